This design comes from an exercise in tuning for small area and a short achievable clock period on the open sky130 flow, not from production work. In this exercise RTL edits were held to simulation tests only and were not proved equivalent to the original. Runs are listed by start time; runs that overlapped did not see each other's results, and the first one shown may already differ from the original design. Some runs may be left out. An edit can pass the tests and still lose a function that they never use.

File: flow/run.sh
#!/bin/bash
# synth_recipe.tcl (not shown) runs the flow's synth.tcl, then flattens the netlist and writes it again
# the make line also repeats each setting of config.mk as NAME=value (left out here)
make -C /OpenROAD-flow-scripts/flow DESIGN_CONFIG=/design/flow/config.mk WORK_HOME=/design/flow/orfs CLKGATE_MAP_FILE= SYNTH_SCRIPT=/design/flow/synth_recipe.tcl finish
File: flow/config.mk
export PLATFORM = sky130hd
export DESIGN_NAME = det_4x4
export DESIGN_NICKNAME = det_4x4
export VERILOG_FILES = /design/flow/design.v
export SDC_FILE = /design/flow/constraint.sdc
export NUM_CORES = 4
export LEC_CHECK = 0
export CAP_MARGIN = 20
export CORE_MARGIN = 2
export CORE_UTILIZATION = 45
export PLACE_DENSITY = 0.6
export SLEW_MARGIN = 20
File: flow/constraint.sdc
create_clock -name core_clock -period 45.0 [get_ports {clk}]
set_input_delay 9.0000 -clock core_clock [delete_from_list [all_inputs] [get_ports {clk}]]
set_output_delay 9.0000 -clock core_clock [all_outputs]
set_load 0.01 [all_outputs]
File: flow/design.v
module det_4x4(
    input clk,
    input [127:0] A,
    output reg signed [7:0] det,
    output reg overflow_flag
);
    wire signed [7:0] a, b, c, d, e, f, g, h, i, j, k, l, m, n, o, p;
    reg signed [31:0] M1, M2, M3, M4;
    reg signed [39:0] det_temp;
    assign a = A[127:120];
    assign b = A[119:112];
    assign c = A[111:104];
    assign d = A[103:96];
    assign e = A[95:88];
    assign f = A[87:80];
    assign g = A[79:72];
    assign h = A[71:64];
    assign i = A[63:56];
    assign j = A[55:48];
    assign k = A[47:40];
    assign l = A[39:32];
    assign m = A[31:24];
    assign n = A[23:16];
    assign o = A[15:8];
    assign p = A[7:0];
    function signed [15:0] bit_mult;
        input signed [7:0] a, b;
        begin
            bit_mult = 0;
            if (b[0]) bit_mult = bit_mult + a;
            if (b[1]) bit_mult = bit_mult + (a <<< 1);
            if (b[2]) bit_mult = bit_mult + (a <<< 2);
            if (b[3]) bit_mult = bit_mult + (a <<< 3);
            if (b[4]) bit_mult = bit_mult + (a <<< 4);
            if (b[5]) bit_mult = bit_mult + (a <<< 5);
            if (b[6]) bit_mult = bit_mult + (a <<< 6);
            if (b[7]) bit_mult = bit_mult - (a <<< 7);   
        end
    endfunction
    function signed [39:0] bit_mult_w;
        input signed [7:0] a;
        input signed [31:0] b;
        begin
            bit_mult_w = 0;
            if (a[0]) bit_mult_w = bit_mult_w + b;
            if (a[1]) bit_mult_w = bit_mult_w + (b <<< 1);
            if (a[2]) bit_mult_w = bit_mult_w + (b <<< 2);
            if (a[3]) bit_mult_w = bit_mult_w + (b <<< 3);
            if (a[4]) bit_mult_w = bit_mult_w + (b <<< 4);
            if (a[5]) bit_mult_w = bit_mult_w + (b <<< 5);
            if (a[6]) bit_mult_w = bit_mult_w + (b <<< 6);
            if (a[7]) bit_mult_w = bit_mult_w - (b <<< 7);   
        end
    endfunction
    always @(posedge clk) begin
        M1 = bit_mult_w(f, (bit_mult(k, p) - bit_mult(l, o)))
           - bit_mult_w(g, (bit_mult(j, p) - bit_mult(l, n)))
           + bit_mult_w(h, (bit_mult(j, o) - bit_mult(k, n)));
        M2 = bit_mult_w(e, (bit_mult(k, p) - bit_mult(l, o)))
           - bit_mult_w(g, (bit_mult(i, p) - bit_mult(l, m)))
           + bit_mult_w(h, (bit_mult(i, o) - bit_mult(k, m)));
        M3 = bit_mult_w(e, (bit_mult(j, p) - bit_mult(l, n)))
           - bit_mult_w(f, (bit_mult(i, p) - bit_mult(l, m)))
           + bit_mult_w(h, (bit_mult(i, n) - bit_mult(j, m)));
        M4 = bit_mult_w(e, (bit_mult(j, o) - bit_mult(k, n)))
           - bit_mult_w(f, (bit_mult(i, o) - bit_mult(k, m)))
           + bit_mult_w(g, (bit_mult(i, n) - bit_mult(j, m)));
        det_temp = bit_mult_w(a, M1) - bit_mult_w(b, M2) + bit_mult_w(c, M3) - bit_mult_w(d, M4);
        det = det_temp[7:0];
        if (det_temp > 127 || det_temp < -128)
            overflow_flag = 1;
        else
            overflow_flag = 0;
    end
endmodule
==> report_table.html, run 1 <==
<table>
<tr><th>Metric</th><th>Value</th></tr>
<tr><th colspan="2">Status</th></tr>
<tr><td>Run status</td><td>finished clean</td></tr>
<tr><th colspan="2">Clock network</th></tr>
<tr><td>Register clock-pin slew on the reported worst setup and hold paths</td><td>0.04 ns</td></tr>
<tr><td>Clock tree root buffer cell</td><td>sky130_fd_sc_hd__clkbuf_16</td></tr>
<tr><td>H-Tree Level Count</td><td>1</td></tr>
<tr><td>Post-cts hold buffer count</td><td>0</td></tr>
<tr><td>Max clock buf depth</td><td>2</td></tr>
<tr><td>Number of buffers created by CTS</td><td>3</td></tr>
<tr><td>Clock tree sinks</td><td>9</td></tr>
<tr><td>TritonCTS clock tree</td><td>built</td></tr>
<tr><th colspan="2">Final layout</th></tr>
<tr><td>Final-stage net count</td><td>36.90k</td></tr>
<tr><td>Synthesis-to-layout area growth</td><td>7.917%</td></tr>
<tr><td>Layout filler cell count</td><td>49.45k</td></tr>
<tr><td>Area taken by multi-input logic gates</td><td>208,200 um2</td></tr>
<tr><td>Share of final-layout standard cells stronger than drive strength 1</td><td>0.08755</td></tr>
<tr><td>Area taken by flip-flops and latches</td><td>180.2 um2</td></tr>
<tr><th colspan="2">STA</th></tr>
<tr><td>Final cycle utilization of the critical path</td><td>0.9596</td></tr>
<tr><td>Number of hold-slack violations in the final timing report</td><td>0</td></tr>
<tr><td>Final setup violation count</td><td>0</td></tr>
<tr><td>Final Critical Period</td><td>43.18 ns</td></tr>
<tr><td>Worst slew margin</td><td>0.1980</td></tr>
<tr><td>Worst-margin pin slew</td><td>1.203 ns</td></tr>
<tr><td>Final Max Slew Viols</td><td>0</td></tr>
<tr><td>Total Negative Setup Slacks</td><td>0 ns</td></tr>
<tr><td>Fmax</td><td>23.16 MHz</td></tr>
<tr><th colspan="2">Critical path</th></tr>
<tr><td>Highest net fanout along the worst path</td><td>6</td></tr>
<tr><td>Cell family contributing the most delay on the critical path</td><td>adder cells</td></tr>
<tr><td>Critical Path RT</td><td>45.11 ns</td></tr>
<tr><td>Max stage delay on crit path</td><td>0.60 ns</td></tr>
<tr><td>Kind of end point of the critical path</td><td>flip-flop</td></tr>
<tr><td>Crit path DAT</td><td>43.29 ns</td></tr>
<tr><td>CP dominant cell by count</td><td>sky130_fd_sc_hd__ha_1</td></tr>
<tr><td>CP Class</td><td>in -&gt; reg</td></tr>
<tr><td>Critical Path Start Type</td><td>input pin</td></tr>
<tr><td>Crit-path slowest cell</td><td>sky130_fd_sc_hd__fa_1</td></tr>
<tr><td>Worst path bufs/invs</td><td>28</td></tr>
<tr><th colspan="2">Global route</th></tr>
<tr><td>Via count of the first global-routing pass</td><td>207.8k</td></tr>
<tr><td>Number of antenna violations at the first check in global routing</td><td>30</td></tr>
<tr><td>Wire length of the first global-routing pass</td><td>1,195,000 um</td></tr>
<tr><td>Total global routing track utilization</td><td>0.3055</td></tr>
<tr><td>Final global-route overflow total</td><td>0</td></tr>
<tr><td>Pin count of the biggest net entering global routing</td><td>125</td></tr>
<tr><th colspan="2">Min path</th></tr>
<tr><td>Path category of the worst min-delay check</td><td>reg -&gt; out</td></tr>
<tr><th colspan="2">Yosys</th></tr>
<tr><td>Netlist Area Pre-Place</td><td>220,000 um2</td></tr>
<tr><td>Synth Area in Compound Gates</td><td>0.2977</td></tr>
<tr><td>Proportion of synthesized flip-flops having asynchronous set or reset</td><td>0</td></tr>
<tr><td>Post-synthesis simple-gate area fraction</td><td>0.1657</td></tr>
<tr><td>Nets in the synthesized netlist</td><td>36.53k</td></tr>
<tr><td>Main combinational cell family by area after synthesis</td><td>compound AO/OA/AOI/OAI gates</td></tr>
<tr><td>Xor and xnor fraction of the mapped netlist area</td><td>0.1380</td></tr>
<tr><td>Top flip-flop cell by instance count after synthesis</td><td>sky130_fd_sc_hd__dfxtp_1</td></tr>
<tr><td>Mean cell area of the mapped netlist</td><td>6.908 um2</td></tr>
<tr><td>Post-Syn Instances</td><td>31.84k</td></tr>
<tr><td>Adder-cell share of the synthesized area</td><td>0.2734</td></tr>
<tr><td>Seq cells post-synth</td><td>9</td></tr>
<tr><td>Multiplexer area fraction after synthesis</td><td>0.05935</td></tr>
<tr><td>Netlist cell types</td><td>107</td></tr>
<tr><td>Post-synthesis sequential area ratio</td><td>0.0008191</td></tr>
<tr><td>Number of synthesized flops with an enable pin</td><td>0</td></tr>
<tr><td>Warnings from Yosys</td><td>1</td></tr>
<tr><th colspan="2">Placed design</th></tr>
<tr><td>Global placer's final weighted congestion</td><td>1.010</td></tr>
<tr><td>Port bufs</td><td>137</td></tr>
<tr><td>Placed wire-length estimate after detailed placement</td><td>675,500 um</td></tr>
<tr><th colspan="2">Floorplanning</th></tr>
<tr><td>Chip width</td><td>703.1 um</td></tr>
<tr><td>Initial core utilization</td><td>0.4521</td></tr>
<tr><td>Row Count</td><td>256</td></tr>
<tr><td>CORE AREA</td><td>486,500 um2</td></tr>
<tr><td>Full die area</td><td>494,400 um2</td></tr>
<tr><td>Vertical die dimension</td><td>703.1 um</td></tr>
<tr><td>Ports placed on the boundary</td><td>138</td></tr>
<tr><th colspan="2">Drt</th></tr>
<tr><td>Remaining antenna violation count</td><td>0</td></tr>
<tr><td>Wire length after detailed routing</td><td>794,100 um</td></tr>
<tr><td>Number of optimization iterations in the first detailed-route pass</td><td>6</td></tr>
<tr><td>Avg Vias per Cell</td><td>5.788</td></tr>
<tr><td>Remaining design rule violation count</td><td>0</td></tr>
<tr><td>1st-iter DRT viols</td><td>14.39k</td></tr>
<tr><td>Routed vias</td><td>223.9k</td></tr>
<tr><td>WL/cell</td><td>20.53 um</td></tr>
<tr><th colspan="2">Flow run</th></tr>
<tr><td>Max-cap violation count</td><td>0</td></tr>
</table>
==> flip-flops by register name, summed over array words and instances, names as in the netlist <==
name / flops
det: 8
overflow_flag: 1
==> final timing paths <==
path                  cells past startpoint   start             to
worst max-delay path                    184   A[57]  overflow_flag
worst min-delay path                      1  det[2]         det[2]
==> logic make-up (layout without fill, tap and decap cells) <==
| group | Yosys count | in the layout |
|---|---|---|
| other | 0 | 17 |
| adder cells (fa/ha/maj) | 4565 | 4565 |
| XOR/XNOR | 3442 | 3442 |
| AND/OR/NAND/NOR | 7981 | 7981 |
| multiplexers | 1192 | 1192 |
| buffers and inverters | 3808 | 4179 |
| AO/OA/AOI/OAI | 10840 | 10840 |
| flip-flops | 9 | 9 |
==> stage by stage <==
stage               cell area (um2)  hold WS, ns  std cells    util  setup WS (ns)
floorplan                    220000        9.304      31840       -         0.1140
global placement             234400        9.754      38590  0.4817         0.2733
detailed placement           234400        9.759      38590  0.4817         0.1058
CTS                          234500        10.01      38590  0.4819         0.1919
global route                 237300        10.03      38660  0.4878        -0.2824
finish                       237400        10.00      38680  0.4879          1.818
==> final cells by class <==
class / count / share of cell area
Multi-Input combinational cell: 28020 / 0.8773
Inverter: 2917 / 0.04622
Timing Repair Buffer: 1258 / 0.04125
Tap cell: 6450 / 0.03400
Sequential cell: 9 / 0.0007591
Clock buffer: 4 / 0.0003321
Antenna cell: 17 / 0.0001792
==> cell usage after synthesis (372+ instances only) <==
master | instances | area share
sky130_fd_sc_hd__fa_1 | 404 | 0.037
sky130_fd_sc_hd__nand3_1 | 372 | 0.0085
sky130_fd_sc_hd__clkbuf_1 | 710 | 0.012
sky130_fd_sc_hd__mux2_2 | 898 | 0.046
sky130_fd_sc_hd__o21ai_0 | 2719 | 0.062
sky130_fd_sc_hd__a21o_1 | 1099 | 0.038
sky130_fd_sc_hd__xnor2_1 | 2494 | 0.099
sky130_fd_sc_hd__o21a_1 | 564 | 0.019
sky130_fd_sc_hd__nor2_1 | 2978 | 0.051
sky130_fd_sc_hd__nand2b_1 | 516 | 0.015
sky130_fd_sc_hd__o21bai_1 | 1085 | 0.037
sky130_fd_sc_hd__inv_1 | 2885 | 0.049
sky130_fd_sc_hd__ha_1 | 4155 | 0.24
sky130_fd_sc_hd__nand2_1 | 2102 | 0.036
sky130_fd_sc_hd__nor3_1 | 490 | 0.011
sky130_fd_sc_hd__xor2_1 | 933 | 0.037
sky130_fd_sc_hd__nor2b_1 | 481 | 0.014
sky130_fd_sc_hd__a21oi_1 | 4011 | 0.091
==> metal layers <==
| layer | track usage | part of all wire | vias up |
|---|---|---|---|
| met5 | 0 | 0.00016 | - |
| met4 | 0.1691 | 0.067 | 18 |
| met3 | 0.02295 | 0.046 | 1118 |
| met2 | 0.5196 | 0.45 | 4879 |
| met1 | 0.3818 | 0.43 | 104200 |
| li1 | - | - | 113600 |
==> layout by cell type, fill, tap and decap left out, types with 60 or more instances in the layout <==
| cell | n |
|---|---|
| sky130_fd_sc_hd__ha_1 | 4128 |
| sky130_fd_sc_hd__a21oi_1 | 3848 |
| sky130_fd_sc_hd__nor2_1 | 2976 |
| sky130_fd_sc_hd__inv_1 | 2861 |
| sky130_fd_sc_hd__o21ai_0 | 2554 |
| sky130_fd_sc_hd__xnor2_1 | 2435 |
| sky130_fd_sc_hd__nand2_1 | 2100 |
| sky130_fd_sc_hd__buf_4 | 1108 |
| sky130_fd_sc_hd__a21o_1 | 1099 |
| sky130_fd_sc_hd__o21bai_1 | 1080 |
| sky130_fd_sc_hd__mux2_2 | 897 |
| sky130_fd_sc_hd__xor2_1 | 887 |
| sky130_fd_sc_hd__o21a_1 | 559 |
| sky130_fd_sc_hd__nand2b_1 | 516 |
| sky130_fd_sc_hd__nor3_1 | 481 |
| sky130_fd_sc_hd__nor2b_1 | 480 |
| sky130_fd_sc_hd__fa_1 | 404 |
| sky130_fd_sc_hd__nand3_1 | 371 |
| sky130_fd_sc_hd__and2_1 | 304 |
| sky130_fd_sc_hd__mux2i_1 | 288 |
| sky130_fd_sc_hd__or3_1 | 189 |
| sky130_fd_sc_hd__o31ai_1 | 174 |
| sky130_fd_sc_hd__a21oi_2 | 159 |
| sky130_fd_sc_hd__a211oi_1 | 150 |
| sky130_fd_sc_hd__and3_1 | 141 |
| sky130_fd_sc_hd__o21ai_1 | 129 |
| sky130_fd_sc_hd__a31oi_1 | 114 |
| sky130_fd_sc_hd__o211ai_1 | 106 |
| sky130_fd_sc_hd__nand4_1 | 92 |
| sky130_fd_sc_hd__or2_2 | 81 |
| sky130_fd_sc_hd__a21boi_0 | 66 |
| sky130_fd_sc_hd__nor4_1 | 60 |
==> what timing repair did <==
action / 4_1_cts / 5_1_grt
setup buffers: 0 / 67
endpoints found under the setup margin: 0 / 1
resized for setup: 0 / 671
Power of run 1 is left out: the tool's default activity adds up to more than one toggle a clock period on the data nets, which glitch-free logic cannot reach.
==> run 2: too many edits to list; what changed since run 1 <==
flow/design.v: 75 -> 6219 lines; modules unchanged: 0
  det_4x4: edited, 75 -> 6215 lines, shown in part
  det_fa: new, 4 lines
==> module det_4x4 as of run 2, first 44 of 6215 lines <==
module det_4x4(
    input clk,
    input [127:0] A,
    output reg signed [7:0] det,
    output reg overflow_flag
);
  wire n1 = A[89] & ~A[88];
  wire n2 = A[90] ^ A[89];
  wire n3 = (A[91] & ~A[90] & ~A[89]) | (~A[91] & A[90] & A[89]);
  wire n4 = A[92] ^ A[91];
  wire n5 = (A[93] & ~A[92] & ~A[91]) | (~A[93] & A[92] & A[91]);
  wire n6 = A[94] ^ A[93];
  wire n7 = (A[95] & ~A[94] & ~A[93]) | (~A[95] & A[94] & A[93]);
  wire n8 = A[25] & ~A[24];
  wire n9 = A[26] ^ A[25];
  wire n10 = (A[27] & ~A[26] & ~A[25]) | (~A[27] & A[26] & A[25]);
  wire n11 = A[28] ^ A[27];
  wire n12 = (A[29] & ~A[28] & ~A[27]) | (~A[29] & A[28] & A[27]);
  wire n13 = A[30] ^ A[29];
  wire n14 = (A[31] & ~A[30] & ~A[29]) | (~A[31] & A[30] & A[29]);
  wire n15 = A[81] & ~A[80];
  wire n16 = A[82] ^ A[81];
  wire n17 = (A[83] & ~A[82] & ~A[81]) | (~A[83] & A[82] & A[81]);
  wire n18 = A[84] ^ A[83];
  wire n19 = (A[85] & ~A[84] & ~A[83]) | (~A[85] & A[84] & A[83]);
  wire n20 = A[86] ^ A[85];
  wire n21 = (A[87] & ~A[86] & ~A[85]) | (~A[87] & A[86] & A[85]);
  wire n22 = A[17] & ~A[16];
  wire n23 = A[18] ^ A[17];
  wire n24 = (A[19] & ~A[18] & ~A[17]) | (~A[19] & A[18] & A[17]);
  wire n25 = A[20] ^ A[19];
  wire n26 = (A[21] & ~A[20] & ~A[19]) | (~A[21] & A[20] & A[19]);
  wire n27 = A[22] ^ A[21];
  wire n28 = (A[23] & ~A[22] & ~A[21]) | (~A[23] & A[22] & A[21]);
  wire n29 = A[73] & ~A[72];
  wire n30 = A[74] ^ A[73];
  wire n31 = (A[75] & ~A[74] & ~A[73]) | (~A[75] & A[74] & A[73]);
  wire n32 = A[76] ^ A[75];
  wire n33 = (A[77] & ~A[76] & ~A[75]) | (~A[77] & A[76] & A[75]);
  wire n34 = A[78] ^ A[77];
  wire n35 = (A[79] & ~A[78] & ~A[77]) | (~A[79] & A[78] & A[77]);
  wire n36 = A[9] & ~A[8];
  wire n37 = A[10] ^ A[9];
  wire n38 = (A[11] & ~A[10] & ~A[9]) | (~A[11] & A[10] & A[9]);
==> module det_fa as of run 2 <==
module det_fa(input a, input b, input c, output s, output co);
  assign s = a ^ b ^ c;
  assign co = (a & b) | (a & c) | (b & c);
endmodule
--- a/flow/config.mk
+++ b/flow/config.mk
@@ -5,8 +5,11 @@
 export SDC_FILE = /design/flow/constraint.sdc
 export NUM_CORES = 4
 export LEC_CHECK = 0
+export ABC_AREA = 1
 export CAP_MARGIN = 20
 export CORE_MARGIN = 2
 export CORE_UTILIZATION = 45
 export PLACE_DENSITY = 0.6
 export SLEW_MARGIN = 20
+export SYNTH_HIERARCHICAL = 1
+export SYNTH_MINIMUM_KEEP_SIZE = 0
==> run 2 against run 1 <==
Still clean. Maximum frequency is 68% higher. Area after synthesis is 68% lower. Worst hold slack better by 0.043 ns. Critical path type unchanged. Critical endpoint unchanged.
==> report_table.html, run 2 <==
<table>
<tr><th>Metric</th><th>Value</th></tr>
<tr><th colspan="2">Clock network</th></tr>
<tr><td>Clock tree sinks</td><td>9 (unchanged)</td></tr>
<tr><td>Register clock-pin slew on the reported worst setup and hold paths</td><td>0.07 ns (was 0.04 ns)</td></tr>
<tr><td>Clock tree root buffer cell</td><td>sky130_fd_sc_hd__clkbuf_16 (unchanged)</td></tr>
<tr><td>Number of buffers created by CTS</td><td>3 (unchanged)</td></tr>
<tr><td>TritonCTS clock tree</td><td>built (unchanged)</td></tr>
<tr><td>Post-cts hold buffer count</td><td>0 (unchanged)</td></tr>
<tr><td>Number of gates resized after cts</td><td>0 (unchanged)</td></tr>
<tr><td>H-Tree Level Count</td><td>1 (unchanged)</td></tr>
<tr><td>Setup bufs post-CTS</td><td>0 (unchanged)</td></tr>
<tr><td>Max clock buf depth</td><td>2 (unchanged)</td></tr>
<tr><th colspan="2">Floorplanning</th></tr>
<tr><td>CORE AREA</td><td>156,600 um2 (was 486,500 um2)</td></tr>
<tr><td>Row Count</td><td>145 (was 256)</td></tr>
<tr><td>Ports placed on the boundary</td><td>138 (unchanged)</td></tr>
<tr><td>Initial core utilization</td><td>0.4544 (was 0.4521)</td></tr>
<tr><td>Chip width</td><td>401.6 um (was 703.1 um)</td></tr>
<tr><td>Full die area</td><td>161,300 um2 (was 494,400 um2)</td></tr>
<tr><td>Vertical die dimension</td><td>401.6 um (was 703.1 um)</td></tr>
<tr><th colspan="2">Yosys</th></tr>
<tr><td>Cell accounting for the most synthesized area</td><td>sky130_fd_sc_hd__fa_1 (was sky130_fd_sc_hd__ha_1)</td></tr>
<tr><td>Nets in the synthesized netlist</td><td>10.82k (was 36.53k)</td></tr>
<tr><td>Netlist Area Pre-Place</td><td>71,140 um2 (was 220,000 um2)</td></tr>
<tr><td>Post-Syn Instances</td><td>9,003 (was 31.84k)</td></tr>
<tr><td>Post-synthesis simple-gate area fraction</td><td>0.1878 (was 0.1657)</td></tr>
<tr><td>Xor and xnor fraction of the mapped netlist area</td><td>0.1560 (was 0.1380)</td></tr>
<tr><td>Seq cells post-synth</td><td>9 (unchanged)</td></tr>
<tr><td>Main combinational cell family by area after synthesis</td><td>adder cells (was compound AO/OA/AOI/OAI gates)</td></tr>
<tr><td>Post-synthesis sequential area ratio</td><td>0.002532 (was 0.0008191)</td></tr>
<tr><td>Number of synthesized flops with an enable pin</td><td>0 (unchanged)</td></tr>
<tr><td>Most common cell in the synthesized netlist</td><td>sky130_fd_sc_hd__nand2_1 (was sky130_fd_sc_hd__ha_1)</td></tr>
<tr><td>Ranking of synthesized cells by instance count</td><td>sky130_fd_sc_hd__nand2_1, sky130_fd_sc_hd__fa_1, sky130_fd_sc_hd__xor2_1, sky130_fd_sc_hd__o22ai_1, sky130_fd_sc_hd__inv_1 (was sky130_fd_sc_hd__ha_1, sky130_fd_sc_hd__a21oi_1, sky130_fd_sc_hd__nor2_1, sky130_fd_sc_hd__inv_1, sky130_fd_sc_hd__o21ai_0)</td></tr>
<tr><td>Top flip-flop cell by instance count after synthesis</td><td>sky130_fd_sc_hd__dfxtp_1 (unchanged)</td></tr>
<tr><td>Mean cell area of the mapped netlist</td><td>7.902 um2 (was 6.908 um2)</td></tr>
<tr><td>Multiplexer area fraction after synthesis</td><td>0 (was 0.05935)</td></tr>
<tr><td>Top-area cell type share of the netlist area</td><td>0.4283 (was 0.2364)</td></tr>
<tr><td>Adder-cell share of the synthesized area</td><td>0.4575 (was 0.2734)</td></tr>
<tr><td>Netlist cell types</td><td>48 (was 107)</td></tr>
<tr><td>Synth Area in Compound Gates</td><td>0.1225 (was 0.2977)</td></tr>
<tr><td>Proportion of synthesized flip-flops having asynchronous set or reset</td><td>0 (unchanged)</td></tr>
<tr><td>Dominant cells by area after synthesis</td><td>sky130_fd_sc_hd__fa_1, sky130_fd_sc_hd__xor2_1, sky130_fd_sc_hd__nand2_1 (was sky130_fd_sc_hd__ha_1, sky130_fd_sc_hd__xnor2_1, sky130_fd_sc_hd__a21oi_1)</td></tr>
<tr><td>Warnings from Yosys</td><td>7 (was 1)</td></tr>
<tr><th colspan="2">Global route</th></tr>
<tr><td>Total global routing track utilization</td><td>0.4980 (was 0.3055)</td></tr>
<tr><td>Busiest metal layer after global routing</td><td>met2 (unchanged)</td></tr>
<tr><td>Wire length of the first global-routing pass</td><td>559,800 um (was 1,195,000 um)</td></tr>
<tr><td>Final global-route overflow total</td><td>0 (unchanged)</td></tr>
<tr><td>Met2 demand-to-capacity share in global routing</td><td>0.7072 (was 0.5196)</td></tr>
<tr><td>Via count of the first global-routing pass</td><td>70.92k (was 207.8k)</td></tr>
<tr><td>GR met1 Demand/Resource</td><td>0.6081 (was 0.3818)</td></tr>
<tr><td>Pin count of the biggest net entering global routing</td><td>46 (was 125)</td></tr>
<tr><td>Met3 track demand over resource in global routing</td><td>0.1978 (was 0.02295)</td></tr>
<tr><td>Number of antenna violations at the first check in global routing</td><td>26 (was 30)</td></tr>
<tr><th colspan="2">Final layout</th></tr>
<tr><td>Synthesis-to-layout area growth</td><td>5.863% (was 7.917%)</td></tr>
<tr><td>Layout filler cell count</td><td>15.38k (was 49.45k)</td></tr>
<tr><td>Share of final-layout standard cells stronger than drive strength 1</td><td>0.05723 (was 0.08755)</td></tr>
<tr><td>Number of standard cells in the final layout excluding fillers</td><td>10.94k (was 38.68k)</td></tr>
<tr><td>Final-stage net count</td><td>10.70k (was 36.90k)</td></tr>
<tr><td>Most common cell after layout, fill and taps aside</td><td>sky130_fd_sc_hd__nand2_1 (was sky130_fd_sc_hd__ha_1)</td></tr>
<tr><td>Number of flip-flops in the largest register</td><td>8 (unchanged)</td></tr>
<tr><td>Area taken by flip-flops and latches</td><td>180.2 um2 (unchanged)</td></tr>
<tr><td>Most frequent cells in the layout</td><td>sky130_fd_sc_hd__nand2_1, sky130_fd_sc_hd__fa_1, sky130_fd_sc_hd__xor2_1, sky130_fd_sc_hd__o22ai_1, sky130_fd_sc_hd__inv_1 (was sky130_fd_sc_hd__ha_1, sky130_fd_sc_hd__a21oi_1, sky130_fd_sc_hd__nor2_1, sky130_fd_sc_hd__inv_1, sky130_fd_sc_hd__o21ai_0)</td></tr>
<tr><td>Area taken by multi-input logic gates</td><td>65,880 um2 (was 208,200 um2)</td></tr>
<tr><th colspan="2">Critical path</th></tr>
<tr><td>Kind of end point of the critical path</td><td>flip-flop (unchanged)</td></tr>
<tr><td>Crit-path slowest cell</td><td>sky130_fd_sc_hd__nand2_1 (was sky130_fd_sc_hd__fa_1)</td></tr>
<tr><td>Max stage delay on crit path</td><td>0.91 ns (was 0.60 ns)</td></tr>
<tr><td>Critical Path RT</td><td>45.19 ns (was 45.11 ns)</td></tr>
<tr><td>Highest net fanout along the worst path</td><td>20 (was 6)</td></tr>
<tr><td>CP dominant cell by count</td><td>sky130_fd_sc_hd__fa_1 (was sky130_fd_sc_hd__ha_1)</td></tr>
<tr><td>CP Class</td><td>in -&gt; reg (unchanged)</td></tr>
<tr><td>Crit path DAT</td><td>25.89 ns (was 43.29 ns)</td></tr>
<tr><td>Worst setup path endpoint</td><td>overflow_flag (unchanged)</td></tr>
<tr><td>Critical Path Start Type</td><td>input pin (unchanged)</td></tr>
<tr><td>Launching instance or port of the critical path</td><td>A[72] (was A[57])</td></tr>
<tr><th colspan="2">Drt</th></tr>
<tr><td>Routed vias</td><td>72.82k (was 223.9k)</td></tr>
<tr><td>Remaining antenna violation count</td><td>0 (unchanged)</td></tr>
<tr><td>Avg Vias per Cell</td><td>6.654 (was 5.788)</td></tr>
<tr><td>Number of optimization iterations in the first detailed-route pass</td><td>9 (was 6)</td></tr>
<tr><td>1st-iter DRT viols</td><td>11.80k (was 14.39k)</td></tr>
<tr><td>WL/cell</td><td>37.23 um (was 20.53 um)</td></tr>
<tr><td>Wire length after detailed routing</td><td>407,400 um (was 794,100 um)</td></tr>
<tr><td>Remaining design rule violation count</td><td>0 (unchanged)</td></tr>
<tr><th colspan="2">STA</th></tr>
<tr><td>RSZ-0062 raised after global routing</td><td>false</td></tr>
<tr><td>Total Negative Setup Slacks</td><td>0 ns (unchanged)</td></tr>
<tr><td>Final Max Slew Viols</td><td>0 (unchanged)</td></tr>
<tr><td>Worst hold margin</td><td>10.04 ns (was 10.00 ns)</td></tr>
<tr><td>Worst slew margin</td><td>0.1234 (was 0.1980)</td></tr>
<tr><td>Final Critical Period</td><td>25.69 ns (was 43.18 ns)</td></tr>
<tr><td>Number of hold-slack violations in the final timing report</td><td>0 (unchanged)</td></tr>
<tr><td>Final cycle utilization of the critical path</td><td>0.5709 (was 0.9596)</td></tr>
<tr><td>Final setup violation count</td><td>0 (unchanged)</td></tr>
<tr><td>Fmax</td><td>38.92 MHz (was 23.16 MHz)</td></tr>
<tr><td>Worst-margin pin slew</td><td>1.306 ns (was 1.203 ns)</td></tr>
<tr><th colspan="2">Placed design</th></tr>
<tr><td>Placed cells</td><td>10.93k (was 38.59k)</td></tr>
<tr><td>Global placer's final weighted congestion</td><td>1.140 (was 1.010)</td></tr>
<tr><td>Placed wire-length estimate after detailed placement</td><td>315,800 um (was 675,500 um)</td></tr>
<tr><td>Port bufs</td><td>137 (unchanged)</td></tr>
<tr><th colspan="2">Min path</th></tr>
<tr><td>Path category of the worst min-delay check</td><td>reg -&gt; out (unchanged)</td></tr>
<tr><td>Worst Hold Launch</td><td>det[2] (unchanged)</td></tr>
<tr><th colspan="2">Flow run</th></tr>
<tr><td>Max-cap violation count</td><td>0 (unchanged)</td></tr>
<tr><th colspan="2">Status</th></tr>
<tr><td>Run status</td><td>finished clean (unchanged)</td></tr>
</table>
run 2: critical path: cells and delay by family:
kind	cells	cell delay, ns
XOR/XNOR	3	1.35
adder cells (fa/ha/maj)	20	9.28
AND/OR/NAND/NOR	16	3.53
AO/OA/AOI/OAI	2	0.71
buffers and inverters	3	1.99
run 2: worst min path at each step:
stage          endpoint  depth (start not counted)
2_1_floorplan    det[0]                          0
3_5_place_dp     det[7]                          1
5_1_grt          det[2]                          1
4_1_cts          det[2]                          1
3_3_place_gp     det[2]                          1
6_report         det[2]                          1
run 2: routing by layer:
layer | share of wire | vias to the layer above
met4 | 0.098 | 14
met3 | 0.15 | 1697
met1 | 0.35 | 35720
met2 | 0.40 | 6557
li1 | - | 28830
met5 | 0.00032 | -
run 2: layout make-up:
cell class              count  share of cell area
multi-input cells        7667              0.8748
repair buffers            464             0.05080
inverters                 733             0.03653
well taps                2058             0.03419
flip-flops and latches      9            0.002392
clock buffers               3           0.0009968
diodes                      8           0.0002658
clock inverters             1          0.00006645
run 2: stage by stage:
step	util	setup WS (ns)	instance area, um2
after CTS	0.4809	19.64	75300
after global routing	0.4809	19.02	75300
after floorplan	-	22.36	71140
final	0.4810	19.31	75320
after detailed placement	0.4804	19.32	75220
after global placement	0.4804	19.26	75220
run 2: cell families after synthesis:
logic type / Yosys count
AOI/OAI and AO/OA: 1452
xor gates and xnor gates: 1247
adders and majority gates: 1688
buffers and inverters: 1327
DFF: 9
and+or+nand+nor: 3280
run 2: per-module statistics from Yosys (local to each module, per instance):
module | flops+latches | area (um2) | cells | copies in the design
det_4x4 | 9 | 40680 | 7481 | 1
det_fa | 0 | 20.02 | 1 | 1522
Power of run 2 is left out for the same reason.
--- run 3: outline of the changes from run 2 ---
flow/design.v: 6219 -> 6317 lines; modules unchanged: 1
  det_4x4: edited, 6215 -> 6309 lines, shown in part
  det_ha: new, 4 lines
==> module det_4x4 as of run 3, first 38 of 6309 lines <==
module det_4x4(
    input clk,
    input [127:0] A,
    output reg signed [7:0] det,
    output reg overflow_flag
);
  wire n1 = A[81] & ~A[80];
  wire n2 = A[82] ^ A[81];
  wire n3 = (A[83] & ~A[82] & ~A[81]) | (~A[83] & A[82] & A[81]);
  wire n4 = A[84] ^ A[83];
  wire n5 = (A[85] & ~A[84] & ~A[83]) | (~A[85] & A[84] & A[83]);
  wire n6 = A[86] ^ A[85];
  wire n7 = (A[87] & ~A[86] & ~A[85]) | (~A[87] & A[86] & A[85]);
  wire n8 = (A[80] & A[120]) ^ A[81];
  wire n9 = ((A[80] & A[121]) | (n1 & A[120])) ^ A[81];
  wire n10 = ((A[80] & A[122]) | (n1 & A[121])) ^ A[81];
  wire n11 = ((A[80] & A[123]) | (n1 & A[122])) ^ A[81];
  wire n12 = ((A[80] & A[124]) | (n1 & A[123])) ^ A[81];
  wire n13 = ((A[80] & A[125]) | (n1 & A[124])) ^ A[81];
  wire n14 = ((A[80] & A[126]) | (n1 & A[125])) ^ A[81];
  wire n15 = ((A[80] & A[127]) | (n1 & A[126])) ^ A[81];
  wire n16 = ~(((A[80] & A[127]) | (n1 & A[127])) ^ A[81]);
  wire n17 = (n2 & A[120]) ^ A[83];
  wire n18 = ((n2 & A[121]) | (n3 & A[120])) ^ A[83];
  wire n19 = ((n2 & A[122]) | (n3 & A[121])) ^ A[83];
  wire n20 = ((n2 & A[123]) | (n3 & A[122])) ^ A[83];
  wire n21 = ((n2 & A[124]) | (n3 & A[123])) ^ A[83];
  wire n22 = ((n2 & A[125]) | (n3 & A[124])) ^ A[83];
  wire n23 = ((n2 & A[126]) | (n3 & A[125])) ^ A[83];
  wire n24 = ((n2 & A[127]) | (n3 & A[126])) ^ A[83];
  wire n25 = ~(((n2 & A[127]) | (n3 & A[127])) ^ A[83]);
  wire n26 = (n4 & A[120]) ^ A[85];
  wire n27 = ((n4 & A[121]) | (n5 & A[120])) ^ A[85];
  wire n28 = ((n4 & A[122]) | (n5 & A[121])) ^ A[85];
  wire n29 = ((n4 & A[123]) | (n5 & A[122])) ^ A[85];
  wire n30 = ((n4 & A[124]) | (n5 & A[123])) ^ A[85];
  wire n31 = ((n4 & A[125]) | (n5 & A[124])) ^ A[85];
  wire n32 = ((n4 & A[126]) | (n5 & A[125])) ^ A[85];
==> module det_ha as of run 3 <==
module det_ha(input a, input b, output s, output co);
  assign s = a ^ b;
  assign co = a & b;
endmodule
removed: flow/run.sh
==> flow/flow/run.sh (new file) <==
#!/bin/bash
# The standard layout (standard.sh, unchanged ORFS steps), with two
# optimisation settings passed to ORFS through the environment:
#  - the timing repair steps aim for a larger setup slack than the default,
#    so repair_timing sizes and buffers the slow high-fanout nets;
#  - the port buffers that buffer_ports inserts on every input and output are
#    buf_4 cells instead of the delay-cell buffer it picks by default.
set -euo pipefail
export SETUP_SLACK_MARGIN=23.5
export BUFFER_PORTS_ARGS="-buffer_cell sky130_fd_sc_hd__buf_4"
bash standard.sh > standard_make.log 2>&1
==> flow/standard.sh (new file) <==
#!/bin/bash
# synth_recipe.tcl (not shown) runs the flow's synth.tcl, then flattens the netlist and writes it again
# the make line also repeats each setting of config.mk as NAME=value (left out here)
make -C /OpenROAD-flow-scripts/flow DESIGN_CONFIG=/design/flow/config.mk WORK_HOME=/design/flow/orfs CLKGATE_MAP_FILE= SYNTH_SCRIPT=/design/flow/synth_recipe.tcl "${@:-finish}"
--- a/flow/config.mk
+++ b/flow/config.mk
@@ -8,8 +8,8 @@
 export ABC_AREA = 1
 export CAP_MARGIN = 20
 export CORE_MARGIN = 2
-export CORE_UTILIZATION = 45
-export PLACE_DENSITY = 0.6
+export CORE_UTILIZATION = 55
+export PLACE_DENSITY = 0.7
 export SLEW_MARGIN = 20
 export SYNTH_HIERARCHICAL = 1
 export SYNTH_MINIMUM_KEEP_SIZE = 0
==> run 3 against run 2 <==
Sequential share of layout area hardly changed. Critical path type unchanged. Global-route usage is 2.0 points higher. Highest routed layer unchanged. Largest cell class unchanged. Synthesized cell count is 5.0% higher. Worst hold slack worse by 0.38 ns.
==> report_table.html, run 3 <==
<table>
<tr><th>Metric</th><th>Value</th></tr>
<tr><th colspan="2">Flow run</th></tr>
<tr><td>Max-cap violation count</td><td>0 (unchanged)</td></tr>
<tr><th colspan="2">Clock network</th></tr>
<tr><td>Clock tree root buffer cell</td><td>sky130_fd_sc_hd__clkbuf_16 (unchanged)</td></tr>
<tr><td>Max clock buf depth</td><td>2 (unchanged)</td></tr>
<tr><td>TritonCTS clock tree</td><td>built (unchanged)</td></tr>
<tr><td>Clock tree sinks</td><td>9 (unchanged)</td></tr>
<tr><td>Post-cts hold buffer count</td><td>0 (unchanged)</td></tr>
<tr><td>Register clock-pin slew on the reported worst setup and hold paths</td><td>0.06 ns (was 0.07 ns)</td></tr>
<tr><td>Number of buffers created by CTS</td><td>3 (unchanged)</td></tr>
<tr><td>H-Tree Level Count</td><td>1 (unchanged)</td></tr>
<tr><th colspan="2">Floorplanning</th></tr>
<tr><td>Row Count</td><td>133 (was 145)</td></tr>
<tr><td>Vertical die dimension</td><td>369.0 um (was 401.6 um)</td></tr>
<tr><td>CORE AREA</td><td>131,800 um2 (was 156,600 um2)</td></tr>
<tr><td>Initial core utilization</td><td>0.5560 (was 0.4544)</td></tr>
<tr><td>Chip width</td><td>369.0 um (was 401.6 um)</td></tr>
<tr><td>Full die area</td><td>136,200 um2 (was 161,300 um2)</td></tr>
<tr><td>Ports placed on the boundary</td><td>138 (unchanged)</td></tr>
<tr><th colspan="2">Yosys</th></tr>
<tr><td>Post-synthesis sequential area ratio</td><td>0.002459 (was 0.002532)</td></tr>
<tr><td>Xor and xnor fraction of the mapped netlist area</td><td>0.1459 (was 0.1560)</td></tr>
<tr><td>Multiplexer area fraction after synthesis</td><td>0 (unchanged)</td></tr>
<tr><td>Adder-cell share of the synthesized area</td><td>0.4500 (was 0.4575)</td></tr>
<tr><td>Warnings from Yosys</td><td>7 (unchanged)</td></tr>
<tr><td>Post-Syn Instances</td><td>9,456 (was 9,003)</td></tr>
<tr><td>Netlist Area Pre-Place</td><td>73,280 um2 (was 71,140 um2)</td></tr>
<tr><td>Most common cell in the synthesized netlist</td><td>sky130_fd_sc_hd__nand2_1 (unchanged)</td></tr>
<tr><td>Number of synthesized flops with an enable pin</td><td>0 (unchanged)</td></tr>
<tr><td>Top flip-flop cell by instance count after synthesis</td><td>sky130_fd_sc_hd__dfxtp_1 (unchanged)</td></tr>
<tr><td>Dominant cells by area after synthesis</td><td>sky130_fd_sc_hd__fa_1, sky130_fd_sc_hd__xor2_1, sky130_fd_sc_hd__nand2_1 (unchanged)</td></tr>
<tr><td>Ranking of synthesized cells by instance count</td><td>sky130_fd_sc_hd__nand2_1, sky130_fd_sc_hd__fa_1, sky130_fd_sc_hd__xor2_1, sky130_fd_sc_hd__o22ai_1, sky130_fd_sc_hd__inv_1 (unchanged)</td></tr>
<tr><td>Main combinational cell family by area after synthesis</td><td>adder cells (unchanged)</td></tr>
<tr><td>Top-area cell type share of the netlist area</td><td>0.4013 (was 0.4283)</td></tr>
<tr><td>Mean cell area of the mapped netlist</td><td>7.749 um2 (was 7.902 um2)</td></tr>
<tr><td>Cell accounting for the most synthesized area</td><td>sky130_fd_sc_hd__fa_1 (unchanged)</td></tr>
<tr><td>Seq cells post-synth</td><td>9 (unchanged)</td></tr>
<tr><td>Proportion of synthesized flip-flops having asynchronous set or reset</td><td>0 (unchanged)</td></tr>
<tr><td>Nets in the synthesized netlist</td><td>11.34k (was 10.82k)</td></tr>
<tr><td>Netlist cell types</td><td>51 (was 48)</td></tr>
<tr><td>Post-synthesis simple-gate area fraction</td><td>0.1980 (was 0.1878)</td></tr>
<tr><td>Synth Area in Compound Gates</td><td>0.1250 (was 0.1225)</td></tr>
<tr><th colspan="2">Global route</th></tr>
<tr><td>Wire length of the first global-routing pass</td><td>506,000 um (was 559,800 um)</td></tr>
<tr><td>Pin count of the biggest net entering global routing</td><td>31 (was 46)</td></tr>
<tr><td>Total global routing track utilization</td><td>0.5176 (was 0.4980)</td></tr>
<tr><td>Final global-route overflow total</td><td>0 (unchanged)</td></tr>
<tr><td>Number of antenna violations at the first check in global routing</td><td>13 (was 26)</td></tr>
<tr><td>Via count of the first global-routing pass</td><td>71.16k (was 70.92k)</td></tr>
<tr><th colspan="2">Placed design</th></tr>
<tr><td>Port bufs</td><td>137 (unchanged)</td></tr>
<tr><td>Placed wire-length estimate after detailed placement</td><td>292,500 um (was 315,800 um)</td></tr>
<tr><td>Global placer's final weighted congestion</td><td>1.130 (was 1.140)</td></tr>
<tr><th colspan="2">Critical path</th></tr>
<tr><td>CP dominant cell by count</td><td>sky130_fd_sc_hd__fa_1 (unchanged)</td></tr>
<tr><td>Launching instance or port of the critical path</td><td>A[11] (was A[72])</td></tr>
<tr><td>Cell family contributing the most delay on the critical path</td><td>adder cells (unchanged)</td></tr>
<tr><td>Crit-path slowest cell</td><td>sky130_fd_sc_hd__fa_1 (was sky130_fd_sc_hd__nand2_1)</td></tr>
<tr><td>CP Class</td><td>in -&gt; reg (unchanged)</td></tr>
<tr><td>Critical Path Start Type</td><td>input pin (unchanged)</td></tr>
<tr><td>Critical Path RT</td><td>45.13 ns (was 45.19 ns)</td></tr>
<tr><td>Highest net fanout along the worst path</td><td>20 (unchanged)</td></tr>
<tr><td>Crit path DAT</td><td>21.40 ns (was 25.89 ns)</td></tr>
<tr><td>Worst path bufs/invs</td><td>8 (was 3)</td></tr>
<tr><td>Crit path depth</td><td>39 (was 44)</td></tr>
<tr><td>Max stage delay on crit path</td><td>0.56 ns (was 0.91 ns)</td></tr>
<tr><td>Kind of end point of the critical path</td><td>flip-flop (unchanged)</td></tr>
<tr><th colspan="2">STA</th></tr>
<tr><td>Final Max Slew Viols</td><td>0 (unchanged)</td></tr>
<tr><td>Final setup violation count</td><td>0 (unchanged)</td></tr>
<tr><td>RSZ-0062 raised after global routing</td><td>false (unchanged)</td></tr>
<tr><td>Worst-margin pin slew</td><td>1.161 ns (was 1.306 ns)</td></tr>
<tr><td>Number of hold-slack violations in the final timing report</td><td>0 (unchanged)</td></tr>
<tr><td>Worst slew margin</td><td>0.2259 (was 0.1234)</td></tr>
<tr><td>Final Critical Period</td><td>21.27 ns (was 25.69 ns)</td></tr>
<tr><td>Final cycle utilization of the critical path</td><td>0.4727 (was 0.5709)</td></tr>
<tr><td>Fmax</td><td>47.01 MHz (was 38.92 MHz)</td></tr>
<tr><td>Total Negative Setup Slacks</td><td>0 ns (unchanged)</td></tr>
<tr><th colspan="2">Final layout</th></tr>
<tr><td>Synthesis-to-layout area growth</td><td>4.100% (was 5.863%)</td></tr>
<tr><td>Most common cell after layout, fill and taps aside</td><td>sky130_fd_sc_hd__nand2_1 (unchanged)</td></tr>
<tr><td>Number of flip-flops in the largest register</td><td>8 (unchanged)</td></tr>
<tr><td>Final-stage net count</td><td>11.13k (was 10.70k)</td></tr>
<tr><td>Share of final-layout standard cells stronger than drive strength 1</td><td>0.06919 (was 0.05723)</td></tr>
<tr><td>Most frequent cells in the layout</td><td>sky130_fd_sc_hd__nand2_1, sky130_fd_sc_hd__fa_1, sky130_fd_sc_hd__xor2_1, sky130_fd_sc_hd__o22ai_1, sky130_fd_sc_hd__inv_1 (unchanged)</td></tr>
<tr><th colspan="2">Min path</th></tr>
<tr><td>Number of cells on the worst hold path</td><td>1 (unchanged)</td></tr>
<tr><td>Worst Hold Launch</td><td>det[1] (was det[2])</td></tr>
<tr><td>Path category of the worst min-delay check</td><td>reg -&gt; out (unchanged)</td></tr>
<tr><th colspan="2">Drt</th></tr>
<tr><td>Avg Vias per Cell</td><td>6.734 (was 6.654)</td></tr>
<tr><td>Routed vias</td><td>74.16k (was 72.82k)</td></tr>
<tr><td>WL/cell</td><td>32.55 um (was 37.23 um)</td></tr>
<tr><td>Remaining design rule violation count</td><td>0 (unchanged)</td></tr>
<tr><td>Number of optimization iterations in the first detailed-route pass</td><td>11 (was 9)</td></tr>
<tr><td>Remaining antenna violation count</td><td>0 (unchanged)</td></tr>
<tr><td>1st-iter DRT viols</td><td>11.37k (was 11.80k)</td></tr>
<tr><td>Wire length after detailed routing</td><td>358,500 um (was 407,400 um)</td></tr>
<tr><th colspan="2">Status</th></tr>
<tr><td>Run status</td><td>finished clean (unchanged)</td></tr>
</table>
[run 3: stage by stage]
| stage | util | area [um2] | hold slack (ns) | worst slack (ns) | instances |
|---|---|---|---|---|---|
| 4_1_cts | 0.5734 | 75580 | 9.663 | 23.51 | 10970 |
| 6_report | 0.5788 | 76280 | 9.666 | 23.73 | 11010 |
| 3_5_place_dp | 0.5718 | 75360 | 9.391 | 22.47 | 10960 |
| 5_1_grt | 0.5787 | 76270 | 9.669 | 23.49 | 11010 |
| 2_1_floorplan | - | 73280 | 9.304 | 24.83 | 9456 |
| 3_3_place_gp | 0.5717 | 75340 | 9.392 | 22.12 | 10960 |
[run 3: final cells by class]
class	instances	area, um2
timing repair buffer	330	2525
inverter	896	3543
sequential	9	180.2
timing repair inverter	3	15.01
multi-input combinational	8008	67720
clock buffer	4	78.83
fill	12380	55520
tap	1755	2196
antenna	8	20.02
[run 3: cell families (layout without fill, tap and decap cells)]
family	count (synthesis)	count (layout)
DFF	9	9
AOI/OAI and AO/OA	1523	1523
xor gates and xnor gates	1214	1214
adders and majority gates	1754	1754
buffers and inverters	1439	1233
and+or+nand+nor	3517	3517
other	0	8
[run 3: timing repair]
| action | 4_1_cts | 5_1_grt |
|---|---|---|
| pin swaps | 0 | 4 |
| gates resized for setup | 46 | 132 |
| setup buffers | 4 | 31 |
| setup endpoints to repair | 1 | 1 |
| hold endpoints to repair | 0 | 0 |
| cloned | 1 | 2 |
[run 3: path summary, 6_finish.rpt]
| kind | endpoint | slack (ns) |
|---|---|---|
| worst max-delay path | overflow_flag | 23.73 |
| worst min-delay path | det[1] | 9.67 |
[run 3: per-layer routing]
layer	vias up	global-route usage	wire length, um
met3	1621	0.2273	60580
met5	-	0.004986	448
met1	35780	0.6428	124000
met2	6396	0.7379	143400
met4	24	0.3141	29990
li1	30340	-	-
[run 3: modules after synthesis, one instance, submodules excluded]
| module | cells | flip-flops and latches | copies in the design | cell area, um2 |
|---|---|---|---|---|
| det_4x4 | 7935 | 9 | 1 | 43330 |
| det_fa | 1 | 0 | 1454 | 20.02 |
| det_ha | 1 | 0 | 67 | 12.51 |
Power of run 3 is left out for the same reason.
==> inputs of run 4 (changes only) <==
--- a/flow/flow/run.sh
+++ b/flow/flow/run.sh
@@ -6,6 +6,6 @@
 #  - the port buffers that buffer_ports inserts on every input and output are
 #    buf_4 cells instead of the delay-cell buffer it picks by default.
 set -euo pipefail
-export SETUP_SLACK_MARGIN=23.5
+export SETUP_SLACK_MARGIN=24
 export BUFFER_PORTS_ARGS="-buffer_cell sky130_fd_sc_hd__buf_4"
 bash standard.sh > standard_make.log 2>&1
==> run 4 against run 3 <==
Still clean on timing, DRC and antenna. Design area grew 1.2%. Area after synthesis unchanged. Setup slack better by 0.49 ns. Final cell count up 0.35%. Routed wire length up 0.30%. Via count rose by 0.61%. Synthesized cell count unchanged. Core utilization up 0.68 points. Global-route usage increased by 0.11 points. Die area unchanged.
==> report_table.html, run 4 <==
<table>
<tr><th>Metric</th><th>Value</th></tr>
<tr><th colspan="2">Status</th></tr>
<tr><td>Run status</td><td>finished clean (unchanged)</td></tr>
<tr><th colspan="2">Yosys</th></tr>
<tr><td>Ranking of synthesized cells by instance count</td><td>sky130_fd_sc_hd__nand2_1, sky130_fd_sc_hd__fa_1, sky130_fd_sc_hd__xor2_1, sky130_fd_sc_hd__o22ai_1, sky130_fd_sc_hd__inv_1 (unchanged)</td></tr>
<tr><td>Mean cell area of the mapped netlist</td><td>7.749 um2 (unchanged)</td></tr>
<tr><td>Top flip-flop cell by instance count after synthesis</td><td>sky130_fd_sc_hd__dfxtp_1 (unchanged)</td></tr>
<tr><td>Cell accounting for the most synthesized area</td><td>sky130_fd_sc_hd__fa_1 (unchanged)</td></tr>
<tr><td>Seq cells post-synth</td><td>9 (unchanged)</td></tr>
<tr><td>Netlist cell types</td><td>51 (unchanged)</td></tr>
<tr><td>Post-synthesis sequential area ratio</td><td>0.002459 (unchanged)</td></tr>
<tr><td>Most common cell in the synthesized netlist</td><td>sky130_fd_sc_hd__nand2_1 (unchanged)</td></tr>
<tr><td>Nets in the synthesized netlist</td><td>11.34k (unchanged)</td></tr>
<tr><td>Netlist Area Pre-Place</td><td>73,280 um2 (unchanged)</td></tr>
<tr><td>Dominant cells by area after synthesis</td><td>sky130_fd_sc_hd__fa_1, sky130_fd_sc_hd__xor2_1, sky130_fd_sc_hd__nand2_1 (unchanged)</td></tr>
<tr><td>Post-Syn Instances</td><td>9,456 (unchanged)</td></tr>
<tr><td>Number of synthesized flops with an enable pin</td><td>0 (unchanged)</td></tr>
<tr><td>Warnings from Yosys</td><td>7 (unchanged)</td></tr>
<tr><td>Proportion of synthesized flip-flops having asynchronous set or reset</td><td>0 (unchanged)</td></tr>
<tr><td>Top-area cell type share of the netlist area</td><td>0.4013 (unchanged)</td></tr>
<tr><th colspan="2">STA</th></tr>
<tr><td>Final Critical Period</td><td>20.79 ns (was 21.27 ns)</td></tr>
<tr><td>Final setup violation count</td><td>0 (unchanged)</td></tr>
<tr><td>Worst hold margin</td><td>9.661 ns (was 9.666 ns)</td></tr>
<tr><td>Worst slew margin</td><td>0.2008 (was 0.2259)</td></tr>
<tr><td>RSZ-0062 raised after global routing</td><td>false (unchanged)</td></tr>
<tr><td>Final cycle utilization of the critical path</td><td>0.4619 (was 0.4727)</td></tr>
<tr><td>Worst-margin pin slew</td><td>1.186 ns (was 1.161 ns)</td></tr>
<tr><td>Total Negative Setup Slacks</td><td>0 ns (unchanged)</td></tr>
<tr><td>Final Max Slew Viols</td><td>0 (unchanged)</td></tr>
<tr><td>Number of hold-slack violations in the final timing report</td><td>0 (unchanged)</td></tr>
<tr><td>Fmax</td><td>48.11 MHz (was 47.01 MHz)</td></tr>
<tr><th colspan="2">Final layout</th></tr>
<tr><td>Final-stage net count</td><td>11.17k (was 11.13k)</td></tr>
<tr><td>Number of flip-flops in the largest register</td><td>8 (unchanged)</td></tr>
<tr><td>Most common cell after layout, fill and taps aside</td><td>sky130_fd_sc_hd__nand2_1 (unchanged)</td></tr>
<tr><td>Most frequent cells in the layout</td><td>sky130_fd_sc_hd__nand2_1, sky130_fd_sc_hd__fa_1, sky130_fd_sc_hd__xor2_1, sky130_fd_sc_hd__o22ai_1, sky130_fd_sc_hd__inv_1 (unchanged)</td></tr>
<tr><td>Share of final-layout standard cells stronger than drive strength 1</td><td>0.08063 (was 0.06919)</td></tr>
<tr><td>Synthesis-to-layout area growth</td><td>5.326% (was 4.100%)</td></tr>
<tr><td>Layout filler cell count</td><td>12.29k (was 12.38k)</td></tr>
<tr><th colspan="2">Min path</th></tr>
<tr><td>Path category of the worst min-delay check</td><td>reg -&gt; out (unchanged)</td></tr>
<tr><th colspan="2">Clock network</th></tr>
<tr><td>Register clock-pin slew on the reported worst setup and hold paths</td><td>0.06 ns (about the same)</td></tr>
<tr><td>H-Tree Level Count</td><td>1 (unchanged)</td></tr>
<tr><td>TritonCTS clock tree</td><td>built (unchanged)</td></tr>
<tr><td>Clock tree sinks</td><td>9 (unchanged)</td></tr>
<tr><td>Post-cts hold buffer count</td><td>0 (unchanged)</td></tr>
<tr><td>Max clock buf depth</td><td>2 (unchanged)</td></tr>
<tr><td>Clock tree root buffer cell</td><td>sky130_fd_sc_hd__clkbuf_16 (unchanged)</td></tr>
<tr><td>Number of buffers created by CTS</td><td>3 (unchanged)</td></tr>
<tr><th colspan="2">Critical path</th></tr>
<tr><td>Launching instance or port of the critical path</td><td>A[9] (was A[11])</td></tr>
<tr><td>Worst setup path endpoint</td><td>overflow_flag (unchanged)</td></tr>
<tr><td>Critical Path RT</td><td>45.13 ns (about the same)</td></tr>
<tr><td>CP dominant cell by count</td><td>sky130_fd_sc_hd__fa_1 (unchanged)</td></tr>
<tr><td>Kind of end point of the critical path</td><td>flip-flop (unchanged)</td></tr>
<tr><td>Crit-path slowest cell</td><td>sky130_fd_sc_hd__ha_1 (was sky130_fd_sc_hd__fa_1)</td></tr>
<tr><td>Highest net fanout along the worst path</td><td>20 (unchanged)</td></tr>
<tr><td>Cell family contributing the most delay on the critical path</td><td>adder cells (unchanged)</td></tr>
<tr><td>Critical Path Start Type</td><td>input pin (unchanged)</td></tr>
<tr><td>CP Class</td><td>in -&gt; reg (unchanged)</td></tr>
<tr><td>Crit path DAT</td><td>20.91 ns (was 21.40 ns)</td></tr>
<tr><td>Crit path depth</td><td>32 (was 39)</td></tr>
<tr><td>Worst path bufs/invs</td><td>3 (was 8)</td></tr>
<tr><td>Max stage delay on crit path</td><td>0.92 ns (was 0.56 ns)</td></tr>
<tr><th colspan="2">Drt</th></tr>
<tr><td>Wire length after detailed routing</td><td>359,600 um (was 358,500 um)</td></tr>
<tr><td>Remaining antenna violation count</td><td>0 (unchanged)</td></tr>
<tr><td>Avg Vias per Cell</td><td>6.752 (was 6.734)</td></tr>
<tr><td>1st-iter DRT viols</td><td>11.40k (was 11.37k)</td></tr>
<tr><td>Remaining design rule violation count</td><td>0 (unchanged)</td></tr>
<tr><td>Routed vias</td><td>74.62k (was 74.16k)</td></tr>
<tr><td>WL/cell</td><td>32.54 um (was 32.55 um)</td></tr>
<tr><td>Number of optimization iterations in the first detailed-route pass</td><td>9 (was 11)</td></tr>
<tr><th colspan="2">Global route</th></tr>
<tr><td>Total global routing track utilization</td><td>0.5186 (was 0.5176)</td></tr>
<tr><td>Number of antenna violations at the first check in global routing</td><td>13 (unchanged)</td></tr>
<tr><td>Final global-route overflow total</td><td>0 (unchanged)</td></tr>
<tr><td>Via count of the first global-routing pass</td><td>71.50k (was 71.16k)</td></tr>
<tr><td>Wire length of the first global-routing pass</td><td>507,400 um (was 506,000 um)</td></tr>
<tr><td>Pin count of the biggest net entering global routing</td><td>31 (unchanged)</td></tr>
<tr><th colspan="2">Floorplanning</th></tr>
<tr><td>Chip width</td><td>369.0 um (unchanged)</td></tr>
<tr><td>Initial core utilization</td><td>0.5560 (unchanged)</td></tr>
<tr><td>Full die area</td><td>136,200 um2 (unchanged)</td></tr>
<tr><td>Row Count</td><td>133 (unchanged)</td></tr>
<tr><td>Ports placed on the boundary</td><td>138 (unchanged)</td></tr>
<tr><td>Vertical die dimension</td><td>369.0 um (unchanged)</td></tr>
<tr><td>CORE AREA</td><td>131,800 um2 (unchanged)</td></tr>
<tr><th colspan="2">Placed design</th></tr>
<tr><td>Port bufs</td><td>137 (unchanged)</td></tr>
<tr><td>Placed wire-length estimate after detailed placement</td><td>292,500 um (unchanged)</td></tr>
<tr><td>Global placer's final weighted congestion</td><td>1.130 (unchanged)</td></tr>
<tr><th colspan="2">Flow run</th></tr>
<tr><td>Max-cap violation count</td><td>0 (unchanged)</td></tr>
</table>
[run 4: layout make-up]
type	count	area, um2	area share
timing repair inverter	4	22.52	0.0002918
sequential	9	180.2	0.002335
multi-input combinational	8008	68100	0.8823
clock buffer	4	78.83	0.001021
timing repair buffer	368	2897	0.03753
inverter	896	3689	0.04779
antenna	7	17.52	0.0002270
tap	1755	2196	0.02845
[run 4: how the worst min path moves through the flow]
stage,cells after the start,to,from
after CTS,1,det[1],det[1]
after global placement,1,det[1],det[1]
after floorplan,0,det[0],det[0]
final,1,det[1],det[1]
after global routing,1,det[1],det[1]
after detailed placement,1,det[1],det[1]
[run 4: metrics by stage]
step / std cells / utilization / cell area (um2) / setup slack, ns
after floorplan: 9456 / - / 73280 / 24.83
after global placement: 10960 / 0.5717 / 75340 / 22.12
after detailed placement: 10960 / 0.5718 / 75360 / 22.47
after CTS: 11000 / 0.5775 / 76110 / 24.00
after global routing: 11050 / 0.5855 / 77170 / 23.98
final: 11050 / 0.5856 / 77180 / 24.21
[run 4: repair_timing]
item / 4_1_cts / 5_1_grt
buffers inserted: 31 / 41
pin swaps: 3 / 4
gates cloned: 3 / 2
gates resized for setup: 141 / 199
endpoints found under the setup margin: 1 / 1
hold endpoints to repair: 0 / 0
[run 4: cells by family after synthesis]
family                     count (synthesis)  synth area share
AOI/OAI and AO/OA                       1523            0.1250
xor gates and xnor gates                1214            0.1459
adders and majority gates               1754            0.4500
buffers and inverters                   1439           0.07873
DFF                                        9          0.002459
and+or+nand+nor                         3517            0.1980
[run 4: per-layer routing]
metal | global-route usage | part of all wire | vias to the layer above
li1 | - | - | 30410
met1 | 0.6445 | 0.35 | 36130
met2 | 0.7382 | 0.40 | 6464
met3 | 0.2226 | 0.17 | 1593
met4 | 0.3239 | 0.085 | 18
met5 | 0.009972 | 0.00078 | -
[run 4: modules after synthesis (local to each module, per instance)]
module,times used,flops+latches
det_4x4,1,9
det_fa,1454,0
det_ha,67,0
Power of run 4 is left out for the same reason.
## Run 5: large edit since run 4, in outline
flow/design.v: 6317 -> 6345 lines; modules unchanged: 2
  det_4x4: edited, 6309 -> 6325 lines, shown in part
  det_sel: new, 3 lines
  det_selb: new, 3 lines
  det_xnor: new, 3 lines
  det_xor: new, 3 lines
==> module det_4x4, changes in run 5, first 32 of 2616 lines <==
@@ -4603,1707 +4603,1723 @@
   wire n3889 = ((n3753 & n504) | (n3754 & n503)) ^ n2723;
   wire n3890 = ~(((n3753 & n504) | (n3754 & n504)) ^ n2723);
   wire s3891, c3891;
-  det_fa u3891 (.a(n238), .b(n1239), .c(n1729), .s(s3891), .co(c3891));
+  det_fa u3891 (.a(n250), .b(n1251), .c(n1741), .s(s3891), .co(c3891));
   wire s3892, c3892;
-  det_fa u3892 (.a(n2709), .b(n3152), .c(n3613), .s(s3892), .co(c3892));
+  det_fa u3892 (.a(n2721), .b(n3260), .c(n3721), .s(s3892), .co(c3892));
   wire s3893, c3893;
-  det_fa u3893 (.a(s3891), .b(s3892), .c(n2984), .s(s3893), .co(c3893));
+  det_fa u3893 (.a(n3026), .b(n3179), .c(n3336), .s(s3893), .co(c3893));
   wire s3894, c3894;
-  det_fa u3894 (.a(n3135), .b(n3294), .c(n3445), .s(s3894), .co(c3894));
+  det_fa u3894 (.a(n3012), .b(n3027), .c(n3164), .s(s3894), .co(c3894));
   wire s3895, c3895;
-  det_fa u3895 (.a(n3596), .b(n3755), .c(s3893), .s(s3895), .co(c3895));
+  det_ha u3895 (.a(n3180), .b(n3322), .s(s3895), .co(c3895));
   wire s3896, c3896;
-  det_fa u3896 (.a(c3891), .b(c3892), .c(n2985), .s(s3896), .co(c3896));
+  det_fa u3896 (.a(n252), .b(n1253), .c(n1743), .s(s3896), .co(c3896));
   wire s3897, c3897;
-  det_fa u3897 (.a(n3136), .b(n3295), .c(n3446), .s(s3897), .co(c3897));
+  det_fa u3897 (.a(n2723), .b(n3278), .c(n3739), .s(s3897), .co(c3897));
   wire s3898, c3898;
-  det_fa u3898 (.a(n3597), .b(n3756), .c(c3893), .s(s3898), .co(c3898));
+  det_fa u3898 (.a(n3013), .b(n3028), .c(n3165), .s(s3898), .co(c3898));
   wire s3899, c3899;
-  det_fa u3899 (.a(c3894), .b(s3896), .c(s3897), .s(s3899), .co(c3899));
+  det_fa u3899 (.a(n3181), .b(n3323), .c(n3338), .s(s3899), .co(c3899));
   wire s3900, c3900;
-  det_ha u3900 (.a(c3895), .b(s3898), .s(s3900), .co(c3900));
==> module det_sel as of run 5 <==
module det_sel(input one, input two, input x, input xm, input ng, output pp);
  assign pp = ((one & x) | (two & xm)) ^ ng;
endmodule
==> module det_selb as of run 5 <==
module det_selb(input one, input x, input two, input xm, output sn);
  assign sn = ~((one & x) | (two & xm));
endmodule
==> module det_xnor as of run 5 <==
module det_xnor(input a, input b, output y);
  assign y = ~(a ^ b);
endmodule
==> module det_xor as of run 5 <==
module det_xor(input a, input b, output y);
  assign y = a ^ b;
endmodule
--- a/flow/flow/run.sh
+++ b/flow/flow/run.sh
@@ -6,6 +6,6 @@
 #  - the port buffers that buffer_ports inserts on every input and output are
 #    buf_4 cells instead of the delay-cell buffer it picks by default.
 set -euo pipefail
-export SETUP_SLACK_MARGIN=24
+export SETUP_SLACK_MARGIN=24.5
 export BUFFER_PORTS_ARGS="-buffer_cell sky130_fd_sc_hd__buf_4"
 bash standard.sh > standard_make.log 2>&1
--- a/flow/config.mk
+++ b/flow/config.mk
@@ -8,8 +8,8 @@
 export ABC_AREA = 1
 export CAP_MARGIN = 20
 export CORE_MARGIN = 2
-export CORE_UTILIZATION = 55
-export PLACE_DENSITY = 0.7
+export CORE_UTILIZATION = 45
+export PLACE_DENSITY = 0.6
 export SLEW_MARGIN = 20
 export SYNTH_HIERARCHICAL = 1
 export SYNTH_MINIMUM_KEEP_SIZE = 0
==> run 5 against run 4 <==
Still clean on timing, DRC and antenna. Critical path depth grew 4. Global-route usage shrank 7.0 points. Maximum frequency grew 2.4%. Clock-buffer cell count shrank 1. Synthesized cell count shrank 0.24%. Non-clock buffer count grew 4. Design area grew 1.2%.
==> report_table.html, run 5 <==
<table>
<tr><th>Metric</th><th>Value</th></tr>
<tr><th colspan="2">STA</th></tr>
<tr><td>Final setup violation count</td><td>0 (unchanged)</td></tr>
<tr><td>Worst slew margin</td><td>0.1317 (was 0.2008)</td></tr>
<tr><td>Final Max Slew Viols</td><td>0 (unchanged)</td></tr>
<tr><td>Number of hold-slack violations in the final timing report</td><td>0 (unchanged)</td></tr>
<tr><td>Fmax</td><td>49.26 MHz (was 48.11 MHz)</td></tr>
<tr><td>Final Critical Period</td><td>20.30 ns (was 20.79 ns)</td></tr>
<tr><td>Worst hold margin</td><td>9.667 ns (was 9.661 ns)</td></tr>
<tr><td>Final cycle utilization of the critical path</td><td>0.4512 (was 0.4619)</td></tr>
<tr><td>RSZ-0062 raised after global routing</td><td>false (unchanged)</td></tr>
<tr><td>Total Negative Setup Slacks</td><td>0 ns (unchanged)</td></tr>
<tr><td>Worst-margin pin slew</td><td>1.301 ns (was 1.186 ns)</td></tr>
<tr><th colspan="2">Critical path</th></tr>
<tr><td>Crit-path slowest cell</td><td>sky130_fd_sc_hd__nand2_1 (was sky130_fd_sc_hd__ha_1)</td></tr>
<tr><td>CP Class</td><td>in -&gt; reg (unchanged)</td></tr>
<tr><td>Crit path DAT</td><td>20.44 ns (was 20.91 ns)</td></tr>
<tr><td>Critical Path Start Type</td><td>input pin (unchanged)</td></tr>
<tr><td>Launching instance or port of the critical path</td><td>A[1] (was A[9])</td></tr>
<tr><td>CP dominant cell by count</td><td>sky130_fd_sc_hd__fa_1 (unchanged)</td></tr>
<tr><td>Highest net fanout along the worst path</td><td>20 (unchanged)</td></tr>
<tr><td>Max stage delay on crit path</td><td>0.86 ns (was 0.92 ns)</td></tr>
<tr><td>Critical Path RT</td><td>45.14 ns (was 45.13 ns)</td></tr>
<tr><td>Kind of end point of the critical path</td><td>flip-flop (unchanged)</td></tr>
<tr><th colspan="2">Clock network</th></tr>
<tr><td>TritonCTS clock tree</td><td>built (unchanged)</td></tr>
<tr><td>Clock tree sinks</td><td>9 (unchanged)</td></tr>
<tr><td>Number of buffers created by CTS</td><td>3 (unchanged)</td></tr>
<tr><td>Max clock buf depth</td><td>2 (unchanged)</td></tr>
<tr><td>Post-cts hold buffer count</td><td>0 (unchanged)</td></tr>
<tr><td>H-Tree Level Count</td><td>1 (unchanged)</td></tr>
<tr><td>Clock tree root buffer cell</td><td>sky130_fd_sc_hd__clkbuf_16 (unchanged)</td></tr>
<tr><td>Register clock-pin slew on the reported worst setup and hold paths</td><td>0.07 ns (was 0.06 ns)</td></tr>
<tr><th colspan="2">Global route</th></tr>
<tr><td>GR met1 Demand/Resource</td><td>0.5867 (was 0.6445)</td></tr>
<tr><td>Final global-route overflow total</td><td>0 (unchanged)</td></tr>
<tr><td>Pin count of the biggest net entering global routing</td><td>31 (unchanged)</td></tr>
<tr><td>Met2 demand-to-capacity share in global routing</td><td>0.6480 (was 0.7382)</td></tr>
<tr><td>Number of antenna violations at the first check in global routing</td><td>20 (was 13)</td></tr>
<tr><td>Via count of the first global-routing pass</td><td>70.18k (was 71.50k)</td></tr>
<tr><td>Busiest metal layer after global routing</td><td>met2 (unchanged)</td></tr>
<tr><td>Total global routing track utilization</td><td>0.4485 (was 0.5186)</td></tr>
<tr><td>Met3 track demand over resource in global routing</td><td>0.1447 (was 0.2226)</td></tr>
<tr><td>Wire length of the first global-routing pass</td><td>532,600 um (was 507,400 um)</td></tr>
<tr><th colspan="2">Drt</th></tr>
<tr><td>Remaining design rule violation count</td><td>0 (unchanged)</td></tr>
<tr><td>Number of optimization iterations in the first detailed-route pass</td><td>9 (unchanged)</td></tr>
<tr><td>1st-iter DRT viols</td><td>10.89k (was 11.40k)</td></tr>
<tr><td>Routed vias</td><td>73.87k (was 74.62k)</td></tr>
<tr><td>Wire length after detailed routing</td><td>383,300 um (was 359,600 um)</td></tr>
<tr><td>Remaining antenna violation count</td><td>0 (unchanged)</td></tr>
<tr><td>WL/cell</td><td>33.48 um (was 32.54 um)</td></tr>
<tr><td>Avg Vias per Cell</td><td>6.452 (was 6.752)</td></tr>
<tr><th colspan="2">Yosys</th></tr>
<tr><td>Seq cells post-synth</td><td>9 (unchanged)</td></tr>
<tr><td>Warnings from Yosys</td><td>7 (unchanged)</td></tr>
<tr><td>Mean cell area of the mapped netlist</td><td>7.761 um2 (was 7.749 um2)</td></tr>
<tr><td>Proportion of synthesized flip-flops having asynchronous set or reset</td><td>0 (unchanged)</td></tr>
<tr><td>Cell accounting for the most synthesized area</td><td>sky130_fd_sc_hd__fa_1 (unchanged)</td></tr>
<tr><td>Netlist Area Pre-Place</td><td>73,210 um2 (was 73,280 um2)</td></tr>
<tr><td>Netlist cell types</td><td>43 (was 51)</td></tr>
<tr><td>Nets in the synthesized netlist</td><td>11.33k (was 11.34k)</td></tr>
<tr><td>Most common cell in the synthesized netlist</td><td>sky130_fd_sc_hd__nand2_1 (unchanged)</td></tr>
<tr><td>Post-synthesis sequential area ratio</td><td>0.002461 (was 0.002459)</td></tr>
<tr><td>Post-Syn Instances</td><td>9,433 (was 9,456)</td></tr>
<tr><td>Number of synthesized flops with an enable pin</td><td>0 (unchanged)</td></tr>
<tr><td>Top flip-flop cell by instance count after synthesis</td><td>sky130_fd_sc_hd__dfxtp_1 (unchanged)</td></tr>
<tr><td>Top-area cell type share of the netlist area</td><td>0.3998 (was 0.4013)</td></tr>
<tr><td>Dominant cells by area after synthesis</td><td>sky130_fd_sc_hd__fa_1, sky130_fd_sc_hd__xor2_1, sky130_fd_sc_hd__nand2_1 (unchanged)</td></tr>
<tr><td>Ranking of synthesized cells by instance count</td><td>sky130_fd_sc_hd__nand2_1, sky130_fd_sc_hd__fa_1, sky130_fd_sc_hd__xor2_1, sky130_fd_sc_hd__o22ai_1, sky130_fd_sc_hd__inv_1 (unchanged)</td></tr>
<tr><th colspan="2">Final layout</th></tr>
<tr><td>Most common cell after layout, fill and taps aside</td><td>sky130_fd_sc_hd__nand2_1 (unchanged)</td></tr>
<tr><td>Most frequent cells in the layout</td><td>sky130_fd_sc_hd__nand2_1, sky130_fd_sc_hd__fa_1, sky130_fd_sc_hd__xor2_1, sky130_fd_sc_hd__o22ai_1, sky130_fd_sc_hd__inv_1 (unchanged)</td></tr>
<tr><td>Synthesis-to-layout area growth</td><td>6.665% (was 5.326%)</td></tr>
<tr><td>Layout Utilization</td><td>0.4814 (was 0.5856)</td></tr>
<tr><td>Summed area of non-filler cells in the final layout</td><td>78,090 um2 (was 77,180 um2)</td></tr>
<tr><td>Number of flip-flops in the largest register</td><td>8 (unchanged)</td></tr>
<tr><td>Final-stage net count</td><td>11.16k (was 11.17k)</td></tr>
<tr><td>Share of final-layout standard cells stronger than drive strength 1</td><td>0.08698 (was 0.08063)</td></tr>
<tr><th colspan="2">Floorplanning</th></tr>
<tr><td>Chip width</td><td>407.3 um (was 369.0 um)</td></tr>
<tr><td>Row Count</td><td>148 (was 133)</td></tr>
<tr><td>Full die area</td><td>165,900 um2 (was 136,200 um2)</td></tr>
<tr><td>Vertical die dimension</td><td>407.3 um (was 369.0 um)</td></tr>
<tr><td>Ports placed on the boundary</td><td>138 (unchanged)</td></tr>
<tr><td>Initial core utilization</td><td>0.4513 (was 0.5560)</td></tr>
<tr><td>CORE AREA</td><td>162,200 um2 (was 131,800 um2)</td></tr>
<tr><th colspan="2">Min path</th></tr>
<tr><td>Path category of the worst min-delay check</td><td>reg -&gt; out (unchanged)</td></tr>
<tr><td>Worst Hold Launch</td><td>det[3] (was det[1])</td></tr>
<tr><th colspan="2">Placed design</th></tr>
<tr><td>Placed wire-length estimate after detailed placement</td><td>310,800 um (was 292,500 um)</td></tr>
<tr><td>Global placer's final weighted congestion</td><td>1.100 (was 1.130)</td></tr>
<tr><td>Port bufs</td><td>137 (unchanged)</td></tr>
<tr><td>Post-place instance area</td><td>75,690 um2 (was 75,360 um2)</td></tr>
<tr><th colspan="2">Status</th></tr>
<tr><td>Run status</td><td>finished clean (unchanged)</td></tr>
<tr><th colspan="2">Flow run</th></tr>
<tr><td>Max-cap violation count</td><td>0 (unchanged)</td></tr>
</table>
[run 5: cell count changes in the layout (fill, tap and decap cells not counted), moves of 12 or more]
cell | previous run | this run
sky130_fd_sc_hd__fa_1 | 1459 | 1446
sky130_fd_sc_hd__ha_1 | 277 | 305
sky130_fd_sc_hd__inv_1 | 720 | 689
sky130_fd_sc_hd__nand2_1 | 2391 | 2347
sky130_fd_sc_hd__nand2_4 | 23 | 42
sky130_fd_sc_hd__nor2_1 | 294 | 274
sky130_fd_sc_hd__o21ai_0 | 307 | 329
sky130_fd_sc_hd__o21ai_1 | 61 | 34
sky130_fd_sc_hd__o21ai_2 | 13 | 25
[run 5: metal layers]
| layer | up-vias | wire [um] |
|---|---|---|
| met5 | - | 186 |
| met4 | 22 | 29730 |
| met3 | 1276 | 52870 |
| met2 | 5631 | 156800 |
| met1 | 36530 | 143700 |
| li1 | 30410 | - |
[run 5: worst max-delay path, delay by kind of cell]
family | cells | cell delay (ns)
compound gates | 2 | 0.49
xor+xnor | 1 | 0.16
fa+ha+maj | 15 | 6.87
buf+inv | 5 | 1.44
simple gates | 13 | 2.44
[run 5: worst paths after layout]
kind	cells after the start	endpoint	slack [ns]
worst min-delay path	1	det[3]	9.67
worst max-delay path	36	overflow_flag	24.70
[run 5: timing repair]
| action | 4_1_cts | 5_1_grt |
|---|---|---|
| cloned | 4 | 2 |
| buffers inserted | 41 | 59 |
| gates resized for setup | 200 | 240 |
| hold endpoints to repair | 0 | 0 |
| pin swaps | 1 | 15 |
| endpoints found under the setup margin | 1 | 1 |
[run 5: area by class of cell]
type                            count  area, um2
Sequential cell                     9      180.2
Fill cell                       16200      84130
Tap cell                         2175       2721
Timing Repair inverter              4      27.53
Inverter                          878       3672
Clock inverter                      1      5.005
Timing Repair Buffer              372       3044
Clock buffer                        3      75.07
Antenna cell                        6      15.01
Multi-Input combinational cell   8000      68350
[run 5: kinds of logic (layout without fill, tap and decap cells)]
kind of cell               count (synthesis)  in the layout  share of synthesized area
and+or+nand+nor                         3474           3474                     0.1953
adders and majority gates               1767           1767                     0.4519
AOI/OAI and AO/OA                       1537           1537                     0.1260
buffers and inverters                   1424           1258                    0.07768
xor gates and xnor gates                1222           1222                     0.1466
DFF                                        9              9                   0.002461
other                                      0              6                          0
[run 5: through the flow]
| step | instances | setup WS (ns) |
|---|---|---|
| after floorplan | 9433 | 25.26 |
| after global routing | 11450 | 24.49 |
| after CTS | 11380 | 24.50 |
| after global placement | 11330 | 22.25 |
| after detailed placement | 11330 | 22.37 |
| final | 11450 | 24.70 |
[run 5: per-module statistics from Yosys, one instance, submodules excluded]
| module | times used | area (um2) | flip-flops and latches |
|---|---|---|---|
| det_4x4 | 1 | 43260 | 9 |
| det_ha | 80 | 12.51 | 0 |
| det_fa | 1446 | 20.02 | 0 |
Power of run 5 is left out for the same reason.
==> inputs of run 6 (changes only) <==
--- a/flow/flow/run.sh
+++ b/flow/flow/run.sh
@@ -6,6 +6,6 @@
 #  - the port buffers that buffer_ports inserts on every input and output are
 #    buf_4 cells instead of the delay-cell buffer it picks by default.
 set -euo pipefail
-export SETUP_SLACK_MARGIN=24.5
+export SETUP_SLACK_MARGIN=24.75
 export BUFFER_PORTS_ARGS="-buffer_cell sky130_fd_sc_hd__buf_4"
 bash standard.sh > standard_make.log 2>&1
==> run 6 against run 5 <==
Flip-flop and latch count is the same. Maximum frequency rose by 0.79%. Final cell count increased by 0.72%. Critical path type unchanged. Largest cell class unchanged.
==> report_table.html, run 6 <==
<table>
<tr><th>Metric</th><th>Value</th></tr>
<tr><th colspan="2">Clock network</th></tr>
<tr><td>H-Tree Level Count</td><td>1 (unchanged)</td></tr>
<tr><td>Clock tree sinks</td><td>9 (unchanged)</td></tr>
<tr><td>Number of buffers created by CTS</td><td>3 (unchanged)</td></tr>
<tr><td>TritonCTS clock tree</td><td>built (unchanged)</td></tr>
<tr><td>Clock tree root buffer cell</td><td>sky130_fd_sc_hd__clkbuf_16 (unchanged)</td></tr>
<tr><td>Max clock buf depth</td><td>2 (unchanged)</td></tr>
<tr><td>Post-cts hold buffer count</td><td>0 (unchanged)</td></tr>
<tr><td>Register clock-pin slew on the reported worst setup and hold paths</td><td>0.07 ns (about the same)</td></tr>
<tr><th colspan="2">Floorplanning</th></tr>
<tr><td>Full die area</td><td>165,900 um2 (unchanged)</td></tr>
<tr><td>Initial core utilization</td><td>0.4513 (unchanged)</td></tr>
<tr><td>Vertical die dimension</td><td>407.3 um (unchanged)</td></tr>
<tr><td>Chip width</td><td>407.3 um (unchanged)</td></tr>
<tr><td>Ports placed on the boundary</td><td>138 (unchanged)</td></tr>
<tr><td>Row Count</td><td>148 (unchanged)</td></tr>
<tr><td>CORE AREA</td><td>162,200 um2 (unchanged)</td></tr>
<tr><th colspan="2">Min path</th></tr>
<tr><td>Path category of the worst min-delay check</td><td>reg -&gt; out (unchanged)</td></tr>
<tr><th colspan="2">STA</th></tr>
<tr><td>Fmax</td><td>49.65 MHz (was 49.26 MHz)</td></tr>
<tr><td>Final setup violation count</td><td>0 (unchanged)</td></tr>
<tr><td>Final cycle utilization of the critical path</td><td>0.4476 (was 0.4512)</td></tr>
<tr><td>Worst slew margin</td><td>0.1478 (was 0.1317)</td></tr>
<tr><td>Final Critical Period</td><td>20.14 ns (was 20.30 ns)</td></tr>
<tr><td>Number of hold-slack violations in the final timing report</td><td>0 (unchanged)</td></tr>
<tr><td>Final Max Slew Viols</td><td>0 (unchanged)</td></tr>
<tr><td>RSZ-0062 raised after global routing</td><td>false (unchanged)</td></tr>
<tr><td>Worst-margin pin slew</td><td>1.277 ns (was 1.301 ns)</td></tr>
<tr><td>Total Negative Setup Slacks</td><td>0 ns (unchanged)</td></tr>
<tr><th colspan="2">Yosys</th></tr>
<tr><td>Post-synthesis sequential area ratio</td><td>0.002461 (unchanged)</td></tr>
<tr><td>Number of synthesized flops with an enable pin</td><td>0 (unchanged)</td></tr>
<tr><td>Most common cell in the synthesized netlist</td><td>sky130_fd_sc_hd__nand2_1 (unchanged)</td></tr>
<tr><td>Netlist cell types</td><td>43 (unchanged)</td></tr>
<tr><td>Netlist Area Pre-Place</td><td>73,210 um2 (unchanged)</td></tr>
<tr><td>Mean cell area of the mapped netlist</td><td>7.761 um2 (unchanged)</td></tr>
<tr><td>Warnings from Yosys</td><td>7 (unchanged)</td></tr>
<tr><td>Ranking of synthesized cells by instance count</td><td>sky130_fd_sc_hd__nand2_1, sky130_fd_sc_hd__fa_1, sky130_fd_sc_hd__xor2_1, sky130_fd_sc_hd__o22ai_1, sky130_fd_sc_hd__inv_1 (unchanged)</td></tr>
<tr><td>Top-area cell type share of the netlist area</td><td>0.3998 (unchanged)</td></tr>
<tr><td>Top flip-flop cell by instance count after synthesis</td><td>sky130_fd_sc_hd__dfxtp_1 (unchanged)</td></tr>
<tr><td>Proportion of synthesized flip-flops having asynchronous set or reset</td><td>0 (unchanged)</td></tr>
<tr><td>Cell accounting for the most synthesized area</td><td>sky130_fd_sc_hd__fa_1 (unchanged)</td></tr>
<tr><td>Seq cells post-synth</td><td>9 (unchanged)</td></tr>
<tr><td>Dominant cells by area after synthesis</td><td>sky130_fd_sc_hd__fa_1, sky130_fd_sc_hd__xor2_1, sky130_fd_sc_hd__nand2_1 (unchanged)</td></tr>
<tr><td>Post-Syn Instances</td><td>9,433 (unchanged)</td></tr>
<tr><td>Nets in the synthesized netlist</td><td>11.33k (unchanged)</td></tr>
<tr><th colspan="2">Final layout</th></tr>
<tr><td>Number of flip-flops in the largest register</td><td>8 (unchanged)</td></tr>
<tr><td>Most frequent cells in the layout</td><td>sky130_fd_sc_hd__nand2_1, sky130_fd_sc_hd__fa_1, sky130_fd_sc_hd__xor2_1, sky130_fd_sc_hd__o22ai_1, sky130_fd_sc_hd__inv_1 (unchanged)</td></tr>
<tr><td>Share of final-layout standard cells stronger than drive strength 1</td><td>0.1035 (was 0.08698)</td></tr>
<tr><td>Synthesis-to-layout area growth</td><td>8.856% (was 6.665%)</td></tr>
<tr><td>Final-stage net count</td><td>11.25k (was 11.16k)</td></tr>
<tr><td>Most common cell after layout, fill and taps aside</td><td>sky130_fd_sc_hd__nand2_1 (unchanged)</td></tr>
<tr><th colspan="2">Placed design</th></tr>
<tr><td>Port bufs</td><td>137 (unchanged)</td></tr>
<tr><td>Placed wire-length estimate after detailed placement</td><td>310,800 um (unchanged)</td></tr>
<tr><td>Global placer's final weighted congestion</td><td>1.100 (unchanged)</td></tr>
<tr><th colspan="2">Drt</th></tr>
<tr><td>Number of optimization iterations in the first detailed-route pass</td><td>9 (unchanged)</td></tr>
<tr><td>Remaining antenna violation count</td><td>0 (unchanged)</td></tr>
<tr><td>Remaining design rule violation count</td><td>0 (unchanged)</td></tr>
<tr><td>1st-iter DRT viols</td><td>10.61k (was 10.89k)</td></tr>
<tr><td>Wire length after detailed routing</td><td>385,900 um (was 383,300 um)</td></tr>
<tr><td>WL/cell</td><td>33.47 um (was 33.48 um)</td></tr>
<tr><td>Avg Vias per Cell</td><td>6.419 (was 6.452)</td></tr>
<tr><td>Routed vias</td><td>74.01k (was 73.87k)</td></tr>
<tr><th colspan="2">Critical path</th></tr>
<tr><td>CP Class</td><td>in -&gt; reg (unchanged)</td></tr>
<tr><td>CP dominant cell by count</td><td>sky130_fd_sc_hd__fa_1 (unchanged)</td></tr>
<tr><td>Kind of end point of the critical path</td><td>flip-flop (unchanged)</td></tr>
<tr><td>Critical Path Start Type</td><td>input pin (unchanged)</td></tr>
<tr><td>Max stage delay on crit path</td><td>0.59 ns (was 0.86 ns)</td></tr>
<tr><td>Critical Path RT</td><td>45.14 ns (about the same)</td></tr>
<tr><td>Highest net fanout along the worst path</td><td>14 (was 20)</td></tr>
<tr><td>Crit path DAT</td><td>20.29 ns (was 20.44 ns)</td></tr>
<tr><td>Crit-path slowest cell</td><td>sky130_fd_sc_hd__fa_1 (was sky130_fd_sc_hd__nand2_1)</td></tr>
<tr><th colspan="2">Global route</th></tr>
<tr><td>Final global-route overflow total</td><td>0 (unchanged)</td></tr>
<tr><td>Wire length of the first global-routing pass</td><td>534,100 um (was 532,600 um)</td></tr>
<tr><td>Total global routing track utilization</td><td>0.4496 (was 0.4485)</td></tr>
<tr><td>Via count of the first global-routing pass</td><td>70.27k (was 70.18k)</td></tr>
<tr><td>Pin count of the biggest net entering global routing</td><td>31 (unchanged)</td></tr>
<tr><td>Number of antenna violations at the first check in global routing</td><td>9 (was 20)</td></tr>
<tr><th colspan="2">Flow run</th></tr>
<tr><td>Max-cap violation count</td><td>0 (unchanged)</td></tr>
<tr><th colspan="2">Status</th></tr>
<tr><td>Run status</td><td>finished clean (unchanged)</td></tr>
</table>
[run 6: area by class of cell]
type                            count  area [um2]
Inverter                          878        3785
Multi-Input combinational cell   8001       68930
Antenna cell                        5       12.51
Fill cell                       16090       82520
Timing Repair Buffer              453        3946
Clock buffer                        3       75.07
Tap cell                         2175        2721
Sequential cell                     9       180.2
Timing Repair inverter              5       35.03
Clock inverter                      1       5.005
[run 6: cell families after synthesis]
| logic type | count (synthesis) | share of synthesized area |
|---|---|---|
| AOI/OAI and AO/OA | 1537 | 0.1260 |
| DFF | 9 | 0.002461 |
| xor gates and xnor gates | 1222 | 0.1466 |
| buffers and inverters | 1424 | 0.07768 |
| adders and majority gates | 1767 | 0.4519 |
| and+or+nand+nor | 3474 | 0.1953 |
[run 6: worst paths after layout]
path    from            end  slack [ns]  cells past startpoint
max    A[61]  overflow_flag       24.86                     39
min   det[3]         det[3]        9.67                      1
[run 6: Yosys stat by module (local to each module, per instance)]
module	cells	cell area (um2)	copies in the design
det_fa	1	20.02	1446
det_ha	1	12.51	80
det_4x4	7907	43260	1
[run 6: critical path: cells and delay by family]
kind | cells | cell delay [ns]
xor gates and xnor gates | 3 | 0.90
AOI/OAI and AO/OA | 5 | 0.78
adders and majority gates | 16 | 7.37
buffers and inverters | 6 | 0.99
and+or+nand+nor | 9 | 1.18
[run 6: per-stage QoR]
stage	cells	setup WS (ns)	hold WS (ns)	util	area, um2
floorplan	9433	25.26	9.304	-	73210
global placement	11330	22.25	9.395	0.4665	75670
detailed placement	11330	22.37	9.396	0.4666	75690
CTS	11400	24.75	9.673	0.4761	77230
global route	11530	24.72	9.675	0.4912	79690
finish	11530	24.86	9.666	0.4913	79690
[run 6: routing by layer]
layer  global-route usage  vias to the layer above  routed length [um]  part of all wire
met3               0.1469                     1227               53100              0.14
li1                     -                    30560                   -                 -
met1               0.5874                    36690              144500              0.37
met5                    0                        -                  98           0.00025
met4               0.2581                       12               29990             0.078
met2               0.6514                     5520              158200              0.41
[run 6: repair_timing]
item / in CTS / in global routing
gates cloned: 5 / 6
setup buffers: 59 / 119
endpoints found under the setup margin: 1 / 1
pin swaps: 4 / 40
resized for setup: 299 / 341
Power of run 6 is left out for the same reason.

[afterwards: timing with drivers on the ports]
How much do the figures lean on ideal ports? The routed layouts below were timed once more, with nothing changed but the port constraints.
Step 1 sets driving cells, clkbuf_16 on the clock port and buf_2 on the other inputs (assumed; they add their load-dependent delay and slew).
Step 2 adds t to the input delays and takes it off the output delays; t is the mean of the earliest and latest rising clock arrival at the registers after step 1. Input paths then give back, and output paths get back, about the clock's delay inside the block.
Slacks: no drivers / after step 1 / after step 2; pairs: no drivers / after step 1.
run | t, ns | slack for setup (ns) | worst data-port slew with drivers (ns)
run 1 | 0.265 | 1.818 / 1.820 / 1.555 | 0.24
run 2 | 0.362 | 19.309 / 19.358 / 18.996 | 0.13
run 3 | 0.283 | 23.728 / 23.703 / 23.420 | 0.17
run 4 | 0.281 | 24.213 / 24.156 / 23.875 | 0.17
run 5 | 0.308 | 24.698 / 24.702 / 24.394 | 0.18
run 6 | 0.306 | 24.857 / 24.777 / 24.471 | 0.19
After both steps every run listed still meets setup and hold. For run 6, which loses most, drivers alone change the setup slack by -0.080 ns; drivers and shift together by -0.386 ns.
